Context: an optimization exercise on an open-source flow, tuned for small area. The choices shown serve that exercise and are no tape-out recipe. At most, simulation tests tie the RTL to the original design; equivalence was not proved. Order is by start time. A run may have started before the one above it ended, and the first run may already hold edits. Some runs may be left out. An edit can pass the tests and still lose a function that they never use. For runs 5 to 9, only the layout was checked, not whether the RTL still works. The flow treats the clock pin as an ideal source, which a real chip does not have. Power and IR drop assume default switching activity.

[flow/run.sh]
#!/bin/bash
# synth_recipe.tcl (not shown) runs the flow's synth.tcl, then flattens the netlist and writes it again
# the make line also repeats each setting of config.mk as NAME=value (left out here)
make -C /OpenROAD-flow-scripts/flow DESIGN_CONFIG=/design/flow/config.mk WORK_HOME=/design/flow/orfs CLKGATE_MAP_FILE= SYNTH_SCRIPT=/design/flow/synth_recipe.tcl finish
[flow/config.mk]
export PLATFORM = sky130hd
export DESIGN_NAME = reverse
export DESIGN_NICKNAME = reverse
export VERILOG_FILES = /design/flow/design.v
export SDC_FILE = /design/flow/constraint.sdc
export NUM_CORES = 4
export LEC_CHECK = 0
export CAP_MARGIN = 20
export CORE_MARGIN = 2
export CORE_UTILIZATION = 40
export SLEW_MARGIN = 20
[flow/constraint.sdc]
create_clock -name core_clock -period 37.0 [get_ports {clk}]
set_input_delay 7.4000 -clock core_clock [delete_from_list [all_inputs] [get_ports {clk}]]
set_output_delay 7.4000 -clock core_clock [all_outputs]
set_load 0.01 [all_outputs]
[flow/design.v]
module reverse (
    input wire clk,            
    input wire rst_n,          
    input wire uart_rx,        
    output wire uart_tx        
);
    localparam CLK_FREQ = 27000000;
    localparam BAUD_RATE = 115200;
    localparam BAUD_DIV = CLK_FREQ / BAUD_RATE;   
    localparam IDLE = 0;
    localparam RECEIVING = 1;
    localparam TRANSMITTING = 2;
    reg [1:0] state;
    reg [7:0] buffer [0:31];   
    reg [4:0] rx_count;        
    reg [5:0] tx_count;        
    wire rx_ready;
    wire [7:0] rx_data;
    reg rx_clear;
    reg tx_start;
    reg [7:0] tx_data;
    wire tx_busy;
    uart_rx #(
        .CLK_FREQ(CLK_FREQ),
        .BAUD_RATE(BAUD_RATE)
    ) rx_inst (
        .clk(clk),
        .rst_n(rst_n),
        .rx(uart_rx),
        .rx_ready(rx_ready),
        .rx_data(rx_data),
        .rx_clear(rx_clear)
    );
    uart_tx #(
        .CLK_FREQ(CLK_FREQ),
        .BAUD_RATE(BAUD_RATE)
    ) tx_inst (
        .clk(clk),
        .rst_n(rst_n),
        .tx(uart_tx),
        .tx_start(tx_start),
        .tx_data(tx_data),
        .tx_busy(tx_busy)
    );
    always @(posedge clk or negedge rst_n) begin
        if (!rst_n) begin
            state <= IDLE;
            rx_count <= 0;
            tx_count <= 0;
            rx_clear <= 0;
            tx_start <= 0;
        end else begin
            rx_clear <= 0;
            tx_start <= 0;
            case (state)
                IDLE: begin
                    rx_count <= 0;
                    tx_count <= 0;
                    if (rx_ready && !rx_clear) begin
                        buffer[0] <= rx_data;
                        rx_count <= 1;
                        rx_clear <= 1;
                        state <= RECEIVING;
                    end
                end
                RECEIVING: begin
                    if (rx_ready && !rx_clear) begin
                        buffer[rx_count] <= rx_data;
                        rx_clear <= 1;
                        if (rx_count == 31) begin
                            state <= TRANSMITTING;
                            tx_count <= 0;
                        end else begin
                            rx_count <= rx_count + 1;
                        end
                    end
                end
                TRANSMITTING: begin
                    if (!tx_busy && !tx_start && tx_count < 32) begin
                        tx_data <= buffer[5'd31 - tx_count[4:0]];
                        tx_start <= 1;
                        tx_count <= tx_count + 1;
                    end else if (tx_count == 32 && !tx_busy && !tx_start) begin
                        state <= IDLE;
                    end
                end
                default: state <= IDLE;
            endcase
        end
    end
endmodule
module uart_rx #(
    parameter CLK_FREQ = 27000000,
    parameter BAUD_RATE = 115200
)(
    input wire clk,
    input wire rst_n,
    input wire rx,
    output reg rx_ready,
    output reg [7:0] rx_data,
    input wire rx_clear
);
    localparam BAUD_DIV = CLK_FREQ / BAUD_RATE;
    localparam HALF_BAUD = BAUD_DIV / 2;
    reg [1:0] rx_sync;
    reg [15:0] baud_counter;
    reg [3:0] bit_counter;
    reg [7:0] shift_reg;
    reg receiving;
    always @(posedge clk or negedge rst_n) begin
        if (!rst_n) begin
            rx_sync <= 2'b11;
            baud_counter <= 0;
            bit_counter <= 0;
            shift_reg <= 0;
            receiving <= 0;
            rx_ready <= 0;
            rx_data <= 0;
        end else begin
            rx_sync <= {rx_sync[0], rx};
            if (rx_clear) begin
                rx_ready <= 0;
            end
            if (!receiving) begin
                if (rx_sync[1] == 0) begin   
                    receiving <= 1;
                    baud_counter <= BAUD_DIV + HALF_BAUD - 1;   
                    bit_counter <= 0;
                end
            end else begin
                if (baud_counter == 0) begin
                    baud_counter <= BAUD_DIV - 1;
                    if (bit_counter < 8) begin
                        shift_reg <= {rx_sync[1], shift_reg[7:1]};
                        bit_counter <= bit_counter + 1;
                    end else begin
                        receiving <= 0;
                        rx_data <= shift_reg;
                        rx_ready <= 1;
                    end
                end else begin
                    baud_counter <= baud_counter - 1;
                end
            end
        end
    end
endmodule
module uart_tx #(
    parameter CLK_FREQ = 27000000,
    parameter BAUD_RATE = 115200
)(
    input wire clk,
    input wire rst_n,
    output reg tx,
    input wire tx_start,
    input wire [7:0] tx_data,
    output reg tx_busy
);
    localparam BAUD_DIV = CLK_FREQ / BAUD_RATE;
    reg [15:0] baud_counter;
    reg [3:0] bit_counter;
    reg [7:0] shift_reg;
    always @(posedge clk or negedge rst_n) begin
        if (!rst_n) begin
            tx <= 1;
            tx_busy <= 0;
            baud_counter <= 0;
            bit_counter <= 0;
            shift_reg <= 0;
        end else begin
            if (!tx_busy) begin
                tx <= 1;   
                if (tx_start) begin
                    shift_reg <= tx_data;
                    tx_busy <= 1;
                    baud_counter <= BAUD_DIV - 1;
                    bit_counter <= 0;
                    tx <= 0;   
                end
            end else begin
                if (baud_counter == 0) begin
                    baud_counter <= BAUD_DIV - 1;
                    if (bit_counter < 8) begin
                        tx <= shift_reg[0];
                        shift_reg <= {1'b0, shift_reg[7:1]};
                        bit_counter <= bit_counter + 1;
                    end else if (bit_counter == 8) begin
                        tx <= 1;   
                        bit_counter <= bit_counter + 1;
                    end else begin
                        tx_busy <= 0;
                    end
                end else begin
                    baud_counter <= baud_counter - 1;
                end
            end
        end
    end
endmodule
==> metrics.cfg, run 1 <==
[final_layout]
largest_register_ff_count=256
reg_top3=buffer x256, rx_inst.baud_counter x16, tx_inst.baud_counter x16
drive_above_1_share=0.112
nFillCells=3260
final_nets=1103
stdcell_count=1580
n_antenna_cell=0
area_delta_synth_final_pct=11.4
regMostFlops=buffer
regArea_um2=10100
multiInputGateArea_um2=4370
final_cell_area_um2=16400

[global_routing]
grt_pass1_wl_mm=58.5
grt_pass1_vias=9250
antenna_found_initial=0
grtUsageTotal=0.205
grt_max_degree=66
gr-total-overflow=0

[clock_network]
insertion_delay_ps=530
cts_tree=yes
cts_setup_buffers=0
clock_sinks=349
htreeDepth=2
cts_resized=0
clock_path_buffers=3
clockRootBuffer=clkbuf_16
cts_buffers=37
cts-hold-fix-buffers=0
clkSlewWorstSetupHoldPaths_ps=60

[critical_path]
end_kind=flip-flop
r2r_start=tx_count[3]
r2r_end=tx_data[7]
cpLargestDelayFamily=simple AND/OR/NAND/NOR gates
path_cells=buf_4, and3_1, and2_1, nand2_1, nor3_1
ff2ff_path_depth=6
worst_path_largest_cell_delay_ps=880
crit_start=rst_n
worstSetupPathType=input pin to flip-flop
path_buf_inv=1
path_max_fanout=24
cp.required_ps=37150
start_kind=input pin
reg2reg_slack_ps=33560
slowest_stage=nor3_1
arrival_ps=9380

[routing]
viasPerCell=5.95
wirelength_mm=38.6
drc=0
wire_per_inst_um=24.5
dr.pass1.iters=7
drt_iter0_markers=1134
vias=9400
ant_nets=0

[synth]
ys_warn_count=4
synth_fp_nets=1100
synth-edff-count=264
async_flop_share=0.244
synth_area_um2=14700
ys_types=68
ys.flop_type=edfxtp_1
ys_top_cells_by_area=edfxtp_1 (54%), dfrtp_1 (14%), mux2i_1 (3.2%)
synth_seq_area_share=0.684
synthCells=1081
syn_avg_cell_area_um2=13.6
synth_top_area_share=0.539
synth_top_area_cell=edfxtp_1
synth_seq_cells=349

[floorplan]
design.die.area_um2=38300
ios=4
fp.dieW_um=196
core_um2=36400
start_util=0.404
rows=70
die_h_um=196

[place]
placed_cell_area_um2=15200
placedCellCount=1512
place.gp.congestion=0.896
port_buffers=3
dp_hpwl_mm=24.4

[outcome]
outcome=timing/DRC/antenna clean

[sta]
fmax_ghz=0.108
slew_headroom=0.268
setup_viol=0
fin_tns_setup_ps=0
worst_slew_pin_slew_ps=1090
slew_violations=0
period_share=0.249
holdWs_ps=359
hold_violations=0
period_needed_ps=9230
rsz0062_at_grt=false
fin_worst_skew_ps=20.1

[worst_hold_path]
min_to=rx_inst.rx_sync[1]
min_from=rx_inst.rx_sync[0]
worstHoldPathCells=0
hold_path.class=flip-flop to flip-flop

[job]
drv_cap=0

final cells by class:
type	instances	area share
tap	468	0.0357
clock buffer	43	0.0579
sequential	349	0.615
timing repair buffer	17	0.00794
multi-input combinational	658	0.267
clock inverter	24	0.0123
inverter	21	0.00481
cells in the mapped netlist (all sizes together), types with 5 or more instances:
cell       n
a21boi     5
a21o       5
nor3b      7
o21ai     59
mux2      28
nor2b     11
o22ai     25
nand4     14
or3        6
o22a       6
inv       20
clkbuf    39
nor3      23
and3      13
nand3     33
a31oi     10
a22o      19
buf       14
ha        16
a22oi     25
and2      17
a2111oi    8
nor4      10
nor2      66
a21oi     32
a222oi     5
a211oi     7
nand2b     8
mux2i     47
nand2     83
xor2       5
dfrtp     82
edfxtp   264
a32o       8
how the worst max path moves through the flow:
stage	to	cells past startpoint	slack [ps]
CTS	buffer[18][0]	5	27710
detailed placement	buffer[18][2]	5	27170
global placement	buffer[18][2]	5	27270
global route	buffer[17][1]	5	27670
finish	buffer[17][4]	5	27770
floorplan	buffer[16][0]	4	28150
routing by layer:
layer,vias up,global-route usage,share of wire
li1,4191,-,-
met1,4667,0.294,0.43
met2,437,0.309,0.44
met3,105,0.0376,0.085
met4,0,0.0816,0.042
met5,-,0,0
cells in the final DEF, fill, tap and decap left out, drive strengths merged, types with 5 or more instances in the layout:
cell,netlist,routed
edfxtp,264,264
nand2,83,83
dfrtp,82,82
nor2,66,66
o21ai,59,59
mux2i,47,47
clkbuf,39,43
nand3,33,33
a21oi,32,32
mux2,28,28
a22oi,25,25
o22ai,25,25
nor3,23,23
inv,20,23
a22o,19,19
clkinv,1,18
and2,17,17
ha,16,16
buf,14,15
nand4,14,14
and3,13,13
nor2b,11,11
a31oi,10,10
nor4,10,10
nand2b,8,8
a2111oi,8,8
a32o,8,8
nor3b,7,7
a211oi,7,7
o22a,6,6
or3,6,6
a21boi,5,5
a222oi,5,5
a21o,5,5
xor2,5,5
worst reg2reg max path: stages, from the launching register on:
cell and delay [ps]:
dfrtp_2 650, buf_4 630, nor3b_1 360, and2_0 390
a22o_1 320, a311oi_1 480, nand4_1 290
kinds of logic after synthesis:
kind of cell,after synthesis,synth area share
flops,349,0.684
simple gates,314,0.108
compound gates,246,0.117
mux,75,0.0534
buf+inv,74,0.0202
fa+ha+maj,16,0.0136
xor+xnor,7,0.00417
per-stage QoR:
stage | setup slack (ps) | util
after global placement | 27270 | 0.418
after floorplan | 28150 | -
final | 27770 | 0.450
after detailed placement | 27170 | 0.418
after global routing | 27670 | 0.450
after CTS | 27710 | 0.449
Power of run 1 is not shown: the default activity estimate is doubtful for this run.
==> run 2: changes to the inputs <==
==> flow/design.v (replaced) <==
module reverse (
    input  wire clk,
    input  wire rst_n,
    input  wire uart_rx,
    output wire uart_tx
);
    localparam [7:0] BIT_LAST   = 8'd233;   
    localparam [7:0] FIRST_LAST = 8'd255;   
    localparam [1:0] S_HUNT = 2'd0;   
    localparam [1:0] S_ALN  = 2'd1;   
    localparam [1:0] S_BITS = 2'd2;   
    reg s1, s2;
    always @(posedge clk or negedge rst_n)
        if (!rst_n) begin
            s1 <= 1'b1;
            s2 <= 1'b1;
        end else begin
            s1 <= uart_rx;
            s2 <= s1;
        end
    reg [6:0] p;
    always @(posedge clk or negedge rst_n)
        if (!rst_n) p <= 7'd0;
        else        p <= p + 7'd1;
    reg [1:0] st;
    reg       m;       
    reg [4:0] j;       
    reg [3:0] n;       
    reg [7:0] c;       
    reg       tx;
    wire [4:0] idx = j ^ {5{m}};
    wire match = (p[6:4] == idx[3:1]) && (p[3] == idx[0]) && !p[2] &&
                 (p[1] == idx[0]) && (p[0] == idx[0]);
    reg [127:0] ra, rb;
    wire tick = (st == S_BITS) && (c == 8'd0);
    wire we   = tick && !m && !n[3];
    wire tap  = idx[4] ? rb[105] : ra[105];
    always @(posedge clk) begin
        ra <= {ra[126:0], (we && !idx[4]) ? s2 : ra[127]};
        rb <= {rb[126:0], (we &&  idx[4]) ? s2 : rb[127]};
    end
    always @(posedge clk) begin
        c <= c - 8'd1;
        case (st)
            S_ALN: if (match) begin
                n <= 4'd0;
                c <= m ? BIT_LAST : FIRST_LAST;
            end
            S_BITS: if (c == 8'd0) begin
                n <= n + 4'd1;
                c <= BIT_LAST;
            end
            default: ;
        endcase
    end
    always @(posedge clk or negedge rst_n) begin
        if (!rst_n) begin
            st <= S_HUNT;
            m  <= 1'b0;
            j  <= 5'd0;
            tx <= 1'b1;
        end else begin
            case (st)
                S_HUNT: if (!s2) st <= S_ALN;
                S_ALN: if (match) begin
                    st <= S_BITS;
                    if (m) tx <= 1'b0;
                end
                default: if (c == 8'd0) begin
                    if (m) begin
                        tx <= n[3] | tap;
                        if (n == 4'd9) begin
                            j <= j + 5'd1;
                            if (j == 5'd31) begin
                                m  <= 1'b0;
                                st <= S_HUNT;
                            end else
                                st <= S_ALN;
                        end
                    end else if (n == 4'd8) begin
                        j <= j + 5'd1;
                        if (j == 5'd31) begin
                            m  <= 1'b1;
                            st <= S_ALN;
                        end else
                            st <= S_HUNT;
                    end
                end
            endcase
        end
    end
    assign uart_tx = tx;
endmodule
==> run 2 against run 1 <==
Effect of this change: first-iteration DRC count shrank 89%; routed wire length decreased by 77%; synthesized cell count shrank 58%; cell count decreased by 54%; clock skew fell by 11 ps; worst hold slack worse by 41 ps; final area down 50%; sequential share of layout area rose by 10 points; worst setup slack improved by 250 ps; area after synthesis shrank 52%; core utilization up 2.3 points; critical endpoint is now uart_tx; highest routed layer unchanged.
==> metrics.cfg, run 2 <==
[outcome]
outcome=timing/DRC/antenna clean

[worst_hold_path]
worstHoldPathCells=0
hold_path.class=flip-flop to flip-flop
min_to=rb[99]
min_from=rb[98]

[final_layout]
drive_above_1_share=0.127
fin_util=0.473
final_common_cell=dfxtp_1
stdcell_count=722
final_nets=492
mostFrequentLayoutCells=dfxtp_1 (264), clkbuf_16 (28), nor2_1 (15), dfrtp_1 (15), nand2_1 (14)
final_cell_area_um2=8150
n_antenna_cell=0
nFillCells=1470
reg_top3=ra x128, rb x128, c x8
area_delta_synth_final_pct=16.3

[critical_path]
r2r_end=n[2]
reg2reg_slack_ps=34420
arrival_ps=1580
worst_path_largest_cell_delay_ps=540
worstSetupPathType=flip-flop to primary output
r2r_start=m
cp.required_ps=29600
ff2ff_path_depth=4
path_buf_inv=1
slowest_stage=dfstp_2
end_kind=primary output
path_max_fanout=3
start_kind=flip-flop
cpLargestDelayFamily=flip-flops
path_cells=clkdlybuf4s50_1
crit_start=tx

[clock_network]
clock_sinks=286
cts_tree=yes
clkSlewWorstSetupHoldPaths_ps=60
clockRootBuffer=clkbuf_16
cts_setup_buffers=0
insertion_delay_ps=520
cts_buffers=26
htreeDepth=1
cts-hold-fix-buffers=0
clock_path_buffers=3
cts_resized=0

[floorplan]
design.die.area_um2=18600
core_um2=17200
fp.dieW_um=136
die_h_um=136
rows=48
start_util=0.406
ios=4

[global_routing]
antenna_found_initial=0
grt_pass1_vias=3092
grt_pass1_wl_mm=15.0
grt_max_degree=19
gr-total-overflow=0
grtUsageTotal=0.101

[routing]
dr.pass1.iters=5
top_layer_used=met4
wl_met1_mm=4.45
drc=0
wl_met3_um=410
ant_nets=0
wire_per_inst_um=12.1
vias=3054
drt_iter0_markers=121
wirelength_mm=8.71
wl_met2_mm=3.60
viasPerCell=4.23

[sta]
rsz0062_at_grt=false
slew_headroom=0.435
fmax_ghz=0.111
fin_worst_skew_ps=9.46
period_share=0.243
setup_viol=0
period_needed_ps=8980
hold_violations=0
worst_slew_pin_slew_ps=841
fin_tns_setup_ps=0
slew_violations=0

[synth]
synth-edff-count=4
ys_types=51
ys.flop_type=dfxtp_1
synth_top_area_cell=dfxtp_1
ys_warn_count=1
synth_seq_cells=286
ys_top_cells_by_area=dfxtp_1 (75%), dfrtp_1 (5.4%), ha_1 (2.0%)
syn_avg_cell_area_um2=15.5
synth_area_um2=7010
synth_seq_area_share=0.836
synthCells=451
synth_fp_nets=465
synth_top_area_share=0.754
synthTopCellsByCount=dfxtp_1 (264), dfrtp_1 (15), nor2_1 (15), nand2_1 (14)
synth_most_common_cell=dfxtp_1
async_flop_share=0.0629

[place]
place.gp.congestion=0.735
port_buffers=3
placed_cell_area_um2=7270
dp_hpwl_mm=4.77
placedCellCount=675

[job]
drv_cap=0

run 2: cell count changes in the layout (fill, tap and decap cells not counted), moves of 19 or more:
cell,change
a22oi_1,-25
mux2_2,-23
nand2_1,-69
nor2_1,-50
dfxtp_1,+264
edfxtp_1,-260
o21ai_0,-52
a22o_1,-19
o22ai_1,-23
dfrtp_1,-59
mux2i_1,-44
nand3_1,-23
run 2: cells by family (layout without fill, tap and decap cells):
group / after synthesis / in the layout / synth area share
fa+ha+maj: 11 / 11 / 0.0196
mux: 8 / 8 / 0.0123
compound gates: 43 / 43 / 0.0436
simple gates: 67 / 67 / 0.0507
xor+xnor: 19 / 19 / 0.0238
flops: 286 / 286 / 0.836
buf+inv: 17 / 63 / 0.0136
run 2: area by class of cell:
class | count | area [um2] | share of cell area
clock buffer | 36 | 781 | 0.0958
tap | 225 | 282 | 0.0346
timing repair buffer | 3 | 30.0 | 0.00369
clock inverter | 11 | 96.3 | 0.0118
sequential | 286 | 5860 | 0.719
inverter | 13 | 48.8 | 0.00599
multi-input combinational | 148 | 1050 | 0.129
run 2: per-layer routing:
metal,global-route usage,vias to the layer above
met5,0,-
met4,0.0451,0
met3,0.0313,24
met2,0.143,52
met1,0.142,1441
li1,-,1537
run 2: worst max-delay path by stage:
| stage | slack (ps) | cells past startpoint | end |
|---|---|---|---|
| finish | 28020 | 1 | uart_tx |
| CTS | 27980 | 1 | uart_tx |
| detailed placement | 28530 | 1 | j[4] |
| floorplan | 29060 | 0 | uart_tx |
| global placement | 28550 | 1 | uart_tx |
| global route | 27960 | 1 | uart_tx |
run 2: per-stage QoR:
stage	setup WS [ps]	hold slack [ps]
after global routing	27960	325
after floorplan	29060	310
after CTS	27980	320
after detailed placement	28530	312
after global placement	28550	313
final	28020	319
Power of run 2 is not shown: the default activity estimate is doubtful for this run.
==> run 3: changes to the inputs <==
--- a/flow/config.mk
+++ b/flow/config.mk
@@ -5,7 +5,9 @@
 export SDC_FILE = /design/flow/constraint.sdc
 export NUM_CORES = 4
 export LEC_CHECK = 0
+export ABC_AREA = 1
 export CAP_MARGIN = 20
 export CORE_MARGIN = 2
-export CORE_UTILIZATION = 40
+export CORE_UTILIZATION = 60
+export CTS_BUF_LIST = sky130_fd_sc_hd__clkbuf_4
 export SLEW_MARGIN = 20
==> run 3 against run 2 <==
Effect of this change: still clean on timing, DRC and antenna; via count is 6.4% higher; cell count grew 2.8%; final area fell by 1.3%; non-clock buffer count did not move; sequential share of layout area up 0.97 points; largest cell class unchanged.
==> metrics.cfg, run 3 <==
[outcome]
outcome=timing/DRC/antenna clean

[routing]
drt_iter0_markers=116
wire_per_inst_um=11.3
vias=3248
drc=0
wirelength_mm=8.39
dr.pass1.iters=4
viasPerCell=4.38
ant_nets=0

[global_routing]
grt_use_met2=0.205
grt_pass1_wl_mm=15.3
antenna_found_initial=0
gr-total-overflow=0
grt_max_degree=19
grtUsageTotal=0.156
groute.layer.met3.usage=0.0648
grt-busiest-layer=met2
grt_pass1_vias=3469
use_met1=0.204

[floorplan]
start_util=0.614
ios=4
die_h_um=112
design.die.area_um2=12500
fp.dieW_um=112
rows=39
core_um2=11400

[place]
port_buffers=3
place.gp.congestion=0.782
dp_hpwl_mm=4.48
placed_cell_area_um2=7180
placedCellCount=627

[final_layout]
final_nets=567
fin_util=0.707
n_antenna_cell=0
area_delta_synth_final_pct=15.2
final_cell_area_um2=8040
stdcell_count=742
reg_top3=ra x128, rb x128, c x8
drive_above_1_share=0.232
mostFrequentLayoutCells=dfxtp_1 (264), clkbuf_4 (108), nand2_1 (55)
final_common_cell=dfxtp_1

[sta]
worst_slew_pin_slew_ps=783
fmax_ghz=0.110
period_share=0.245
slew_headroom=0.476
hold_violations=0
rsz0062_at_grt=false
fin_worst_skew_ps=31.8
period_needed_ps=9060
slew_violations=0
setup_viol=0
fin_tns_setup_ps=0

[critical_path]
cpLargestDelayFamily=flip-flops
worst_path_largest_cell_delay_ps=530
start_kind=flip-flop
path_cells=clkdlybuf4s50_1
path_max_fanout=2
arrival_ps=1660
slowest_stage=dfstp_2
cp.required_ps=29600
path_buf_inv=1
worstSetupPathType=flip-flop to primary output
end_kind=primary output

[clock_network]
cts_setup_buffers=0
cts-hold-fix-buffers=0
cts_resized=0
insertion_delay_ps=630
cts_tree=yes
cts_buffers=67
clock_sinks=286
clock_path_buffers=3
htreeDepth=3
clockRootBuffer=clkbuf_4
clkSlewWorstSetupHoldPaths_ps=60

[synth]
synth_fp_nets=496
muxShareOfSynthArea=0
ys_warn_count=1
synth_seq_cells=286
synthAdderAreaFrac=0.0197
synth_top_family_by_area=simple AND/OR/NAND/NOR gates
synth_top_area_share=0.757
ys_types=31
syn_avg_cell_area_um2=14.5
synth_compound_area_frac=0.0181
synth_top_area_cell=dfxtp_1
synth_most_common_cell=dfxtp_1
synth-edff-count=4
ys.flop_type=dfxtp_1
synthTopCellsByCount=dfxtp_1 (264), nand2_1 (55), inv_1 (28), nand3_1 (19), dfrtp_1 (15)
synth-simple-area-share=0.0825
synth_seq_area_share=0.840
synth_area_um2=6980
async_flop_share=0.0629
synthCells=482
ys_top_cells_by_area=dfxtp_1 (76%), dfrtp_1 (5.4%), nand2_1 (3.0%)
yosys.area_share.xor_xnor=0.0201

[worst_hold_path]
hold_path.class=flip-flop to flip-flop

[job]
drv_cap=0

-- run 3: cell types whose count changed after synthesis, sizes merged, moves of 4 or more --
cell / previous run / this run
xor2: 6 / 11
inv: 12 / 30
xnor2: 13 / 5
nor2b: 5 / 1
nor2: 15 / 19
nand3: 10 / 21
nand2: 14 / 69
mux2: 5 / 0
-- run 3: cell type report --
cell class	count	area (um2)
Clock buffer	108	811
Clock inverter	7	52.6
Fill cell	799	3330
Inverter	32	128
Multi-Input combinational cell	163	980
Sequential cell	286	5860
Tap cell	143	179
Timing Repair Buffer	3	30.0
-- run 3: final timing paths --
kind	startpoint	endpoint	slack [ps]	cells past startpoint
max in group asynchronous	rst_n	st[0]	29260	1
worst max register to register	m	n[2]	35010	7
worst min-delay path	ra[68]	ra[69]	310	0
worst min register to register	ra[68]	ra[69]	310	0
worst max-delay path	tx	uart_tx	27940	1
min in group asynchronous	rst_n	m	7230	1
-- run 3: metal layers --
| layer | vias to the layer above | share of wire | wire length (um) |
|---|---|---|---|
| met1 | 1468 | 0.50 | 4220 |
| met3 | 29 | 0.048 | 399 |
| met5 | - | 0 | 0 |
| met4 | 0 | 0.039 | 325 |
| li1 | 1691 | - | - |
| met2 | 60 | 0.41 | 3440 |
-- run 3: cell families after synthesis --
| kind of cell | Yosys count |
|---|---|
| flip-flops | 286 |
| AO/OA/AOI/OAI | 21 |
| AND/OR/NAND/NOR | 115 |
| adder cells (fa/ha/maj) | 11 |
| XOR/XNOR | 16 |
| buffers and inverters | 33 |
-- run 3: per-stage QoR --
stage | hold slack [ps] | setup slack [ps]
after floorplan | 310 | 29070
after global placement | 311 | 28540
after detailed placement | 312 | 28530
after CTS | 309 | 27870
after global routing | 320 | 27880
final | 308 | 27940
Power of run 3 is not shown: the default activity estimate is doubtful for this run.
==> run 4: changes to the inputs <==
--- a/flow/config.mk
+++ b/flow/config.mk
@@ -10,4 +10,6 @@
 export CORE_MARGIN = 2
 export CORE_UTILIZATION = 60
 export CTS_BUF_LIST = sky130_fd_sc_hd__clkbuf_4
+export CTS_CLUSTER_DIAMETER = 50
+export CTS_CLUSTER_SIZE = 12
 export SLEW_MARGIN = 20
==> run 4 against run 3 <==
Effect of this change: critical path depth unchanged; die area stayed put; register-to-register slack gained 40 ps; global-route usage is 2.0 points lower; sequential cell count unchanged; sequential share of layout area grew 6.0 points.
==> metrics.cfg, run 4 <==
[outcome]
outcome=timing/DRC/antenna clean

[floorplan]
core_um2=11400
rows=39
start_util=0.614
die_h_um=112
design.die.area_um2=12500
ios=4
fp.dieW_um=112

[routing]
vias=2970
wirelength_mm=7.79
dr.pass1.iters=4
drc=0
drt_iter0_markers=134
ant_nets=0
wire_per_inst_um=11.8
viasPerCell=4.49

[sta]
hold_violations=0
fin_worst_skew_ps=29.9
slew_violations=0
period_share=0.246
period_needed_ps=9090
fin_tns_setup_ps=0
worst_slew_pin_slew_ps=807
rsz0062_at_grt=false
slew_headroom=0.460
fmax_ghz=0.110
setup_viol=0

[worst_hold_path]
hold_path.class=flip-flop to flip-flop

[clock_network]
clockRootBuffer=clkbuf_4
cts_setup_buffers=0
clkSlewWorstSetupHoldPaths_ps=110
cts-hold-fix-buffers=0
cts_tree=yes
clock_sinks=286
insertion_delay_ps=640
htreeDepth=1
cts_resized=0
clock_path_buffers=3
cts_buffers=28

[synth]
syn_avg_cell_area_um2=14.5
ys_warn_count=1
ys.flop_type=dfxtp_1
ys_top_cells_by_area=dfxtp_1 (76%), dfrtp_1 (5.4%), nand2_1 (3.0%)
synth_top_area_cell=dfxtp_1
synth_area_um2=6980
ys_types=31
synth-edff-count=4
synth_seq_area_share=0.840
synth_top_area_share=0.757
synth_seq_cells=286
synth_fp_nets=496
async_flop_share=0.0629
synthTopCellsByCount=dfxtp_1 (264), nand2_1 (55), inv_1 (28), nand3_1 (19), dfrtp_1 (15)
synthCells=482
synth_most_common_cell=dfxtp_1

[global_routing]
grtUsageTotal=0.136
grt_max_degree=19
grt_use_met2=0.191
grt_pass1_vias=3021
gr-total-overflow=0
grt-busiest-layer=met1
grt_pass1_wl_mm=14.0
groute.layer.met3.usage=0.0327
antenna_found_initial=0
use_met1=0.202

[critical_path]
cp.required_ps=29600
arrival_ps=1690
reg2reg_slack_ps=35050
slowest_stage=dfstp_2
path_buf_inv=1
path_cells=clkdlybuf4s50_1
start_kind=flip-flop
cpLargestDelayFamily=flip-flops
worstSetupPathType=flip-flop to primary output
worst_path_largest_cell_delay_ps=550
path_max_fanout=2
end_kind=primary output

[place]
port_buffers=3
dp_hpwl_mm=4.48
place.gp.congestion=0.782

[final_layout]
n_antenna_cell=0
final_nets=528
fin_util=0.653
mostFrequentLayoutCells=dfxtp_1 (264), nand2_1 (55), clkbuf_4 (30)
reg_top3=ra x128, rb x128, c x8
drive_above_1_share=0.121
final_common_cell=dfxtp_1
area_delta_synth_final_pct=6.47

[job]
drv_cap=0

[run 4: cell count changes in the layout (fill, tap and decap cells not counted)]
cell and change:
clkinv_2 +2, clkbuf_4 -78, clkinv_4 +1, bufinv_16 -1, inv_2 -1, clkinv_1 -4
inv_4 +1
[run 4: cell type report]
type | count | area, um2
fillers | 860 | 3940
flip-flops and latches | 286 | 5860
multi-input cells | 163 | 980
repair buffers | 3 | 30.0
clock buffers | 30 | 225
well taps | 143 | 179
inverters | 32 | 128
clock inverters | 5 | 28.8
[run 4: kinds of logic after synthesis]
logic type               count (synthesis)  synth area share
AO/OA/AOI/OAI                           21            0.0181
XOR/XNOR                                16            0.0201
adder cells (fa/ha/maj)                 11            0.0197
buffers and inverters                   33            0.0199
flip-flops                             286             0.840
AND/OR/NAND/NOR                        115            0.0825
[run 4: final timing paths]
kind / start / end / depth (start not counted)
min in group asynchronous: rst_n / p[6] / 1
worst min-delay path: rb[3] / rb[4] / 0
worst max register to register: m / n[0] / 7
max in group asynchronous: rst_n / j[0] / 1
worst max-delay path: tx / uart_tx / 1
worst min register to register: rb[3] / rb[4] / 0
[run 4: layer usage]
layer	vias up	share of wire
met2	42	0.39
met3	24	0.034
met4	0	0.035
met5	-	0
li1	1562	-
met1	1342	0.54
[run 4: metrics by stage]
| step | worst slack, ps | cells | hold slack, ps | area (um2) |
|---|---|---|---|---|
| final | 27910 | 662 | 313 | 7430 |
| after floorplan | 29070 | 482 | 310 | 6980 |
| after global routing | 27830 | 662 | 317 | 7430 |
| after global placement | 28540 | 627 | 311 | 7180 |
| after CTS | 27860 | 662 | 299 | 7430 |
| after detailed placement | 28530 | 627 | 312 | 7180 |
Power of run 4 is not shown: the default activity estimate is doubtful for this run.
==> run 5: changes to the inputs <==
==> flow/design.v (replaced) <==
module reverse (
    input  wire clk,
    input  wire rst_n,
    input  wire uart_rx,
    output wire uart_tx
);
    localparam [7:0] C_END   = 8'hff;
    localparam [7:0] C_BIT   = 8'ha0;
    localparam [7:0] C_SHORT = 8'haf;
    localparam [1:0] S_HUNT = 2'd0;   
    localparam [1:0] S_ALN  = 2'd1;   
    localparam [1:0] S_BITS = 2'd2;   
    reg s1, s2;
    always @(posedge clk or negedge rst_n)
        if (!rst_n) begin
            s1 <= 1'b1;
            s2 <= 1'b1;
        end else begin
            s1 <= uart_rx;
            s2 <= s1;
        end
    reg [6:0] p;
    always @(posedge clk or negedge rst_n)
        if (!rst_n) p <= 7'd0;
        else        p <= p + 7'd1;
    reg [1:0] st;
    reg [5:0] j;       
    reg [3:0] n;       
    reg [7:0] c;       
    reg       tx;
    wire       m   = j[5];
    wire [4:0] idx = j[4:0] ^ {5{m}};
    wire match = (p[6:4] == idx[3:1]) && (p[3] == idx[0]) && !p[2] &&
                 (p[1] == idx[0]) && (p[0] == idx[0]);
    wire tick = (st == S_BITS) && (c == C_END);
    wire last = n[3] & n[0];   
    reg [127:0] ra, rb;
    wire we  = tick && !m && (n != 4'd0) && !last;
    wire tap = idx[4] ? rb[105] : ra[105];
    always @(posedge clk) begin
        ra <= {ra[126:0], (we && !idx[4]) ? s2 : ra[127]};
        rb <= {rb[126:0], (we &&  idx[4]) ? s2 : rb[127]};
    end
    always @(posedge clk) begin
        c <= {c[6:0], c[7] ^ c[5] ^ c[4] ^ c[3]};
        if (st == S_ALN && match) begin
            n <= 4'd0;
            c <= m ? C_BIT : C_SHORT;
        end else if (tick) begin
            n <= n + 4'd1;
            c <= C_BIT;
        end
    end
    always @(posedge clk or negedge rst_n) begin
        if (!rst_n) begin
            st <= S_HUNT;
            j  <= 6'd0;
            tx <= 1'b1;
        end else begin
            case (st)
                S_HUNT: if (!s2) st <= S_ALN;
                S_ALN: if (match) begin
                    st <= S_BITS;
                    if (m) tx <= 1'b0;
                end
                default: if (tick) begin
                    if (m) tx <= n[3] | tap;
                    if (last) begin
                        j  <= j + 6'd1;
                        st <= (j[4:0] == 5'd31) ^ m ? S_ALN : S_HUNT;
                    end
                end
            endcase
        end
    end
    assign uart_tx = tx;
endmodule
--- a/flow/config.mk
+++ b/flow/config.mk
@@ -10,6 +10,6 @@
 export CORE_MARGIN = 2
 export CORE_UTILIZATION = 60
 export CTS_BUF_LIST = sky130_fd_sc_hd__clkbuf_4
-export CTS_CLUSTER_DIAMETER = 50
-export CTS_CLUSTER_SIZE = 12
+export CTS_CLUSTER_DIAMETER = 40
+export CTS_CLUSTER_SIZE = 10
 export SLEW_MARGIN = 20
==> run 5 against run 4 <==
Effect of this change: area after synthesis down 4.4%; core utilization up 0.93 points; routed wire length down 2.2%; critical path depth unchanged; worst hold slack better by 1.6 ps; non-clock buffer count unchanged; die area down 4.3%; global-route usage up 0.42 points; sequential share of layout area up 2.1 points.
==> metrics.cfg, run 5 <==
[outcome]
outcome=timing/DRC/antenna clean

[synth]
synth-edff-count=0
synth_fp_nets=464
synth_top_area_share=0.805
synth_most_common_cell=dfxtp_1
ys.flop_type=dfxtp_1
async_flop_share=0.0629
synthCells=456
ys_top_cells_by_area=dfxtp_1 (80%), dfrtp_1 (5.6%), nand2_1 (3.3%)
ys_types=25
synth_seq_cells=286
synth_top_area_cell=dfxtp_1
ys_warn_count=1
synthTopCellsByCount=dfxtp_1 (268), nand2_1 (58), inv_1 (30), nand3_1 (16), dfrtp_1 (15)
synth_seq_area_share=0.873
synth_area_um2=6670
syn_avg_cell_area_um2=14.6

[place]
placed_cell_area_um2=6860
port_buffers=3
dp_hpwl_mm=4.06
place.gp.congestion=0.848
placedCellCount=598
dp_slack_ps=28550

[sta]
hold_violations=0
rsz0062_at_grt=false
slew_headroom=0.444
slew_violations=0
period_needed_ps=9040
worst_slew_pin_slew_ps=831
period_share=0.244
fin_worst_skew_ps=20.5
setup_viol=0
fmax_ghz=0.111
fin_tns_setup_ps=0
layout_setup_ws_ps=27960

[final_layout]
final_common_cell=dfxtp_1
area_delta_synth_final_pct=7.75
mostFrequentLayoutCells=dfxtp_1 (268), nand2_1 (58), clkbuf_4 (39)
final_nets=503
final_cell_area_um2=7180
stdcell_count=642
drive_above_1_share=0.108
reg_top3=ra x128, rb x128, c x8
n_antenna_cell=0

[floorplan]
design.die.area_um2=12000
core_um2=10800
die_h_um=109
fp.dieW_um=109
rows=38
ios=4
start_util=0.615

[clock_network]
cts_tree=yes
insertion_delay_ps=580
cts_buffers=35
cts-hold-fix-buffers=0
cts_resized=0
htreeDepth=2
clkSlewWorstSetupHoldPaths_ps=100
clock_sinks=286
cts_setup_buffers=0
clockRootBuffer=clkbuf_4
clock_path_buffers=3

[routing]
drt_iter0_markers=143
dr.pass1.iters=4
drc=0
viasPerCell=4.47
vias=2870
ant_nets=0
wirelength_mm=7.61
wire_per_inst_um=11.9

[critical_path]
start_kind=flip-flop
arrival_ps=1640
worstSetupPathType=flip-flop to primary output
cpLargestDelayFamily=flip-flops
end_kind=primary output
path_buf_inv=1
path_max_fanout=2
path_cells=clkdlybuf4s50_1
worst_path_largest_cell_delay_ps=550
slowest_stage=dfstp_2
cp.required_ps=29600

[global_routing]
gr-total-overflow=0
grt_max_degree=19
grt_pass1_vias=2772
grtUsageTotal=0.140
grt_pass1_wl_mm=12.9
antenna_found_initial=0

[worst_hold_path]
hold_path.class=flip-flop to flip-flop

[job]
drv_cap=0

[run 5: cell types whose count changed after synthesis, moves of 4 or more]
cell,delta
nand2_2,-10
dfxtp_1,+4
edfxtp_1,-4
o21ai_0,+8
a21oi_1,-6
ha_1,-6
[run 5: logic make-up after synthesis]
logic type,share of synthesized area
AOI/OAI and AO/OA,0.0146
xor gates and xnor gates,0.0184
adders and majority gates,0.00938
buffers and inverters,0.0203
DFF,0.873
and+or+nand+nor,0.0646
[run 5: worst paths after layout]
kind,start,to,slack (ps),cells past startpoint
worst max register to register,j[5],c[0],35140,10
worst max-delay path,tx,uart_tx,27960,1
worst min-delay path,rb[103],rb[104],310,0
worst min register to register,rb[103],rb[104],310,0
max in group asynchronous,rst_n,j[3],29190,1
min in group asynchronous,rst_n,p[5],7290,1
[run 5: final cells by class]
cell class	count	area (um2)
Multi-Input combinational cell	136	713
Inverter	33	124
Clock inverter	5	30.0
Sequential cell	286	5820
Timing Repair Buffer	3	30.0
Clock buffer	39	293
Tap cell	140	175
Fill cell	820	3660
[run 5: per-stage QoR]
step | hold WS (ps) | utilization
after floorplan | 310 | -
after global placement | 311 | 0.633
after detailed placement | 312 | 0.633
after CTS | 320 | 0.663
after global routing | 330 | 0.663
final | 315 | 0.663
[run 5: per-layer routing]
layer	global-route usage	wire length [um]	share of wire	vias to the layer above
li1	-	-	-	1487
met1	0.209	4140	0.54	1313
met2	0.181	2950	0.39	45
met3	0.0421	290	0.038	25
met4	0.0778	235	0.031	0
met5	0	0	0	-
Power of run 5 is not shown: the default activity estimate is doubtful for this run.
==> run 6: changes to the inputs <==
--- a/flow/config.mk
+++ b/flow/config.mk
@@ -9,7 +9,7 @@
 export CAP_MARGIN = 20
 export CORE_MARGIN = 2
 export CORE_UTILIZATION = 60
-export CTS_BUF_LIST = sky130_fd_sc_hd__clkbuf_4
-export CTS_CLUSTER_DIAMETER = 40
-export CTS_CLUSTER_SIZE = 10
+export CTS_BUF_LIST = sky130_fd_sc_hd__clkbuf_16
+export CTS_CLUSTER_DIAMETER = 80
+export CTS_CLUSTER_SIZE = 36
 export SLEW_MARGIN = 20
==> run 6 against run 5 <==
Effect of this change: still clean; synthesized cell count unchanged; worst setup slack better by 110 ps; maximum frequency increased by 1.2%; count of clock-buffer cells in the layout is 26 lower; via count down 4.5%; global-route usage down 0.70 points; worst hold slack got worse by 12 ps; critical path type unchanged.
==> metrics.cfg, run 6 <==
[final_layout]
multiInputGateArea_um2=713
n_antenna_cell=0
nFillCells=784
drive_above_1_share=0.0525
reg_top3=ra x128, rb x128, c x8
final_nets=480
final_common_cell=dfxtp_1
mostFrequentLayoutCells=dfxtp_1 (268), nand2_1 (58), inv_1 (33)
regArea_um2=5820
final_cell_area_um2=7240
area_delta_synth_final_pct=8.65

[sta]
fin_tns_setup_ps=0
slew_headroom=0.455
hold_violations=0
rsz0062_at_grt=false
fmax_ghz=0.112
worst_slew_pin_slew_ps=816
fin_worst_skew_ps=27.0
setup_viol=0
slew_violations=0
period_share=0.242
period_needed_ps=8940

[synth]
synthCells=456
synth_fp_nets=464
synth_seq_cells=286
synth-edff-count=0
ys_types=25
ys.flop_type=dfxtp_1
synth_most_common_cell=dfxtp_1
ys_top_cells_by_area=dfxtp_1 (80%), dfrtp_1 (5.6%), nand2_1 (3.3%)
syn_avg_cell_area_um2=14.6
synth_top_area_cell=dfxtp_1
synth_seq_area_share=0.873
synthTopCellsByCount=dfxtp_1 (268), nand2_1 (58), inv_1 (30), nand3_1 (16), dfrtp_1 (15)
synth_area_um2=6670
synth_top_area_share=0.805
ys_warn_count=1
async_flop_share=0.0629

[global_routing]
grt_pass1_wl_mm=12.5
grtUsageTotal=0.133
grt_pass1_vias=2626
antenna_found_initial=0
gr-total-overflow=0
grt_max_degree=38

[job]
drv_cap=0

[clock_network]
htreeDepth=1
cts_buffers=12
cts_setup_buffers=0
insertion_delay_ps=470
clock_sinks=286
clockRootBuffer=clkbuf_16
cts-hold-fix-buffers=0
clkSlewWorstSetupHoldPaths_ps=110
cts_tree=yes
cts_resized=0
clock_path_buffers=3

[routing]
dr.pass1.iters=5
vias=2742
drc=0
ant_nets=0
wire_per_inst_um=12.1
wirelength_mm=7.42
viasPerCell=4.45
drt_iter0_markers=113

[place]
port_buffers=3
place.gp.congestion=0.848
placed_cell_area_um2=6860
dp_hpwl_mm=4.06

[critical_path]
reg2reg_slack_ps=35140
end_kind=primary output
cp.required_ps=29600
path_max_fanout=2
slowest_stage=dfstp_2
cpLargestDelayFamily=flip-flops
worst_path_largest_cell_delay_ps=550
worstSetupPathType=flip-flop to primary output
path_buf_inv=1
arrival_ps=1540
path_cells=clkdlybuf4s50_1
start_kind=flip-flop

[worst_hold_path]
hold_path.class=flip-flop to flip-flop

[floorplan]
design.die.area_um2=12000
die_h_um=109
fp.dieW_um=109
core_um2=10800
start_util=0.615
rows=38
ios=4

[outcome]
outcome=timing/DRC/antenna clean

[run 6: cell types whose count changed in the layout (fill, tap and decap cells not counted), sizes merged]
| cell | delta |
|---|---|
| inv | +1 |
| clkbuf | -26 |
| clkinvlp | -2 |
| clkinv | +1 |
[run 6: stage by stage]
stage	setup slack [ps]	cells	utilization	hold slack [ps]
4_1_cts	28040	616	0.668	302
5_1_grt	27990	616	0.668	301
3_3_place_gp	28570	598	0.633	311
6_report	28060	616	0.668	303
3_5_place_dp	28550	598	0.633	312
2_1_floorplan	29070	456	-	310
[run 6: final timing paths]
kind,start,end,depth (start not counted)
hold / removal,ra[52],ra[53],0
min in group asynchronous,rst_n,p[0],1
setup / recovery,tx,uart_tx,1
max in group asynchronous,rst_n,st[0],1
hold reg to reg,ra[52],ra[53],0
setup reg to reg,j[5],c[0],10
[run 6: cell families (layout without fill, tap and decap cells)]
kind of cell / count (synthesis) / count (layout) / share of synthesized area
buffers and inverters: 34 / 54 / 0.0203
adder cells (fa/ha/maj): 5 / 5 / 0.00938
AO/OA/AOI/OAI: 19 / 19 / 0.0146
XOR/XNOR: 14 / 14 / 0.0184
flip-flops: 286 / 286 / 0.873
AND/OR/NAND/NOR: 98 / 98 / 0.0646
[run 6: cell type report]
cell class	count	area share
clock buffer	13	0.0449
clock inverter	5	0.00794
inverter	33	0.0171
multi-input combinational	136	0.0984
sequential	286	0.803
tap	140	0.0242
timing repair buffer	3	0.00415
[run 6: layer usage]
layer  vias up  GRT usage  wire length, um
li1       1430          -                -
met1      1269      0.204             4060
met2        29      0.190             2980
met3        14     0.0249              180
met4         0     0.0488              203
met5         -          0                0
Power of run 6 is not shown: the default activity estimate is doubtful for this run.
==> run 7: changes to the inputs <==
--- a/flow/config.mk
+++ b/flow/config.mk
@@ -8,8 +8,8 @@
 export ABC_AREA = 1
 export CAP_MARGIN = 20
 export CORE_MARGIN = 2
-export CORE_UTILIZATION = 60
-export CTS_BUF_LIST = sky130_fd_sc_hd__clkbuf_16
-export CTS_CLUSTER_DIAMETER = 80
-export CTS_CLUSTER_SIZE = 36
+export CORE_UTILIZATION = 75
+export CTS_BUF_LIST = sky130_fd_sc_hd__clkbuf_8
+export CTS_CLUSTER_DIAMETER = 50
+export CTS_CLUSTER_SIZE = 20
 export SLEW_MARGIN = 20
==> run 7 against run 6 <==
Effect of this change: global-route usage rose by 5.8 points; still clean; cell count decreased by 4.2%; critical path type unchanged; routed wire length up 17%; largest cell class unchanged.
==> metrics.cfg, run 7 <==
[sta]
fmax_ghz=0.112
fin_tns_setup_ps=0
worst_slew_pin_slew_ps=790
rsz0062_at_grt=false
layout_setup_ws_ps=28040
slew_violations=0
period_needed_ps=8960
slew_headroom=0.471
period_share=0.242
setup_viol=0
hold_violations=0
fin_worst_skew_ps=21.7

[critical_path]
path_depth=1
end_kind=primary output
path_max_fanout=2
arrival_ps=1560
slowest_stage=dfstp_2
worst_path_largest_cell_delay_ps=540
r2r_end=c[0]
cpLargestDelayFamily=flip-flops
ff2ff_path_depth=10
r2r_start=j[5]
path_cells=clkdlybuf4s50_1
start_kind=flip-flop
worstSetupPathType=flip-flop to primary output
cp.required_ps=29600
reg2reg_slack_ps=35070
path_buf_inv=1

[synth]
synthCells=456
synth-edff-count=0
synthTopCellsByCount=dfxtp_1 (268), nand2_1 (58), inv_1 (30), nand3_1 (16), dfrtp_1 (15)
synth_seq_cells=286
ys_top_cells_by_area=dfxtp_1 (80%), dfrtp_1 (5.6%), nand2_1 (3.3%)
async_flop_share=0.0629
synth_seq_area_share=0.873
synth_top_area_share=0.805
ys_warn_count=1
synth_area_um2=6670
synth_most_common_cell=dfxtp_1
synth_top_area_cell=dfxtp_1
ys_types=25
synth_fp_nets=464
syn_avg_cell_area_um2=14.6
ys.flop_type=dfxtp_1

[global_routing]
grt_pass1_vias=2975
gr-total-overflow=0
grt_max_degree=22
antenna_found_initial=0
grt_pass1_wl_mm=14.6
grtUsageTotal=0.191

[final_layout]
area_delta_synth_final_pct=6.62
nFillCells=406
reg_top3=ra x128, rb x128, c x8
n_antenna_cell=0
final_common_cell=dfxtp_1
mostFrequentLayoutCells=dfxtp_1 (268), nand2_1 (58), inv_1 (33)
fin_util=0.819
drive_above_1_share=0.0643
final_nets=486

[floorplan]
design.die.area_um2=9660
rows=34
die_h_um=98.3
fp.dieW_um=98.3
core_um2=8680
ios=4
start_util=0.768

[clock_network]
cts_setup_buffers=0
cts_tree=yes
cts_buffers=18
clockRootBuffer=clkbuf_8
htreeDepth=1
clock_sinks=286
cts_resized=0
clkSlewWorstSetupHoldPaths_ps=110
cts-hold-fix-buffers=0
clock_path_buffers=3
insertion_delay_ps=500

[place]
dp_slack_ps=28560
place.gp.congestion=0.796
dp_hpwl_mm=5.14
port_buffers=3

[routing]
viasPerCell=4.79
dr.pass1.iters=4
ant_nets=0
wire_per_inst_um=14.7
wirelength_mm=8.67
drc=0
drt_iter0_markers=81
vias=2825

[job]
drv_cap=0

[worst_hold_path]
worstHoldPathCells=0
min_to=rb[89]
min_from=rb[88]
hold_path.class=flip-flop to flip-flop

[outcome]
outcome=timing/DRC/antenna clean

==> run 7: cell counts after synthesis <==
No cell type changed its count.
==> run 7: kinds of logic after synthesis <==
family                     synth area share
xor gates and xnor gates             0.0184
and+or+nand+nor                      0.0646
adders and majority gates           0.00938
buffers and inverters                0.0203
DFF                                   0.873
AOI/OAI and AO/OA                    0.0146
==> run 7: worst max-delay path by stage <==
| stage | endpoint | from | slack (ps) |
|---|---|---|---|
| 2_1_floorplan | uart_tx | tx | 29070 |
| 3_5_place_dp | uart_tx | tx | 28560 |
| 6_report | uart_tx | tx | 28040 |
| 4_1_cts | uart_tx | tx | 28020 |
| 5_1_grt | uart_tx | tx | 28000 |
| 3_3_place_gp | uart_tx | tx | 28570 |
==> run 7: layout make-up <==
| type | count | area, um2 | area share |
|---|---|---|---|
| Clock inverter | 5 | 26.3 | 0.00370 |
| Sequential cell | 286 | 5820 | 0.819 |
| Timing Repair Buffer | 3 | 30.0 | 0.00422 |
| Clock buffer | 19 | 262 | 0.0368 |
| Multi-Input combinational cell | 136 | 713 | 0.100 |
| Tap cell | 108 | 135 | 0.0190 |
| Inverter | 33 | 124 | 0.0174 |
==> run 7: routing by layer <==
metal,global-route usage,share of wire,up-vias
met3,0.0422,0.036,20
met5,0,0,-
met2,0.297,0.46,46
li1,-,-,1447
met1,0.271,0.48,1312
met4,0.0706,0.028,0
==> run 7: through the flow <==
step / instances / area (um2) / hold slack (ps)
after floorplan: 456 / 6670 / 310
after global placement: 566 / 6820 / 311
after detailed placement: 566 / 6820 / 312
after CTS: 590 / 7110 / 330
after global routing: 590 / 7110 / 335
final: 590 / 7110 / 324
Power of run 7 is not shown: the default activity estimate is doubtful for this run.
==> run 8: changes to the inputs <==
==> flow/design.v (replaced) <==
module reverse (
    input  wire clk,
    input  wire rst_n,
    input  wire uart_rx,
    output wire uart_tx
);
    localparam [7:0] C_END   = 8'hff;
    localparam [7:0] C_BIT   = 8'ha0;
    localparam [7:0] C_SHORT = 8'haf;
    reg s1, s2;
    always @(posedge clk or negedge rst_n)
        if (!rst_n) begin
            s1 <= 1'b1;
            s2 <= 1'b1;
        end else begin
            s1 <= uart_rx;
            s2 <= s1;
        end
    reg [6:0] p;
    always @(posedge clk or negedge rst_n)
        if (!rst_n) p <= 7'd0;
        else        p <= p + 7'd1;
    reg       run;     
    reg [5:0] j;       
    reg [3:0] n;       
    reg [7:0] c;       
    reg       tx;
    wire       m   = j[5];
    wire [4:0] idx = j[4:0] ^ {5{m}};
    wire match = (p[6:4] == idx[3:1]) && (p[3] == idx[0]) && !p[2] &&
                 (p[1] == idx[0]) && (p[0] == idx[0]);
    wire go   = !run && match && (m || !s2);
    wire tick = run && (c == C_END);
    wire last = n[3] & n[0];   
    reg [127:0] ra, rb;
    wire we  = tick && !m && (n != 4'd0) && !last;
    wire tap = idx[4] ? rb[105] : ra[105];
    always @(posedge clk) begin
        ra <= {ra[126:0], (we && !idx[4]) ? s2 : ra[127]};
        rb <= {rb[126:0], (we &&  idx[4]) ? s2 : rb[127]};
    end
    always @(posedge clk) begin
        c <= {c[6:0], c[7] ^ c[5] ^ c[4] ^ c[3]};
        if (go) begin
            n <= 4'd0;
            c <= m ? C_BIT : C_SHORT;
        end else if (tick) begin
            n <= n + 4'd1;
            c <= C_BIT;
        end
    end
    always @(posedge clk or negedge rst_n) begin
        if (!rst_n) begin
            run <= 1'b0;
            j   <= 6'd0;
            tx  <= 1'b1;
        end else if (go) begin
            run <= 1'b1;
            if (m) tx <= 1'b0;
        end else if (tick) begin
            if (m) tx <= n[3] | tap;
            if (last) begin
                j   <= j + 6'd1;
                run <= 1'b0;
            end
        end
    end
    assign uart_tx = tx;
endmodule
==> flow/config.mk (replaced) <==
export PLATFORM = sky130hd
export DESIGN_NAME = reverse
export DESIGN_NICKNAME = reverse
export VERILOG_FILES = /design/flow/design.v
export SDC_FILE = /design/flow/constraint.sdc
export NUM_CORES = 4
export LEC_CHECK = 0
export ABC_AREA = 0
export CAP_MARGIN = 20
export CORE_MARGIN = 2
export CORE_UTILIZATION = 85
export CTS_BUF_LIST = sky130_fd_sc_hd__clkbuf_16
export CTS_CLUSTER_DIAMETER = 60
export CTS_CLUSTER_SIZE = 30
export SLEW_MARGIN = 20
==> run 8 against run 7 <==
Effect of this change: the flow now stops in 3_5_place_dp; area after synthesis down 3.1%; synthesized cell count is 18% lower.
==> metrics.cfg, run 8 <==
[outcome]
outcome=did not finish
failing_step=3_5_place_dp
error=Error: detail_place.tcl, 38 bad optional access

[synth]
ys_types=34
synth_seq_area_share=0.897
async_flop_share=0.0596
ys_warn_count=1
synthTopCellsByCount=dfxtp_1 (268), dfrtp_1 (14), xnor2_1 (11), inv_1 (9), xor2_1 (8)
synth_most_common_cell=dfxtp_1
synth_fp_nets=383
synth_area_um2=6460
synthCells=376
synth-edff-count=0
syn_avg_cell_area_um2=17.2
synth_seq_cells=285
synth_top_area_cell=dfxtp_1
synth_top_area_share=0.831
ys_top_cells_by_area=dfxtp_1 (83%), dfrtp_1 (5.4%), xnor2_1 (1.5%)
ys.flop_type=dfxtp_1

[place]
port_buffers=3
place.gp.congestion=0.730

[floorplan]
start_util=0.886
fp.dieW_um=91.2
die_h_um=91.2
rows=31
ios=4

==> run 8: changes by cell type after synthesis, sizes merged, moves of 3 or more <==
| cell | change |
|---|---|
| or2 | +4 |
| o21ai | -11 |
| nand3 | -10 |
| inv | -23 |
| o32ai | +3 |
| a21oi | -5 |
| nand2 | -52 |
| mux2 | +4 |
| mux2i | +3 |
| xnor2 | +7 |
| nor2 | -5 |
==> run 8: stage by stage <==
| step | cell area [um2] | instances | power (W) | setup slack [ps] |
|---|---|---|---|---|
| floorplan | 6460 | 376 | 0.000314 | 29060 |
| global placement | 6610 | 477 | 0.000315 | 28560 |
==> run 8: worst max-delay path by stage <==
stage	start	to	cells after the start
global placement	tx	uart_tx	1
floorplan	tx	uart_tx	0
==> run 8: kinds of logic after synthesis <==
logic type	after synthesis	share of synthesized area
buffers and inverters	10	0.00600
AOI/OAI and AO/OA	12	0.0161
DFF	285	0.897
and+or+nand+nor	39	0.0358
muxes	7	0.0116
xor gates and xnor gates	19	0.0258
adders and majority gates	4	0.00775
==> run 8: power by group through the flow <==
stage	registers, W	clock network (W)	logic, W
2_1_floorplan	0.000314	0	0.0000000492
3_3_place_gp	0.000314	0	0.000000587
==> run 9: changes to the inputs <==
--- a/flow/config.mk
+++ b/flow/config.mk
@@ -8,8 +8,8 @@
 export ABC_AREA = 0
 export CAP_MARGIN = 20
 export CORE_MARGIN = 2
-export CORE_UTILIZATION = 85
-export CTS_BUF_LIST = sky130_fd_sc_hd__clkbuf_16
-export CTS_CLUSTER_DIAMETER = 60
-export CTS_CLUSTER_SIZE = 30
+export CORE_UTILIZATION = 75
+export CTS_BUF_LIST = sky130_fd_sc_hd__clkbuf_8
+export CTS_CLUSTER_DIAMETER = 50
+export CTS_CLUSTER_SIZE = 20
 export SLEW_MARGIN = 20
==> run 9 against run 8 <==
Effect of this change: now clean on timing, DRC and antenna; synthesized cell count is the same; area after synthesis unchanged.
==> metrics.cfg, run 9 <==
[synth]
synthCells=376
synth_seq_cells=285
ys.flop_type=dfxtp_1
synth_area_um2=6460
synth_seq_area_share=0.897
synthTopCellsByCount=dfxtp_1 (268), dfrtp_1 (14), xnor2_1 (11), inv_1 (9), xor2_1 (8)
synth_top_area_share=0.831
ys_types=34
ys_warn_count=1
ys_top_cells_by_area=dfxtp_1 (83%), dfrtp_1 (5.4%), xnor2_1 (1.5%)
synth_most_common_cell=dfxtp_1
synth_top_area_cell=dfxtp_1
syn_avg_cell_area_um2=17.2
synth-edff-count=0
synth_fp_nets=383
async_flop_share=0.0596

[final_layout]
area_delta_synth_final_pct=7.05
drive_above_1_share=0.0948
n_antenna_cell=0
fin_util=0.833
final_nets=405
regArea_um2=5790
reg_top3=ra x128, rb x128, c x8
multiInputGateArea_um2=627
final_common_cell=dfxtp_1
mostFrequentLayoutCells=dfxtp_1 (268), clkbuf_8 (20), dfrtp_1 (14)
final_cell_area_um2=6920
nFillCells=351

[critical_path]
path_buf_inv=1
start_kind=flip-flop
cp.required_ps=29600
slowest_stage=dfstp_2
arrival_ps=1590
path_cells=clkdlybuf4s50_1
worst_path_largest_cell_delay_ps=560
end_kind=primary output
path_max_fanout=3
cpLargestDelayFamily=flip-flops
worstSetupPathType=flip-flop to primary output

[global_routing]
grt_pass1_wl_mm=14.1
grt_max_degree=22
grtUsageTotal=0.191
gr-total-overflow=0
antenna_found_initial=0
grt_pass1_vias=2713

[floorplan]
rows=33
design.die.area_um2=9370
core_um2=8300
fp.dieW_um=96.8
ios=4
die_h_um=96.8
start_util=0.778

[routing]
vias=2511
viasPerCell=4.96
wire_per_inst_um=16.6
drc=0
wirelength_mm=8.38
ant_nets=0
dr.pass1.iters=4
drt_iter0_markers=56

[place]
place.gp.congestion=0.701
dp_slack_ps=28560
placed_cell_area_um2=6620
port_buffers=3
dp_hpwl_mm=4.53

[clock_network]
insertion_delay_ps=510
clock_sinks=285
cts-hold-fix-buffers=0
clockRootBuffer=clkbuf_8
cts_setup_buffers=0
htreeDepth=1
clock_path_buffers=3
cts_tree=yes
cts_buffers=18
cts_resized=0
clkSlewWorstSetupHoldPaths_ps=120

[sta]
slew_headroom=0.369
hold_violations=0
rsz0062_at_grt=false
period_needed_ps=8990
setup_viol=0
slew_violations=0
period_share=0.243
layout_setup_ws_ps=28010
fin_worst_skew_ps=18.7
worst_slew_pin_slew_ps=940
fin_tns_setup_ps=0
fmax_ghz=0.111

[worst_hold_path]
hold_path.class=flip-flop to flip-flop

[outcome]
outcome=timing/DRC/antenna clean

[job]
drv_cap=0

run 9: cell counts after synthesis:
Identical to the previous run, type by type.
run 9: per-layer routing:
layer	vias to the layer above	share of wire	track usage
met2	43	0.46	0.302
li1	1232	-	-
met4	0	0.037	0.0878
met5	-	0	0
met1	1208	0.47	0.265
met3	28	0.030	0.0311
run 9: stage by stage:
stage | hold WS, ps | instances
floorplan | 310 | 376
global placement | 312 | 483
detailed placement | 312 | 483
CTS | 325 | 506
global route | 327 | 506
finish | 322 | 506
run 9: final cells by class:
class                      count  share of cell area
clock buffer                  20              0.0398
multi-input combinational     81              0.0906
tap                          105              0.0190
clock inverter                 3             0.00344
sequential                   285               0.838
inverter                       9             0.00489
timing repair buffer           3             0.00434
run 9: final timing paths:
path | depth (start not counted) | slack [ps] | end | start
max in group asynchronous | 1 | 29190 | p[0] | rst_n
min reg2reg | 0 | 320 | rb[22] | rb[21]
max | 1 | 28010 | uart_tx | tx
min in group asynchronous | 1 | 7320 | j[5] | rst_n
max reg2reg | 5 | 34900 | n[3] | c[5]
min | 0 | 320 | rb[22] | rb[21]
run 9: kinds of logic (layout without fill, tap and decap cells):
kind of cell,after synthesis,after routing,synth area share
and+or+nand+nor,39,39,0.0358
AOI/OAI and AO/OA,12,12,0.0161
buffers and inverters,10,35,0.00600
adders and majority gates,4,4,0.00775
xor gates and xnor gates,19,19,0.0258
muxes,7,7,0.0116
DFF,285,285,0.897
Power of run 9 is not shown: the default activity estimate is doubtful for this run.
==> run 10: changes to the inputs <==
--- a/flow/design.v
+++ b/flow/design.v
@@ -8,17 +8,13 @@
     localparam [7:0] C_BIT   = 8'ha0;
     localparam [7:0] C_SHORT = 8'haf;
     reg s1, s2;
-    always @(posedge clk or negedge rst_n)
-        if (!rst_n) begin
-            s1 <= 1'b1;
-            s2 <= 1'b1;
-        end else begin
-            s1 <= uart_rx;
-            s2 <= s1;
-        end
+    always @(posedge clk) begin
+        s1 <= uart_rx;
+        s2 <= s1;
+    end
     reg [6:0] p;
     always @(posedge clk or negedge rst_n)
-        if (!rst_n) p <= 7'd0;
+        if (!rst_n) p <= 7'd1;
         else        p <= p + 7'd1;
     reg       run;     
     reg [5:0] j;       
@@ -27,8 +23,7 @@
     reg       tx;
     wire       m   = j[5];
     wire [4:0] idx = j[4:0] ^ {5{m}};
-    wire match = (p[6:4] == idx[3:1]) && (p[3] == idx[0]) && !p[2] &&
-                 (p[1] == idx[0]) && (p[0] == idx[0]);
+    wire match = (p[6:4] == idx[3:1]) && (p[3:1] == 3'd0) && (p[0] == idx[0]);
     wire go   = !run && match && (m || !s2);
     wire tick = run && (c == C_END);
     wire last = n[3] & n[0];   
--- a/flow/config.mk
+++ b/flow/config.mk
@@ -8,8 +8,8 @@
 export ABC_AREA = 0
 export CAP_MARGIN = 20
 export CORE_MARGIN = 2
-export CORE_UTILIZATION = 75
+export CORE_UTILIZATION = 70
 export CTS_BUF_LIST = sky130_fd_sc_hd__clkbuf_8
 export CTS_CLUSTER_DIAMETER = 50
-export CTS_CLUSTER_SIZE = 20
+export CTS_CLUSTER_SIZE = 16
 export SLEW_MARGIN = 20
==> run 10 against run 9 <==
Effect of this change: still clean; core utilization decreased by 6.6 points; synthesized cell count rose by 0.27%; worst hold slack worse by 2.4 ps; die area up 7.5%; sequential cell count did not move; worst setup slack improved by 8.1 ps; area after synthesis is 0.66% higher; global-route usage is 2.2 points lower; critical path type unchanged; largest cell class unchanged.
==> metrics.cfg, run 10 <==
[outcome]
outcome=timing/DRC/antenna clean

[clock_network]
cts_setup_buffers=0
cts-hold-fix-buffers=0
clock_path_buffers=3
insertion_delay_ps=520
cts_tree=yes
clock_sinks=285
clkSlewWorstSetupHoldPaths_ps=100
cts_buffers=22
htreeDepth=1
clockRootBuffer=clkbuf_8
cts_resized=0

[routing]
wirelength_mm=7.73
viasPerCell=4.70
wire_per_inst_um=15.0
ant_nets=0
drt_iter0_markers=55
dr.pass1.iters=4
drc=0
vias=2421

[floorplan]
design.die.area_um2=10100
die_h_um=100
core_um2=9110
ios=4
start_util=0.714
rows=35
fp.dieW_um=100

[global_routing]
antenna_found_initial=0
grt_max_degree=18
grtUsageTotal=0.169
grt_pass1_vias=2644
gr-total-overflow=0
grt_pass1_wl_mm=13.2

[synth]
synth_area_um2=6500
ys_types=36
synth_seq_area_share=0.889
synth-edff-count=0
syn_avg_cell_area_um2=17.2
ys_warn_count=1
synth_fp_nets=384
synth_top_area_share=0.831
synth_top_area_cell=dfxtp_1
ys_top_cells_by_area=dfxtp_1 (83%), dfrtp_1 (5.0%), xnor2_1 (2.2%)
synthTopCellsByCount=dfxtp_1 (270), xnor2_1 (16), dfrtp_1 (13), nand2_1 (10), inv_1 (9)
synthCells=377
ys.flop_type=dfxtp_1
synth_most_common_cell=dfxtp_1
async_flop_share=0.0526
synth_seq_cells=285

[sta]
slew_violations=0
setup_viol=0
fin_tns_setup_ps=0
fin_worst_skew_ps=19.2
period_share=0.243
hold_violations=0
slew_headroom=0.546
worst_slew_pin_slew_ps=678
fmax_ghz=0.111
period_needed_ps=8980
rsz0062_at_grt=false

[final_layout]
mostFrequentLayoutCells=dfxtp_1 (270), clkbuf_8 (22), xnor2_1 (16)
multiInputGateArea_um2=666
regArea_um2=5780
area_delta_synth_final_pct=7.50
final_common_cell=dfxtp_1
n_antenna_cell=0
stdcell_count=515
reg_top3=ra x128, rb x128, c x8
final_nets=408
drive_above_1_share=0.0916
nFillCells=527

[critical_path]
worst_path_largest_cell_delay_ps=550
start_kind=flip-flop
worstSetupPathType=flip-flop to primary output
end_kind=primary output
cp.required_ps=29600
cpLargestDelayFamily=flip-flops
path_max_fanout=3
crit_start=tx
slowest_stage=dfstp_2
r2r_start=c[5]
path_cells=clkdlybuf4s50_1
path_buf_inv=1
arrival_ps=1580

[place]
dp_hpwl_mm=3.97
placedCellCount=488
place.gp.congestion=0.758
port_buffers=3

[job]
drv_cap=0

[worst_hold_path]
hold_path.class=flip-flop to flip-flop
min_from=ra[122]

run 10: per-stage QoR:
stage,util,setup slack [ps],hold slack [ps],cell area [um2]
5_1_grt,0.767,27950,336,6990
3_3_place_gp,0.730,28550,313,6650
2_1_floorplan,-,29060,310,6500
4_1_cts,0.767,27980,330,6990
6_report,0.767,28020,320,6990
3_5_place_dp,0.730,28550,312,6650
run 10: path summary, 6_finish.rpt:
check	to	slack, ps	cells past startpoint
worst max-delay path	uart_tx	28020	1
worst min register to register	ra[123]	320	0
worst max register to register	ra[0]	35120	4
worst min-delay path	ra[123]	320	0
max in group asynchronous	p[3]	29260	1
min in group asynchronous	j[5]	7280	1
run 10: area by class of cell:
| class | instances | share of cell area |
|---|---|---|
| flip-flops and latches | 285 | 0.827 |
| inverters | 9 | 0.00483 |
| multi-input cells | 80 | 0.0952 |
| clock inverters | 5 | 0.00519 |
| clock buffers | 22 | 0.0433 |
| well taps | 111 | 0.0199 |
| repair buffers | 3 | 0.00430 |
run 10: worst register-to-register path: stages, from the launching register on:
cell	delay (ps)
dfxtp_1	420
nand4_4	160
or3_1	540
nor3_1	280
mux2_1	370
run 10: kinds of logic (layout without fill, tap and decap cells):
kind of cell	after synthesis	count (layout)	share of synthesized area
mux	8	8	0.0131
compound gates	12	12	0.0206
xor+xnor	20	20	0.0269
buf+inv	12	39	0.00827
fa+ha+maj	4	4	0.00770
simple gates	36	36	0.0341
flops	285	285	0.889
run 10: layer usage:
metal	vias to the layer above	global-route usage	routed length (um)
met5	-	0	0
met4	0	0.0580	152
met3	14	0.0383	263
met2	24	0.253	3420
met1	1143	0.246	3890
li1	1240	-	-
Power of run 10 is not shown: the default activity estimate is doubtful for this run.
==> run 11: changes to the inputs <==
==> flow/flow/run.sh (new file) <==
#!/bin/bash
# Standard ORFS layout, with one change: after the standard synthesis, the
# combinational logic between the registers is re-mapped by ABC with an
# area-oriented script. Every register instance is kept as the standard
# synthesis made it (same name, same cell); only the gates between them change.
set -euo pipefail
W=$(pwd)
LIB=$FLOW_HOME/platforms/$FLOW_PLATFORM/lib/sky130_fd_sc_hd__tt_025C_1v80.lib
R=$W/orfs/results/$FLOW_PLATFORM/reverse/base

bash standard.sh synth > $W/std_synth.log 2>&1

cp $R/1_2_yosys.v $W/remap_in.v
DU=$(grep -o 'cell ("sky130_fd_sc_hd__\(lpflow\|probe\)[^"]*")' $LIB | sed 's/cell ("\(.*\)")/-dont_use \1/' | tr '\n' ' ')
sed -e "s|@LIB@|$LIB|g" -e "s|@DU@|$DU|g" -e "s|@IN@|$W/remap_in.v|g" -e "s|@OUT@|$W/remap_out.v|g" \
    flow/remap.ys > $W/remap.ys
yosys -s $W/remap.ys > $W/remap.log 2>&1

# the registers must be the same instances as before
grep -E '^\s*sky130_fd_sc_hd__(df|edf|sdf|dl)\S* ' $W/remap_in.v | sort > $W/regs_in.txt
grep -E '^\s*sky130_fd_sc_hd__(df|edf|sdf|dl)\S* ' $W/remap_out.v | sort > $W/regs_out.txt
cmp $W/regs_in.txt $W/regs_out.txt

cp $W/remap_out.v $R/1_2_yosys.v
bash standard.sh > $W/std_finish.log 2>&1
==> flow/flow/remap.ys (new file) <==
# pass 1: cell functions from the library, the registers kept as black
# boxes; flatten the gates and re-map them with ABC
read_liberty -ignore_miss_func @LIB@
blackbox sky130_fd_sc_hd__df* sky130_fd_sc_hd__edf* sky130_fd_sc_hd__sdf* sky130_fd_sc_hd__dl*
read_verilog @IN@
hierarchy -top reverse
flatten
hierarchy -top reverse
opt -purge
abc -liberty @LIB@ @DU@ -script +strash;ifraig;dc2;dch,-f;amap;topo
opt_clean -purge
write_verilog -noattr -nohex -nodec @OUT@.pass1.v
design -reset
# pass 2: the same clean-up ORFS's synthesis ends with
read_liberty -lib @LIB@
read_verilog @OUT@.pass1.v
hierarchy -check -top reverse
splitnets
opt_clean -purge
hilomap -singleton -hicell sky130_fd_sc_hd__conb_1 HI -locell sky130_fd_sc_hd__conb_1 LO
insbuf -buf sky130_fd_sc_hd__buf_4 A X
rename -hide w:*$func$*
check -assert -mapped
tee -o @OUT@.stat stat -liberty @LIB@
write_verilog -noattr -nohex -nodec @OUT@
==> flow/standard.sh (new file) <==
#!/bin/bash
# synth_recipe.tcl (not shown) runs the flow's synth.tcl, then flattens the netlist and writes it again
# the make line also repeats each setting of config.mk as NAME=value (left out here)
make -C /OpenROAD-flow-scripts/flow DESIGN_CONFIG=/design/flow/config.mk WORK_HOME=/design/flow/orfs CLKGATE_MAP_FILE= SYNTH_SCRIPT=/design/flow/synth_recipe.tcl "${@:-finish}"
removed: flow/run.sh
==> run 11 against run 10 <==
Effect of this change: critical path depth is the same; final area down 2.9%; highest routed layer unchanged; worst setup slack better by 8.7 ps; count of clock-buffer cells in the layout down 1; global-route usage fell by 0.81 points.
==> metrics.cfg, run 11 <==
[outcome]
outcome=timing/DRC/antenna clean

[clock_network]
clkSlewWorstSetupHoldPaths_ps=90
clock_path_buffers=3
cts_setup_buffers=0
clock_sinks=285
clockRootBuffer=clkbuf_8
insertion_delay_ps=500
htreeDepth=1
cts_tree=yes
cts_resized=0
cts-hold-fix-buffers=0
cts_buffers=21

[sta]
setup_viol=0
period_needed_ps=8970
rsz0062_at_grt=false
fmax_ghz=0.111
worst_slew_pin_slew_ps=738
period_share=0.243
hold_violations=0
slew_headroom=0.504
layout_setup_ws_ps=28030
slew_violations=0
fin_tns_setup_ps=0
fin_worst_skew_ps=9.75

[global_routing]
grt_pass1_vias=2562
grt_pass1_wl_mm=12.5
antenna_found_initial=0
grtUsageTotal=0.161
gr-total-overflow=0
grt_max_degree=18

[critical_path]
slowest_stage=dfstp_2
cp.required_ps=29600
r2r_end=j[5]
path_cells=clkdlybuf4s50_1
start_kind=flip-flop
path_buf_inv=1
r2r_start=run
arrival_ps=1570
worstSetupPathType=flip-flop to primary output
reg2reg_slack_ps=34680
endpoint=uart_tx
ff2ff_path_depth=11
worst_path_largest_cell_delay_ps=550
crit_start=tx
end_kind=primary output
path_max_fanout=3
path_depth=1
cpLargestDelayFamily=flip-flops

[routing]
wire_per_inst_um=13.7
drt_iter0_markers=56
wirelength_mm=7.19
vias=2475
ant_nets=0
dr.pass1.iters=4
drc=0
viasPerCell=4.71

[final_layout]
mostFrequentLayoutCells=dfxtp_1 (270), clkbuf_8 (21), clkinv_1 (18), nor2_1 (18), nand2_1 (16)
drive_above_1_share=0.0600
final_nets=418
area_delta_synth_final_pct=7.51
n_antenna_cell=0
reg_top3=ra x128, rb x128, c x8
final_common_cell=dfxtp_1

[synth]
syn_avg_cell_area_um2=16.2
synthCells=389
ys_warn_count=1
synth_fp_nets=392
synth_area_um2=6310

[floorplan]
design.die.area_um2=9800
start_util=0.724
die_h_um=99.0
ios=4
core_um2=8720
rows=34
fp.dieW_um=99.0

[worst_hold_path]
hold_path.class=flip-flop to flip-flop
worstHoldPathCells=0

[job]
drv_cap=0

[place]
dp_hpwl_mm=4.03
dp_slack_ps=28550
place.gp.congestion=0.760
port_buffers=3

run 11: cell types whose count changed in the layout (fill, tap and decap cells not counted), sizes merged, moves of 4 or more:
cell,before,now
a21oi,2,7
clkinv,1,19
ha,4,0
inv,13,2
mux2,4,0
mux2i,4,0
nand2,10,16
nor2,2,18
o21ai,2,8
xnor2,16,1
xor2,4,0
run 11: through the flow:
step                 util  area [um2]  hold WS (ps)  instances
global placement    0.743        6480           312        500
floorplan               -        6310           310        389
global route        0.778        6790           328        525
detailed placement  0.743        6480           312        500
finish              0.778        6790           327        525
CTS                 0.778        6790           323        525
run 11: routing by layer:
layer | up-vias | share of wire | GRT usage
met1 | 1148 | 0.53 | 0.240
li1 | 1286 | - | -
met5 | - | 0 | 0
met3 | 16 | 0.027 | 0.0340
met2 | 25 | 0.43 | 0.235
met4 | 0 | 0.022 | 0.0611
run 11: how the worst min path moves through the flow:
stage,from,endpoint,slack [ps]
global route,ra[123],ra[124],330
floorplan,ra[99],ra[100],310
finish,ra[123],ra[124],330
global placement,rb[37],rb[38],310
detailed placement,ra[100],ra[101],310
CTS,ra[123],ra[124],320
run 11: layout make-up:
type / count / area [um2]
tap: 108 / 135
fill: 512 / 1930
sequential: 285 / 5780
multi-input combinational: 86 / 464
inverter: 18 / 67.6
clock inverter: 4 / 20.0
timing repair buffer: 3 / 30.0
clock buffer: 21 / 289
Power of run 11 is not shown: the default activity estimate is doubtful for this run.
==> run 12: changes to the inputs <==
--- a/flow/flow/run.sh
+++ b/flow/flow/run.sh
@@ -4,6 +4,9 @@
 # area-oriented script. Every register instance is kept as the standard
 # synthesis made it (same name, same cell); only the gates between them change.
 set -euo pipefail
+
+# clock tree: clusters of flip-flops, each driven by one buffer
+STD_ARGS=("CTS_ARGS=-sink_clustering_enable -repair_clock_nets -sink_clustering_size 20 -sink_clustering_max_diameter 50 -buf_list {sky130_fd_sc_hd__clkbuf_4 sky130_fd_sc_hd__clkbuf_8} -dont_use_dummy_load")
 W=$(pwd)
 LIB=$FLOW_HOME/platforms/$FLOW_PLATFORM/lib/sky130_fd_sc_hd__tt_025C_1v80.lib
 R=$W/orfs/results/$FLOW_PLATFORM/reverse/base
@@ -22,4 +25,4 @@
 cmp $W/regs_in.txt $W/regs_out.txt
 
 cp $W/remap_out.v $R/1_2_yosys.v
-bash standard.sh > $W/std_finish.log 2>&1
+bash standard.sh "${STD_ARGS[@]}" finish > $W/std_finish.log 2>&1
==> run 12 against run 11 <==
Effect of this change: worst setup slack gained 52 ps; sequential cell count is the same; via count shrank 0.97%; routed wire length shrank 3.6%; register-to-register slack is essentially flat; area after synthesis is the same; maximum frequency grew 0.58%; synthesized cell count is the same; critical path depth is the same; die area is the same; cell count shrank 1.3%; critical endpoint unchanged.
==> metrics.cfg, run 12 <==
[outcome]
outcome=timing/DRC/antenna clean

[sta]
rsz0062_at_grt=false
slew_violations=0
period_share=0.241
layout_setup_ws_ps=28080
period_needed_ps=8920
hold_violations=0
setup_viol=0
slew_headroom=0.484
fin_tns_setup_ps=0
fin_worst_skew_ps=49.1
worst_slew_pin_slew_ps=767
fmax_ghz=0.112

[final_layout]
regArea_um2=5780
multiInputGateArea_um2=464
final_nets=415
drive_above_1_share=0.0488
final_common_cell=dfxtp_1
n_antenna_cell=0
nFillCells=517
area_delta_synth_final_pct=6.54
mostFrequentLayoutCells=dfxtp_1 (270), clkinv_1 (18), nor2_1 (18), clkbuf_8 (18), nand2_1 (16)
reg_top3=ra x128, rb x128, c x8
stdcell_count=518
fin_util=0.771

[critical_path]
path_cells=clkdlybuf4s50_1
end_kind=primary output
slowest_stage=dfstp_2
reg2reg_slack_ps=34690
start_kind=flip-flop
cpLargestDelayFamily=flip-flops
path_buf_inv=1
r2r_start=run
endpoint=uart_tx
path_max_fanout=3
worstSetupPathType=flip-flop to primary output
crit_start=tx
path_depth=1
arrival_ps=1520
ff2ff_path_depth=11
r2r_end=j[5]
worst_path_largest_cell_delay_ps=540
cp.required_ps=29600

[floorplan]
die_h_um=99.0
core_um2=8720
rows=34
start_util=0.724
ios=4
design.die.area_um2=9800
fp.dieW_um=99.0

[global_routing]
grtUsageTotal=0.154
grt_pass1_vias=2494
antenna_found_initial=0
grt_pass1_wl_mm=11.9
grt_max_degree=21
gr-total-overflow=0

[clock_network]
cts_resized=0
insertion_delay_ps=490
clockRootBuffer=clkbuf_8
clock_sinks=285
cts_setup_buffers=0
htreeDepth=1
cts-hold-fix-buffers=0
clock_path_buffers=3
clkSlewWorstSetupHoldPaths_ps=100
cts_tree=yes
cts_buffers=18

[synth]
synthCells=389
synth_fp_nets=392
syn_avg_cell_area_um2=16.2
synth_area_um2=6310
ys_warn_count=1

[routing]
wl_met1_mm=3.76
dr.pass1.iters=4
ant_nets=0
wl_met3_um=238
viasPerCell=4.73
wirelength_mm=6.93
drc=0
wl_met2_mm=2.80
drt_iter0_markers=45
top_layer_used=met4
vias=2451
wire_per_inst_um=13.4

[worst_hold_path]
hold_path.class=flip-flop to flip-flop

[job]
drv_cap=0

[place]
place.gp.congestion=0.760
dp_hpwl_mm=4.03
dp_slack_ps=28550
port_buffers=3
placedCellCount=500

==> run 12: per-layer routing <==
layer  track usage  vias to the layer above
met5             0                        -
met4        0.0537                        0
met3        0.0411                       15
met2         0.216                       29
met1         0.236                     1127
li1              -                     1280
==> run 12: worst min path at each step <==
stage	start	endpoint	slack, ps	depth (start not counted)
floorplan	ra[99]	ra[100]	310	0
global placement	rb[37]	rb[38]	310	0
detailed placement	ra[100]	ra[101]	310	0
CTS	ra[103]	ra[104]	280	0
global route	ra[111]	ra[112]	280	0
finish	ra[103]	ra[104]	280	0
==> run 12: cell type report <==
| class | count | area share |
|---|---|---|
| Clock buffer | 18 | 0.0368 |
| Inverter | 18 | 0.0100 |
| Timing Repair Buffer | 3 | 0.00446 |
| Tap cell | 108 | 0.0201 |
| Sequential cell | 285 | 0.860 |
| Multi-Input combinational cell | 86 | 0.0690 |
==> run 12: stage by stage <==
| step | hold slack [ps] | instance area (um2) |
|---|---|---|
| final | 277 | 6730 |
| after global routing | 282 | 6730 |
| after CTS | 279 | 6730 |
| after detailed placement | 312 | 6480 |
| after global placement | 312 | 6480 |
| after floorplan | 310 | 6310 |
==> run 12: worst register-to-register path: stages, from the launching register on <==
cell and delay [ps]:
dfrtp_1 420, nand4_1 160, nor3_1 270, clkinv_1 250, nor2_1 250, nand2_1 130, nor2_1 190, nand2_1 120
nor2_1 170, nand2_1 100, clkinv_1 60, o22ai_1 70
Power of run 12 is not shown: the default activity estimate is doubtful for this run.
==> run 13: changes to the inputs <==
--- a/flow/flow/run.sh
+++ b/flow/flow/run.sh
@@ -6,7 +6,7 @@
 set -euo pipefail
 
 # clock tree: clusters of flip-flops, each driven by one buffer
-STD_ARGS=("CTS_ARGS=-sink_clustering_enable -repair_clock_nets -sink_clustering_size 20 -sink_clustering_max_diameter 50 -buf_list {sky130_fd_sc_hd__clkbuf_4 sky130_fd_sc_hd__clkbuf_8} -dont_use_dummy_load")
+STD_ARGS=("CTS_ARGS=-sink_clustering_enable -repair_clock_nets -sink_clustering_size 10 -sink_clustering_max_diameter 40 -buf_list sky130_fd_sc_hd__clkbuf_4 -root_buf sky130_fd_sc_hd__clkbuf_8 -dont_use_dummy_load")
 W=$(pwd)
 LIB=$FLOW_HOME/platforms/$FLOW_PLATFORM/lib/sky130_fd_sc_hd__tt_025C_1v80.lib
 R=$W/orfs/results/$FLOW_PLATFORM/reverse/base
==> run 13 against run 12 <==
Effect of this change: global-route usage up 0.69 points; worst setup slack worse by 26 ps; core utilization up 0.44 points; worst hold slack better by 33 ps; clock skew down 16 ps; routed wire length up 3.0%; synthesized cell count unchanged; register-to-register slack about the same; sequential cell count unchanged.
==> metrics.cfg, run 13 <==
[synth]
synth_area_um2=6310
synthCells=389
syn_avg_cell_area_um2=16.2
ys_warn_count=1
synth_fp_nets=392

[global_routing]
antenna_found_initial=0
gr-total-overflow=0
grt_pass1_vias=2640
grt_pass1_wl_mm=12.1
grt_max_degree=16
grtUsageTotal=0.161

[clock_network]
htreeDepth=2
clock_path_buffers=3
cts-hold-fix-buffers=0
cts_resized=0
clkSlewWorstSetupHoldPaths_ps=100
insertion_delay_ps=470
clock_sinks=285
cts_setup_buffers=0
cts_buffers=34
cts_tree=yes
clockRootBuffer=clkbuf_8

[worst_hold_path]
hold_path.class=flip-flop to flip-flop

[final_layout]
final_nets=431
mostFrequentLayoutCells=dfxtp_1 (270), clkbuf_4 (29), clkinv_1 (18), nor2_1 (18), nand2_1 (16)
reg_top3=ra x128, rb x128, c x8
n_antenna_cell=0
area_delta_synth_final_pct=7.15
drive_above_1_share=0.0845
final_common_cell=dfxtp_1
fin_util=0.776
stdcell_count=534

[critical_path]
path_buf_inv=1
worstSetupPathType=flip-flop to primary output
slowest_stage=dfstp_2
cpLargestDelayFamily=flip-flops
path_cells=clkdlybuf4s50_1
cp.required_ps=29600
start_kind=flip-flop
arrival_ps=1550
path_max_fanout=3
worst_path_largest_cell_delay_ps=550
end_kind=primary output

[sta]
period_share=0.242
slew_violations=0
fin_tns_setup_ps=0
worst_slew_pin_slew_ps=741
setup_viol=0
holdWs_ps=310
slew_headroom=0.501
fmax_ghz=0.112
period_needed_ps=8950
rsz0062_at_grt=false
fin_worst_skew_ps=33.4
hold_violations=0

[job]
drv_cap=0

[floorplan]
design.die.area_um2=9800
start_util=0.724
die_h_um=99.0
ios=4
rows=34
fp.dieW_um=99.0
core_um2=8720

[routing]
wire_per_inst_um=13.4
vias=2527
wirelength_mm=7.14
dr.pass1.iters=4
drt_iter0_markers=68
ant_nets=0
drc=0
viasPerCell=4.73

[place]
port_buffers=3
placedCellCount=500
place.gp.congestion=0.760
dp_hpwl_mm=4.03

[outcome]
outcome=timing/DRC/antenna clean

==> run 13: area by class of cell <==
cell class | count | area, um2
inverters | 18 | 67.6
fillers | 537 | 1950
well taps | 108 | 135
repair buffers | 3 | 30.0
clock buffers | 34 | 287
multi-input cells | 86 | 464
flip-flops and latches | 285 | 5780
==> run 13: final timing paths <==
| path | slack [ps] | start | to | cells past startpoint |
|---|---|---|---|---|
| min in group asynchronous | 7330 | rst_n | run | 1 |
| worst min-delay path | 310 | ra[92] | ra[93] | 0 |
| max in group asynchronous | 29200 | rst_n | p[3] | 1 |
| worst max-delay path | 28050 | tx | uart_tx | 1 |
| worst min register to register | 310 | ra[92] | ra[93] | 0 |
| worst max register to register | 34690 | run | j[5] | 11 |
==> run 13: per-layer routing <==
metal,vias up,track usage,share of wire
met4,0,0.0854,0.018
met3,11,0.0539,0.043
met5,-,0,0
met2,43,0.224,0.42
li1,1325,-,-
met1,1148,0.227,0.52
==> run 13: through the flow <==
step / setup slack (ps) / instance area (um2)
final: 28050 / 6770
after detailed placement: 28550 / 6480
after floorplan: 29060 / 6310
after global routing: 28010 / 6770
after CTS: 28030 / 6770
after global placement: 28550 / 6480
Power of run 13 is not shown: the default activity estimate is doubtful for this run.
==> run 14: changes to the inputs <==
--- a/flow/design.v
+++ b/flow/design.v
@@ -6,7 +6,7 @@
 );
     localparam [7:0] C_END   = 8'hff;
     localparam [7:0] C_BIT   = 8'ha0;
-    localparam [7:0] C_SHORT = 8'haf;
+    localparam [7:0] C_SHORT = 8'ha8;
     reg s1, s2;
     always @(posedge clk) begin
         s1 <= uart_rx;
@@ -29,7 +29,7 @@
     wire last = n[3] & n[0];   
     reg [127:0] ra, rb;
     wire we  = tick && !m && (n != 4'd0) && !last;
-    wire tap = idx[4] ? rb[105] : ra[105];
+    wire tap = idx[4] ? rb[84] : ra[84];
     always @(posedge clk) begin
         ra <= {ra[126:0], (we && !idx[4]) ? s2 : ra[127]};
         rb <= {rb[126:0], (we &&  idx[4]) ? s2 : rb[127]};
--- a/flow/flow/run.sh
+++ b/flow/flow/run.sh
@@ -1,15 +1,20 @@
 #!/bin/bash
-# Standard ORFS layout, with one change: after the standard synthesis, the
-# combinational logic between the registers is re-mapped by ABC with an
-# area-oriented script. Every register instance is kept as the standard
-# synthesis made it (same name, same cell); only the gates between them change.
+# Standard ORFS layout (standard.sh), with these changes:
+# - after the standard synthesis, the combinational logic between the
+#   registers is re-mapped by ABC with an area-oriented script (remap.ys);
+#   every register instance is kept as the standard synthesis made it (same
+#   name, same cell), only the gates between them change;
+# - clock tree: flip-flops clustered 20 to a clkbuf_8, no dummy loads;
+# - the port buffers are buf_1 cells.
+# Each tool's output goes to a log file of its own in this folder.
 set -euo pipefail
-
-# clock tree: clusters of flip-flops, each driven by one buffer
-STD_ARGS=("CTS_ARGS=-sink_clustering_enable -repair_clock_nets -sink_clustering_size 10 -sink_clustering_max_diameter 40 -buf_list sky130_fd_sc_hd__clkbuf_4 -root_buf sky130_fd_sc_hd__clkbuf_8 -dont_use_dummy_load")
 W=$(pwd)
 LIB=$FLOW_HOME/platforms/$FLOW_PLATFORM/lib/sky130_fd_sc_hd__tt_025C_1v80.lib
 R=$W/orfs/results/$FLOW_PLATFORM/reverse/base
+STD_ARGS=(
+  "CTS_ARGS=-sink_clustering_enable -repair_clock_nets -sink_clustering_size 20 -sink_clustering_max_diameter 50 -buf_list {sky130_fd_sc_hd__clkbuf_4 sky130_fd_sc_hd__clkbuf_8} -dont_use_dummy_load"
+  "BUFFER_PORTS_ARGS=-buffer_cell sky130_fd_sc_hd__buf_1"
+)
 
 bash standard.sh synth > $W/std_synth.log 2>&1
 
==> run 14 against run 13 <==
Effect of this change: highest routed layer unchanged; still clean on timing, DRC and antenna; sequential share of layout area grew 0.99 points; critical endpoint unchanged; worst hold slack lost 9.0 ps; non-clock buffer count is the same; cell count shrank 2.8%; register-to-register slack lost 110 ps; global-route usage shrank 0.90 points.
==> metrics.cfg, run 14 <==
[sta]
slew_headroom=0.469
rsz0062_at_grt=false
fin_worst_skew_ps=73.9
slew_violations=0
holdWs_ps=301
worst_slew_pin_slew_ps=796
fmax_ghz=0.118
setup_viol=0
period_needed_ps=8490
fin_tns_setup_ps=0
hold_violations=0
period_share=0.230

[critical_path]
r2r_end=n[0]
r2r_start=j[5]
reg2reg_slack_ps=34580
worstSetupPathType=flip-flop to primary output
path_max_fanout=2
crit_start=tx
path_depth=1
start_kind=flip-flop
path_buf_inv=1
end_kind=primary output
worst_path_largest_cell_delay_ps=530
ff2ff_path_depth=10
endpoint=uart_tx
cp.required_ps=29600
path_cells=buf_1
slowest_stage=dfstp_2
arrival_ps=1090
cpLargestDelayFamily=flip-flops

[clock_network]
clock_path_buffers=3
cts_tree=yes
cts-hold-fix-buffers=0
clockRootBuffer=clkbuf_8
insertion_delay_ps=500
clkSlewWorstSetupHoldPaths_ps=110
htreeDepth=1
cts_setup_buffers=0
cts_buffers=18
cts_resized=0
clock_sinks=285

[final_layout]
drive_above_1_share=0.0487
final_common_cell=dfxtp_1
n_antenna_cell=0
fin_util=0.767
final_nets=416
regArea_um2=5780
mostFrequentLayoutCells=dfxtp_1 (270), clkinv_1 (26), nor2_1 (20)
area_delta_synth_final_pct=6.26
multiInputGateArea_um2=414
reg_top3=ra x128, rb x128, c x8
nFillCells=506

[synth]
synth_area_um2=6290
synth_fp_nets=393
synthCells=390
syn_avg_cell_area_um2=16.1
ys_warn_count=1

[outcome]
outcome=timing/DRC/antenna clean

[global_routing]
grt_pass1_wl_mm=11.8
grtUsageTotal=0.152
gr-total-overflow=0
grt_pass1_vias=2405
antenna_found_initial=0
grt_max_degree=21

[routing]
viasPerCell=4.70
wire_per_inst_um=13.6
ant_nets=0
drt_iter0_markers=42
wirelength_mm=7.04
vias=2439
dr.pass1.iters=4
drc=0

[job]
drv_cap=0

[floorplan]
fp.dieW_um=98.8
ios=4
core_um2=8720
rows=34
start_util=0.722
die_h_um=98.8
design.die.area_um2=9770

[place]
port_buffers=3
place.gp.congestion=0.735
dp_hpwl_mm=3.71

[worst_hold_path]
hold_path.class=flip-flop to flip-flop
worstHoldPathCells=0

## run 14: how the worst min path moves through the flow
stage / from / end / slack, ps
floorplan: ra[99] / ra[100] / 310
global placement: ra[62] / ra[63] / 310
detailed placement: ra[35] / ra[36] / 310
CTS: ra[112] / ra[113] / 290
global route: ra[112] / ra[113] / 300
finish: ra[112] / ra[113] / 300
## run 14: metal layers
layer / up-vias / wire (um) / GRT usage
li1: 1265 / - / -
met1: 1135 / 3730 / 0.233
met2: 21 / 2910 / 0.219
met3: 18 / 179 / 0.0319
met4: 0 / 221 / 0.0537
met5: - / 0 / 0
## run 14: layout make-up
cell class | instances | area share
clock buffer | 18 | 0.0370
inverter | 26 | 0.0146
multi-input combinational | 79 | 0.0619
sequential | 285 | 0.865
tap | 108 | 0.0202
timing repair buffer | 3 | 0.00168
## run 14: per-stage QoR
stage / cell area [um2] / worst slack, ps / instances
2_1_floorplan: 6290 / 29070 / 390
3_3_place_gp: 6440 / 28950 / 501
3_5_place_dp: 6440 / 28950 / 501
4_1_cts: 6690 / 28490 / 519
5_1_grt: 6690 / 28460 / 519
6_report: 6690 / 28510 / 519
Power of run 14 is not shown: the default activity estimate is doubtful for this run.
==> run 15: changes to the inputs <==
--- a/flow/flow/run.sh
+++ b/flow/flow/run.sh
@@ -12,7 +12,7 @@
 LIB=$FLOW_HOME/platforms/$FLOW_PLATFORM/lib/sky130_fd_sc_hd__tt_025C_1v80.lib
 R=$W/orfs/results/$FLOW_PLATFORM/reverse/base
 STD_ARGS=(
-  "CTS_ARGS=-sink_clustering_enable -repair_clock_nets -sink_clustering_size 20 -sink_clustering_max_diameter 50 -buf_list {sky130_fd_sc_hd__clkbuf_4 sky130_fd_sc_hd__clkbuf_8} -dont_use_dummy_load"
+  "CTS_ARGS=-sink_clustering_enable -repair_clock_nets -sink_clustering_size 24 -sink_clustering_max_diameter 60 -buf_list {sky130_fd_sc_hd__clkbuf_8 sky130_fd_sc_hd__clkbuf_16} -dont_use_dummy_load"
   "BUFFER_PORTS_ARGS=-buffer_cell sky130_fd_sc_hd__buf_1"
 )
 
==> run 15 against run 14 <==
Effect of this change: still clean on timing, DRC and antenna; first-iteration DRC count increased by 29%; worst hold slack improved by 12 ps; routed wire length increased by 16%.
==> metrics.cfg, run 15 <==
[sta]
fin_worst_skew_ps=19.4
worst_slew_pin_slew_ps=782
period_needed_ps=8570
rsz0062_at_grt=false
slew_headroom=0.479
slew_violations=0
fin_tns_setup_ps=0
setup_viol=0
period_share=0.232
fmax_ghz=0.117
hold_violations=0

[worst_hold_path]
min_from=ra[52]
worstHoldPathCells=0
hold_path.class=flip-flop to flip-flop
min_to=ra[53]

[critical_path]
slowest_stage=dfstp_2
path_cells=buf_1
start_kind=flip-flop
crit_start=tx
end_kind=primary output
ff2ff_path_depth=10
cp.required_ps=29600
worst_path_largest_cell_delay_ps=540
path_max_fanout=2
arrival_ps=1170
reg2reg_slack_ps=34550
path_buf_inv=1
worstSetupPathType=flip-flop to primary output
r2r_start=j[5]
cpLargestDelayFamily=flip-flops
r2r_end=n[0]

[final_layout]
regArea_um2=5780
area_delta_synth_final_pct=7.75
mostFrequentLayoutCells=dfxtp_1 (270), clkinv_1 (26), nor2_1 (20)
final_common_cell=dfxtp_1
drive_above_1_share=0.0417
multiInputGateArea_um2=414
reg_top3=ra x128, rb x128, c x8
nFillCells=456
final_nets=413
n_antenna_cell=0

[global_routing]
gr-total-overflow=0
grt_pass1_wl_mm=13.3
grt_max_degree=25
antenna_found_initial=0
grtUsageTotal=0.176
grt_pass1_vias=2535

[floorplan]
design.die.area_um2=9770
die_h_um=98.8
start_util=0.722
ios=4
fp.dieW_um=98.8
core_um2=8720
rows=34

[routing]
drc=0
dr.pass1.iters=5
drt_iter0_markers=54
viasPerCell=4.77
vias=2462
ant_nets=0
wire_per_inst_um=15.8
wirelength_mm=8.14

[place]
dp_hpwl_mm=3.71
place.gp.congestion=0.735
port_buffers=3

[synth]
synth_area_um2=6290
ys_warn_count=1
synthCells=390
syn_avg_cell_area_um2=16.1
synth_fp_nets=393

[clock_network]
clock_path_buffers=3
cts_tree=yes
cts-hold-fix-buffers=0
htreeDepth=1
cts_resized=0
clockRootBuffer=clkbuf_8
cts_buffers=15
clock_sinks=285
cts_setup_buffers=0
clkSlewWorstSetupHoldPaths_ps=90
insertion_delay_ps=500

[outcome]
outcome=timing/DRC/antenna clean

[job]
drv_cap=0

-- run 15: changes by cell type in the layout (fill, tap and decap cells not counted) --
cell / delta
clkbuf_16: +12
clkbuf_8: -15
-- run 15: worst register-to-register path, delay by kind of cell (launching register included) --
| family | cells | cell delay [ps] |
|---|---|---|
| DFF | 1 | 440 |
| AOI/OAI and AO/OA | 4 | 830 |
| buffers and inverters | 3 | 630 |
| and+or+nand+nor | 3 | 470 |
-- run 15: cell type report --
cell class | instances | share of cell area
inverter | 26 | 0.0144
tap | 108 | 0.0199
multi-input combinational | 79 | 0.0611
timing repair buffer | 3 | 0.00166
sequential | 285 | 0.853
clock buffer | 15 | 0.0504
-- run 15: worst max-delay path by stage --
stage	to	slack, ps	cells past startpoint
finish	uart_tx	28430	1
global route	uart_tx	28380	1
CTS	uart_tx	28410	1
detailed placement	uart_tx	28950	1
global placement	uart_tx	28950	1
floorplan	uart_tx	29070	0
-- run 15: per-layer routing --
layer  routed length (um)  global-route usage
met5                    0                   0
met2                 3810               0.282
met1                 3930               0.257
met3                  280              0.0312
met4                  128              0.0411
-- run 15: stage by stage --
stage | cells | hold slack, ps | worst slack (ps) | instance area, um2 | utilization
floorplan | 390 | 310 | 29070 | 6290 | -
detailed placement | 501 | 312 | 28950 | 6440 | 0.739
global route | 516 | 317 | 28380 | 6780 | 0.778
CTS | 516 | 303 | 28410 | 6780 | 0.778
finish | 516 | 313 | 28430 | 6780 | 0.778
global placement | 501 | 310 | 28950 | 6440 | 0.739
Power of run 15 is not shown: the default activity estimate is doubtful for this run.
==> run 16: changes to the inputs <==
--- a/flow/flow/run.sh
+++ b/flow/flow/run.sh
@@ -12,7 +12,7 @@
 LIB=$FLOW_HOME/platforms/$FLOW_PLATFORM/lib/sky130_fd_sc_hd__tt_025C_1v80.lib
 R=$W/orfs/results/$FLOW_PLATFORM/reverse/base
 STD_ARGS=(
-  "CTS_ARGS=-sink_clustering_enable -repair_clock_nets -sink_clustering_size 24 -sink_clustering_max_diameter 60 -buf_list {sky130_fd_sc_hd__clkbuf_8 sky130_fd_sc_hd__clkbuf_16} -dont_use_dummy_load"
+  "CTS_ARGS=-sink_clustering_enable -repair_clock_nets -sink_clustering_size 12 -sink_clustering_max_diameter 45 -buf_list {sky130_fd_sc_hd__clkbuf_4} -dont_use_dummy_load"
   "BUFFER_PORTS_ARGS=-buffer_cell sky130_fd_sc_hd__buf_1"
 )
 
==> run 16 against run 15 <==
Effect of this change: sequential cell count unchanged; count of clock-buffer cells in the layout increased by 12; first-iteration DRC count is 46% lower; die area is the same; maximum frequency decreased by 0.89%; via count up 0.20%; area after synthesis unchanged; critical path type unchanged.
==> metrics.cfg, run 16 <==
[outcome]
outcome=timing/DRC/antenna clean

[place]
dp_slack_ps=28950
placed_cell_area_um2=6440
port_buffers=3
place.gp.congestion=0.735
dp_hpwl_mm=3.71

[final_layout]
multiInputGateArea_um2=414
nFillCells=531
final_common_cell=dfxtp_1
regArea_um2=5780
area_delta_synth_final_pct=5.55
final_nets=425
mostFrequentLayoutCells=dfxtp_1 (270), clkbuf_4 (27), clkinv_1 (26)
reg_top3=ra x128, rb x128, c x8
n_antenna_cell=0
fin_util=0.762
final_cell_area_um2=6640
drive_above_1_share=0.0690

[synth]
syn_avg_cell_area_um2=16.1
synth_area_um2=6290
synth_fp_nets=393
synthCells=390
ys_warn_count=1

[global_routing]
groute.layer.met3.usage=0.0340
grt_pass1_vias=2420
grt_max_degree=16
grtUsageTotal=0.143
grt-busiest-layer=met1
use_met1=0.224
grt_use_met2=0.194
antenna_found_initial=0
gr-total-overflow=0
grt_pass1_wl_mm=11.2

[routing]
wire_per_inst_um=12.5
wirelength_mm=6.62
viasPerCell=4.67
drt_iter0_markers=29
drc=0
vias=2467
dr.pass1.iters=4
ant_nets=0

[sta]
worst_slew_pin_slew_ps=804
setup_viol=0
slew_violations=0
hold_violations=0
slew_headroom=0.464
layout_setup_ws_ps=28350
rsz0062_at_grt=false
fin_tns_setup_ps=0
fin_worst_skew_ps=28.9
fmax_ghz=0.116
period_share=0.234
period_needed_ps=8650

[clock_network]
cts_resized=0
cts_buffers=27
cts-hold-fix-buffers=0
clock_sinks=285
clkSlewWorstSetupHoldPaths_ps=110
htreeDepth=1
insertion_delay_ps=580
clockRootBuffer=clkbuf_4
clock_path_buffers=3
cts_tree=yes
cts_setup_buffers=0

[critical_path]
path_buf_inv=1
slowest_stage=dfstp_2
cpLargestDelayFamily=flip-flops
arrival_ps=1250
cp.required_ps=29600
worst_path_largest_cell_delay_ps=540
start_kind=flip-flop
path_max_fanout=2
worstSetupPathType=flip-flop to primary output
path_cells=buf_1
end_kind=primary output

[floorplan]
start_util=0.722
fp.dieW_um=98.8
ios=4
design.die.area_um2=9770
rows=34
core_um2=8720
die_h_um=98.8

[job]
drv_cap=0

[worst_hold_path]
hold_path.class=flip-flop to flip-flop

[run 16: per-stage QoR]
| step | instances | hold WS, ps |
|---|---|---|
| final | 528 | 313 |
| after global routing | 528 | 303 |
| after CTS | 528 | 298 |
| after detailed placement | 501 | 312 |
| after global placement | 501 | 310 |
| after floorplan | 390 | 310 |
[run 16: final timing paths]
check	slack (ps)	endpoint	depth (start not counted)	start
max	28350	uart_tx	1	tx
min	310	ra[53]	0	ra[52]
max reg2reg	34580	c[0]	10	j[5]
min reg2reg	310	ra[53]	0	ra[52]
max in group asynchronous	29610	run	1	rst_n
min in group asynchronous	6890	p[3]	1	rst_n
[run 16: area by class of cell]
cell class / instances / area share
inverters: 26 / 0.0147
clock buffers: 27 / 0.0305
well taps: 108 / 0.0203
flip-flops and latches: 285 / 0.870
repair buffers: 3 / 0.00169
multi-input cells: 79 / 0.0623
[run 16: per-layer routing]
metal,vias up,wire length [um],share of wire
li1,1284,-,-
met1,1149,3610,0.55
met2,26,2680,0.40
met3,8,221,0.033
met4,0,108,0.016
met5,-,0,0
Power of run 16 is not shown: the default activity estimate is doubtful for this run.
==> run 17: changes to the inputs <==
--- a/flow/design.v
+++ b/flow/design.v
@@ -18,17 +18,20 @@
         else        p <= p + 7'd1;
     reg       run;     
     reg [5:0] j;       
-    reg [3:0] n;       
     reg [7:0] c;       
     reg       tx;
     wire       m   = j[5];
     wire [4:0] idx = j[4:0] ^ {5{m}};
-    wire match = (p[6:4] == idx[3:1]) && (p[3:1] == 3'd0) && (p[0] == idx[0]);
+    wire [6:0] t0  = {idx[3:1], 3'b000, idx[0]};
+    wire match = (p == t0);
     wire go   = !run && match && (m || !s2);
     wire tick = run && (c == C_END);
-    wire last = n[3] & n[0];   
+    wire [4:0] u    = p[4:0] - t0[4:0];
+    wire       last = (u[4:1] == 4'd2);               
+    wire       high = (u == 5'd26) || (u == 5'd4);    
+    wire       skip = (u == 5'd11) || (u == 5'd5);    
     reg [127:0] ra, rb;
-    wire we  = tick && !m && (n != 4'd0) && !last;
+    wire we  = tick && !m && !skip;
     wire tap = idx[4] ? rb[84] : ra[84];
     always @(posedge clk) begin
         ra <= {ra[126:0], (we && !idx[4]) ? s2 : ra[127]};
@@ -36,13 +39,10 @@
     end
     always @(posedge clk) begin
         c <= {c[6:0], c[7] ^ c[5] ^ c[4] ^ c[3]};
-        if (go) begin
-            n <= 4'd0;
+        if (go)
             c <= m ? C_BIT : C_SHORT;
-        end else if (tick) begin
-            n <= n + 4'd1;
+        else if (tick)
             c <= C_BIT;
-        end
     end
     always @(posedge clk or negedge rst_n) begin
         if (!rst_n) begin
@@ -53,7 +53,7 @@
             run <= 1'b1;
             if (m) tx <= 1'b0;
         end else if (tick) begin
-            if (m) tx <= n[3] | tap;
+            if (m) tx <= high | tap;
             if (last) begin
                 j   <= j + 6'd1;
                 run <= 1'b0;
--- a/flow/flow/run.sh
+++ b/flow/flow/run.sh
@@ -12,7 +12,7 @@
 LIB=$FLOW_HOME/platforms/$FLOW_PLATFORM/lib/sky130_fd_sc_hd__tt_025C_1v80.lib
 R=$W/orfs/results/$FLOW_PLATFORM/reverse/base
 STD_ARGS=(
-  "CTS_ARGS=-sink_clustering_enable -repair_clock_nets -sink_clustering_size 12 -sink_clustering_max_diameter 45 -buf_list {sky130_fd_sc_hd__clkbuf_4} -dont_use_dummy_load"
+  "CTS_ARGS=-sink_clustering_enable -repair_clock_nets -sink_clustering_size 20 -sink_clustering_max_diameter 50 -buf_list {sky130_fd_sc_hd__clkbuf_4 sky130_fd_sc_hd__clkbuf_8} -dont_use_dummy_load"
   "BUFFER_PORTS_ARGS=-buffer_cell sky130_fd_sc_hd__buf_1"
 )
 
==> run 17 against run 16 <==
Effect of this change: highest routed layer unchanged; sequential share of layout area down 0.41 points; still clean on timing, DRC and antenna; core utilization barely moved; routed wire length is 3.3% lower; count of clock-buffer cells in the layout shrank 9; critical path type unchanged; register-to-register slack got worse by 270 ps; die area down 1.6%; clock skew rose by 7.5 ps; critical endpoint unchanged; global-route usage rose by 0.23 points; worst hold slack got worse by 3.1 ps; synthesized cell count fell by 1.3%; maximum frequency grew 1.1%; first-iteration DRC count increased to 2.6 times the previous value.
==> metrics.cfg, run 17 <==
[job]
drv_cap=0

[critical_path]
path_cells=buf_1
path_max_fanout=2
slowest_stage=dfstp_2
cpLargestDelayFamily=flip-flops
path_depth=1
ff2ff_path_depth=12
end_kind=primary output
arrival_ps=1150
worst_path_largest_cell_delay_ps=540
cp.required_ps=29600
worstSetupPathType=flip-flop to primary output
path_buf_inv=1
start_kind=flip-flop

[clock_network]
cts-hold-fix-buffers=0
clockRootBuffer=clkbuf_8
insertion_delay_ps=480
cts_resized=0
clock_sinks=281
cts_buffers=18
cts_tree=yes
htreeDepth=1
clock_path_buffers=3
clkSlewWorstSetupHoldPaths_ps=100
cts_setup_buffers=0

[floorplan]
die_h_um=98.0
start_util=0.717
design.die.area_um2=9610
ios=4
fp.dieW_um=98.0
rows=34
core_um2=8640

[sta]
fin_tns_setup_ps=0
hold_violations=0
setup_viol=0
holdWs_ps=310
fin_worst_skew_ps=36.4
period_needed_ps=8550
rsz0062_at_grt=false
period_share=0.231
slew_headroom=0.469
worst_slew_pin_slew_ps=797
slew_violations=0
fmax_ghz=0.117

[routing]
wl_met1_mm=3.52
dr.pass1.iters=4
wl_met3_um=229
viasPerCell=4.55
wire_per_inst_um=12.4
wirelength_mm=6.40
drc=0
wl_met2_mm=2.48
top_layer_used=met4
ant_nets=0
drt_iter0_markers=76
vias=2340

[final_layout]
final_common_cell=dfxtp_1
reg_top3=ra x128, rb x128, c x8
drive_above_1_share=0.0493
mostFrequentLayoutCells=dfxtp_1 (266), nor2_1 (28), clkinv_1 (19)
nFillCells=532
area_delta_synth_final_pct=6.37
final_nets=411
n_antenna_cell=0

[global_routing]
grt_max_degree=21
grt_pass1_vias=2387
antenna_found_initial=0
grt_pass1_wl_mm=11.3
grtUsageTotal=0.145
gr-total-overflow=0

[worst_hold_path]
worstHoldPathCells=0
hold_path.class=flip-flop to flip-flop

[place]
dp_hpwl_mm=3.61
port_buffers=3
place.gp.congestion=0.832

[outcome]
outcome=timing/DRC/antenna clean

[synth]
syn_avg_cell_area_um2=16.1
synth_area_um2=6190
ys_warn_count=1
synthCells=385
synth_fp_nets=388

-- run 17: area by class of cell --
| class | count | area (um2) | share of cell area |
|---|---|---|---|
| inverter | 19 | 71.3 | 0.0108 |
| clock buffer | 18 | 248 | 0.0376 |
| multi-input combinational | 85 | 414 | 0.0629 |
| sequential | 281 | 5700 | 0.866 |
| timing repair buffer | 3 | 11.3 | 0.00171 |
| tap | 108 | 135 | 0.0205 |
-- run 17: path summary, 6_finish.rpt --
| check | startpoint | slack [ps] | end |
|---|---|---|---|
| hold / removal | s1 | 310 | s2 |
| hold reg to reg | s1 | 310 | s2 |
| max in group asynchronous | rst_n | 29490 | j[4] |
| setup reg to reg | j[5] | 34310 | j[5] |
| min in group asynchronous | rst_n | 6980 | j[1] |
| setup / recovery | tx | 28450 | uart_tx |
-- run 17: layer usage --
layer,up-vias,GRT usage
li1,1256,-
met1,1040,0.232
met2,29,0.194
met3,15,0.0336
met4,0,0.0566
met5,-,0
-- run 17: stage by stage --
step                utilization  cells  worst slack (ps)  cell area (um2)
finish                    0.762    514             28450             6580
global route              0.762    514             28390             6580
CTS                       0.762    514             28420             6580
detailed placement        0.734    496             28940             6330
global placement          0.734    496             28950             6330
floorplan                     -    385             29070             6190
Power of run 17 is not shown: the default activity estimate is doubtful for this run.
==> run 18: changes to the inputs <==
--- a/flow/flow/run.sh
+++ b/flow/flow/run.sh
@@ -12,7 +12,7 @@
 LIB=$FLOW_HOME/platforms/$FLOW_PLATFORM/lib/sky130_fd_sc_hd__tt_025C_1v80.lib
 R=$W/orfs/results/$FLOW_PLATFORM/reverse/base
 STD_ARGS=(
-  "CTS_ARGS=-sink_clustering_enable -repair_clock_nets -sink_clustering_size 20 -sink_clustering_max_diameter 50 -buf_list {sky130_fd_sc_hd__clkbuf_4 sky130_fd_sc_hd__clkbuf_8} -dont_use_dummy_load"
+  "CTS_ARGS=-sink_clustering_enable -repair_clock_nets -sink_clustering_size 22 -sink_clustering_max_diameter 45 -buf_list {sky130_fd_sc_hd__clkbuf_4 sky130_fd_sc_hd__clkbuf_8} -dont_use_dummy_load"
   "BUFFER_PORTS_ARGS=-buffer_cell sky130_fd_sc_hd__buf_1"
 )
 
==> run 18 against run 17 <==
Effect of this change: clock skew grew 3.3 ps; first-iteration DRC count shrank 32%; via count is essentially flat; worst setup slack gained 30 ps; critical path depth is the same; core utilization shrank 0.16 points; highest routed layer unchanged.
==> metrics.cfg, run 18 <==
[critical_path]
path_max_fanout=2
end_kind=primary output
slowest_stage=dfstp_2
cp.required_ps=29600
cpLargestDelayFamily=flip-flops
worst_path_largest_cell_delay_ps=530
start_kind=flip-flop
worstSetupPathType=flip-flop to primary output
path_buf_inv=1
path_cells=buf_1
arrival_ps=1120

[place]
port_buffers=3
dp_hpwl_mm=3.61
place.gp.congestion=0.832

[final_layout]
n_antenna_cell=0
area_delta_synth_final_pct=6.15
reg_top3=ra x128, rb x128, c x8
drive_above_1_share=0.0469
final_common_cell=dfxtp_1
final_nets=410
mostFrequentLayoutCells=dfxtp_1 (266), nor2_1 (28), clkinv_1 (19)

[routing]
vias=2341
ant_nets=0
wirelength_mm=6.35
wire_per_inst_um=12.4
drc=0
dr.pass1.iters=4
viasPerCell=4.56
drt_iter0_markers=52

[worst_hold_path]
hold_path.class=flip-flop to flip-flop

[clock_network]
cts_tree=yes
clkSlewWorstSetupHoldPaths_ps=110
cts-hold-fix-buffers=0
htreeDepth=1
cts_resized=0
clock_sinks=281
cts_setup_buffers=0
clock_path_buffers=3
cts_buffers=17
clockRootBuffer=clkbuf_8
insertion_delay_ps=480

[floorplan]
rows=34
ios=4
die_h_um=98.0
fp.dieW_um=98.0
design.die.area_um2=9610
start_util=0.717
core_um2=8640

[synth]
ys_warn_count=1
syn_avg_cell_area_um2=16.1
synthCells=385
synth_area_um2=6190
synth_fp_nets=388

[global_routing]
grt_pass1_wl_mm=11.1
grtUsageTotal=0.142
gr-total-overflow=0
grt_max_degree=23
grt_pass1_vias=2359
antenna_found_initial=0

[sta]
fmax_ghz=0.117
slew_headroom=0.473
fin_worst_skew_ps=39.7
setup_viol=0
rsz0062_at_grt=false
fin_tns_setup_ps=0
slew_violations=0
period_share=0.230
holdWs_ps=311
worst_slew_pin_slew_ps=791
period_needed_ps=8520
hold_violations=0

[outcome]
outcome=timing/DRC/antenna clean

[job]
drv_cap=0

[run 18: layer usage]
metal / vias to the layer above / global-route usage / share of wire
met1: 1047 / 0.229 / 0.55
met4: 0 / 0.0534 / 0.025
li1: 1248 / - / -
met5: - / 0 / 0
met3: 14 / 0.0308 / 0.037
met2: 32 / 0.191 / 0.39
[run 18: final timing paths]
kind	startpoint	endpoint	slack, ps	cells past startpoint
min reg2reg	rb[5]	rb[6]	310	0
min in group asynchronous	rst_n	run	6970	1
max reg2reg	j[5]	j[5]	34290	12
max in group asynchronous	rst_n	j[4]	29500	1
max	tx	uart_tx	28480	1
min	rb[5]	rb[6]	310	0
[run 18: worst register-to-register path: cells and delay by family, from the launching register on]
family	cells	cell delay (ps)
compound gates	3	680
simple gates	8	1350
flops	1	390
buf+inv	1	200
[run 18: per-stage QoR]
stage                     worst slack (ps)  utilization  instance area [um2]  instances
after floorplan                      29070            -                 6190        385
after global placement               28950        0.734                 6330        496
after detailed placement             28940        0.734                 6330        496
after CTS                            28450        0.761                 6570        513
after global routing                 28430        0.761                 6570        513
final                                28480        0.761                 6570        513
[run 18: cell type report]
class / count / area [um2]
clock buffers: 17 / 234
multi-input cells: 85 / 414
fillers: 540 / 2070
well taps: 108 / 135
flip-flops and latches: 281 / 5700
repair buffers: 3 / 11.3
inverters: 19 / 71.3
Power of run 18 is not shown: the default activity estimate is doubtful for this run.
==> run 19: changes to the inputs <==
--- a/flow/flow/run.sh
+++ b/flow/flow/run.sh
@@ -12,7 +12,7 @@
 LIB=$FLOW_HOME/platforms/$FLOW_PLATFORM/lib/sky130_fd_sc_hd__tt_025C_1v80.lib
 R=$W/orfs/results/$FLOW_PLATFORM/reverse/base
 STD_ARGS=(
-  "CTS_ARGS=-sink_clustering_enable -repair_clock_nets -sink_clustering_size 22 -sink_clustering_max_diameter 45 -buf_list {sky130_fd_sc_hd__clkbuf_4 sky130_fd_sc_hd__clkbuf_8} -dont_use_dummy_load"
+  "CTS_ARGS=-sink_clustering_enable -repair_clock_nets -sink_clustering_size 16 -sink_clustering_max_diameter 40 -buf_list {sky130_fd_sc_hd__clkbuf_4 sky130_fd_sc_hd__clkbuf_8} -sink_clustering_buffer sky130_fd_sc_hd__clkbuf_8 -root_buf sky130_fd_sc_hd__clkbuf_8 -dont_use_dummy_load"
   "BUFFER_PORTS_ARGS=-buffer_cell sky130_fd_sc_hd__buf_1"
 )
 
==> run 19 against run 18 <==
Effect of this change: still clean; core utilization grew 0.80 points; critical path depth is the same; sequential cell count is the same; worst hold slack lost 16 ps; area after synthesis is the same; critical path type unchanged.
==> metrics.cfg, run 19 <==
[routing]
dr.pass1.iters=4
vias=2379
drc=0
viasPerCell=4.59
drt_iter0_markers=34
wire_per_inst_um=12.5
wirelength_mm=6.46
ant_nets=0

[critical_path]
worstSetupPathType=flip-flop to primary output
end_kind=primary output
slowest_stage=dfstp_2
path_buf_inv=1
path_max_fanout=2
cpLargestDelayFamily=flip-flops
path_cells=buf_1
cp.required_ps=29600
worst_path_largest_cell_delay_ps=530
arrival_ps=1130
start_kind=flip-flop

[floorplan]
design.die.area_um2=9610
rows=34
fp.dieW_um=98.0
ios=4
start_util=0.717
core_um2=8640
die_h_um=98.0

[clock_network]
cts-hold-fix-buffers=0
cts_resized=0
cts_buffers=22
clock_sinks=281
clkSlewWorstSetupHoldPaths_ps=90
clockRootBuffer=clkbuf_8
cts_tree=yes
cts_setup_buffers=0
htreeDepth=1
insertion_delay_ps=490
clock_path_buffers=3

[place]
port_buffers=3
place.gp.congestion=0.832
dp_hpwl_mm=3.61

[synth]
synth_area_um2=6190
synth_fp_nets=388
synthCells=385
syn_avg_cell_area_um2=16.1
ys_warn_count=1

[sta]
fmax_ghz=0.117
period_share=0.231
worst_slew_pin_slew_ps=788
rsz0062_at_grt=false
fin_worst_skew_ps=34.4
slew_headroom=0.474
setup_viol=0
period_needed_ps=8530
fin_tns_setup_ps=0
slew_violations=0
hold_violations=0

[final_layout]
final_common_cell=dfxtp_1
mostFrequentLayoutCells=dfxtp_1 (266), nor2_1 (28), clkbuf_8 (22)
n_antenna_cell=0
drive_above_1_share=0.0585
final_nets=415
reg_top3=ra x128, rb x128, c x8
area_delta_synth_final_pct=7.26

[outcome]
outcome=timing/DRC/antenna clean

[global_routing]
gr-total-overflow=0
grt_pass1_wl_mm=11.3
grt_max_degree=17
grt_pass1_vias=2455
grtUsageTotal=0.146
antenna_found_initial=0

[job]
drv_cap=0

[worst_hold_path]
hold_path.class=flip-flop to flip-flop

==> run 19: changes by cell type in the layout (fill, tap and decap cells not counted) <==
| cell | previous run | this run |
|---|---|---|
| clkbuf_8 | 17 | 22 |
==> run 19: final cells by class <==
cell class / count / area, um2
inverters: 19 / 71.3
repair buffers: 3 / 11.3
multi-input cells: 85 / 414
fillers: 527 / 2000
flip-flops and latches: 281 / 5700
clock buffers: 22 / 303
well taps: 108 / 135
==> run 19: worst paths after layout <==
kind / startpoint / end / slack (ps) / cells past startpoint
worst max-delay path: tx / uart_tx / 28470 / 1
worst min-delay path: ra[85] / ra[86] / 290 / 0
worst max register to register: j[5] / j[5] / 34300 / 12
worst min register to register: ra[85] / ra[86] / 290 / 0
max in group asynchronous: rst_n / p[1] / 29510 / 1
min in group asynchronous: rst_n / j[2] / 6990 / 1
==> run 19: stage by stage <==
stage	area, um2	setup WS (ps)	cells	hold slack (ps)	util
3_5_place_dp	6330	28940	496	312	0.734
2_1_floorplan	6190	29070	385	310	-
5_1_grt	6640	28410	518	294	0.769
3_3_place_gp	6330	28950	496	313	0.734
4_1_cts	6640	28440	518	287	0.769
6_report	6640	28470	518	295	0.769
==> run 19: per-layer routing <==
metal,global-route usage,up-vias,share of wire
met5,0,-,0
met4,0.0566,0,0.013
met3,0.0365,6,0.038
met2,0.200,30,0.41
met1,0.226,1088,0.54
li1,-,1255,-
Power of run 19 is not shown: the default activity estimate is doubtful for this run.
==> run 20: changes to the inputs <==
--- a/flow/flow/run.sh
+++ b/flow/flow/run.sh
@@ -4,17 +4,21 @@
 #   registers is re-mapped by ABC with an area-oriented script (remap.ys);
 #   every register instance is kept as the standard synthesis made it (same
 #   name, same cell), only the gates between them change;
-# - clock tree: flip-flops clustered 20 to a clkbuf_8, no dummy loads;
+# - clock tree: flip-flops clustered 12 to a clkbuf_4, no dummy loads; after
+#   routing, the slew at the flip-flop clock pins is measured (clkslew.tcl)
+#   and any leaf buffer whose pins see more than 116 ps is upsized in the
+#   clock tree (upsize.tcl), then the layout is routed again from there;
+#   if that does not settle, the clock tree is rebuilt with clkbuf_8 leaves;
 # - the port buffers are buf_1 cells.
 # Each tool's output goes to a log file of its own in this folder.
 set -euo pipefail
 W=$(pwd)
 LIB=$FLOW_HOME/platforms/$FLOW_PLATFORM/lib/sky130_fd_sc_hd__tt_025C_1v80.lib
 R=$W/orfs/results/$FLOW_PLATFORM/reverse/base
-STD_ARGS=(
-  "CTS_ARGS=-sink_clustering_enable -repair_clock_nets -sink_clustering_size 16 -sink_clustering_max_diameter 40 -buf_list {sky130_fd_sc_hd__clkbuf_4 sky130_fd_sc_hd__clkbuf_8} -sink_clustering_buffer sky130_fd_sc_hd__clkbuf_8 -root_buf sky130_fd_sc_hd__clkbuf_8 -dont_use_dummy_load"
-  "BUFFER_PORTS_ARGS=-buffer_cell sky130_fd_sc_hd__buf_1"
-)
+LIMIT_PS=116
+CTS_MAIN="CTS_ARGS=-sink_clustering_enable -repair_clock_nets -sink_clustering_size 12 -sink_clustering_max_diameter 45 -buf_list {sky130_fd_sc_hd__clkbuf_4} -dont_use_dummy_load"
+CTS_SAFE="CTS_ARGS=-sink_clustering_enable -repair_clock_nets -sink_clustering_size 20 -sink_clustering_max_diameter 50 -buf_list {sky130_fd_sc_hd__clkbuf_4 sky130_fd_sc_hd__clkbuf_8} -dont_use_dummy_load"
+PORTS="BUFFER_PORTS_ARGS=-buffer_cell sky130_fd_sc_hd__buf_1"
 
 bash standard.sh synth > $W/std_synth.log 2>&1
 
@@ -30,4 +34,26 @@
 cmp $W/regs_in.txt $W/regs_out.txt
 
 cp $W/remap_out.v $R/1_2_yosys.v
-bash standard.sh "${STD_ARGS[@]}" finish > $W/std_finish.log 2>&1
+bash standard.sh "$CTS_MAIN" "$PORTS" finish > $W/std_finish_0.log 2>&1
+
+# leaf buffers whose flip-flop clock pins see too much slew
+slow() {
+  ODB=$R/6_final.odb LIB=$LIB SDC=$R/6_final.sdc SPEF=$R/6_final.spef OUT=$W/clkslew_$1.txt \
+    openroad -no_init -exit flow/clkslew.tcl > $W/clkslew_$1.log 2>&1 || exit 1
+  [[ -s $W/clkslew_$1.txt ]] || exit 1
+  awk -v l=$LIMIT_PS '$2 > l {print $1}' $W/clkslew_$1.txt > $W/slow_$1.txt
+  [[ -s $W/slow_$1.txt ]]
+}
+
+i=0
+while slow $i; do
+  i=$((i + 1))
+  if [[ $i -gt 3 ]]; then
+    bash standard.sh "$CTS_SAFE" "$PORTS" clean_cts > $W/std_clean_cts.log 2>&1
+    bash standard.sh "$CTS_SAFE" "$PORTS" finish > $W/std_finish_safe.log 2>&1
+    break
+  fi
+  ODB=$R/4_1_cts.odb LIB=$LIB LIST=$W/slow_$((i - 1)).txt \
+    openroad -no_init -exit flow/upsize.tcl > $W/upsize_$i.log 2>&1
+  bash standard.sh "$CTS_MAIN" "$PORTS" finish > $W/std_finish_$i.log 2>&1
+done
==> flow/flow/clkslew.tcl (new file) <==
# per clock-tree leaf driver: the worst slew at the flip-flop clock pins it drives (ps)
read_db $::env(ODB)
read_liberty $::env(LIB)
read_sdc $::env(SDC)
read_spef $::env(SPEF)
set out [open $::env(OUT) w]
set worst [dict create]
foreach pin [get_pins -hierarchical */CLK] {
  set inst [get_property $pin full_name]
  set s 0.0
  foreach a {max min} {
    foreach e {rise fall} {
      set v [get_property $pin slew_${a}_$e]
      if {[string is double -strict $v]} { set s [expr {max($s, [sta::time_ui_sta $v] * 1e12)}] }
    }
  }
  set net [get_nets -of_objects $pin]
  set drv ""
  foreach p [get_pins -of_objects $net -filter "direction==output"] { set drv [get_full_name [get_cells -of_objects $p]] }
  if {![dict exists $worst $drv] || [dict get $worst $drv] < $s} { dict set worst $drv $s }
}
dict for {k v} $worst { puts $out "$k [format %.2f $v]" }
close $out
==> flow/flow/upsize.tcl (new file) <==
# upsize the named clock-tree buffers in the CTS result and legalize
read_liberty $::env(LIB)
read_db $::env(ODB)
set f [open $::env(LIST)]
foreach name [split [string trim [read $f]] "\n"] {
  if {$name eq ""} { continue }
  set inst [[ord::get_db_block] findInst $name]
  set m [[$inst getMaster] getName]
  set to [dict get {sky130_fd_sc_hd__clkbuf_4 sky130_fd_sc_hd__clkbuf_8 sky130_fd_sc_hd__clkbuf_8 sky130_fd_sc_hd__clkbuf_16} $m]
  puts "upsize $name $m -> $to"
  replace_cell $name $to
}
close $f
detailed_placement
check_placement -verbose
write_db $::env(ODB)
--- a/flow/config.mk
+++ b/flow/config.mk
@@ -9,7 +9,4 @@
 export CAP_MARGIN = 20
 export CORE_MARGIN = 2
 export CORE_UTILIZATION = 70
-export CTS_BUF_LIST = sky130_fd_sc_hd__clkbuf_8
-export CTS_CLUSTER_DIAMETER = 50
-export CTS_CLUSTER_SIZE = 16
 export SLEW_MARGIN = 20
==> run 20 against run 19 <==
Effect of this change: first-iteration DRC count rose by 35%; non-clock buffer count did not move; core utilization fell by 1.0 points; cell count rose by 0.97%; global-route usage rose by 0.19 points; synthesized cell count did not move; sequential cell count did not move; routed wire length barely moved; worst setup slack got worse by 92 ps; critical path depth did not move; final area fell by 1.3%.
==> metrics.cfg, run 20 <==
[sta]
hold_violations=0
period_share=0.233
fin_worst_skew_ps=47.6
rsz0062_at_grt=false
holdWs_ps=287
slew_violations=0
fin_tns_setup_ps=0
worst_slew_pin_slew_ps=790
setup_viol=0
slew_headroom=0.473
fmax_ghz=0.116
period_needed_ps=8630

[routing]
drc=0
vias=2394
drt_iter0_markers=46
wire_per_inst_um=12.4
ant_nets=0
dr.pass1.iters=4
wirelength_mm=6.46
viasPerCell=4.58

[clock_network]
cts_resized=0
clockRootBuffer=clkbuf_4
clock_path_buffers=3
insertion_delay_ps=580
htreeDepth=1
clkSlewWorstSetupHoldPaths_ps=110
cts_tree=yes
clock_sinks=281
cts_setup_buffers=0
cts_buffers=27
cts-hold-fix-buffers=0

[final_layout]
regArea_um2=5700
nFillCells=539
final_cell_area_um2=6550
area_delta_synth_final_pct=5.84
final_common_cell=dfxtp_1
final_nets=420
n_antenna_cell=0
mostFrequentLayoutCells=dfxtp_1 (266), nor2_1 (28), clkbuf_4 (25)
drive_above_1_share=0.0699
reg_top3=ra x128, rb x128, c x8
fin_util=0.758
multiInputGateArea_um2=414

[place]
dp_hpwl_mm=3.61
place.gp.congestion=0.832
placed_cell_area_um2=6330
port_buffers=3

[worst_hold_path]
hold_path.class=flip-flop to flip-flop

[global_routing]
grt_pass1_wl_mm=11.5
antenna_found_initial=0
gr-total-overflow=0
grt_max_degree=16
grt_pass1_vias=2502
grtUsageTotal=0.148

[synth]
synthCells=385
synth_fp_nets=388
synth_area_um2=6190
ys_warn_count=1
syn_avg_cell_area_um2=16.1

[outcome]
outcome=timing/DRC/antenna clean

[job]
drv_cap=0

[floorplan]
design.die.area_um2=9610
rows=34
start_util=0.717
core_um2=8640
die_h_um=98.0
ios=4
fp.dieW_um=98.0

[critical_path]
path_cells=buf_1
worst_path_largest_cell_delay_ps=530
slowest_stage=dfstp_2
start_kind=flip-flop
cpLargestDelayFamily=flip-flops
arrival_ps=1230
path_max_fanout=2
end_kind=primary output
path_buf_inv=1
cp.required_ps=29600
worstSetupPathType=flip-flop to primary output

run 20: layout make-up:
| cell class | instances | area share |
|---|---|---|
| repair buffers | 3 | 0.00172 |
| clock buffers | 27 | 0.0329 |
| multi-input cells | 85 | 0.0632 |
| flip-flops and latches | 281 | 0.871 |
| well taps | 108 | 0.0206 |
| inverters | 19 | 0.0109 |
run 20: final timing paths:
check,startpoint,endpoint,slack [ps],cells after the start
max reg2reg,j[5],j[5],34290,12
min reg2reg,rb[11],rb[12],290,0
max,tx,uart_tx,28370,1
min,rb[11],rb[12],290,0
max in group asynchronous,rst_n,p[5],29590,1
min in group asynchronous,rst_n,j[1],6870,1
run 20: layer usage:
layer	part of all wire	routed length (um)	track usage	vias up
met2	0.40	2590	0.200	38
met3	0.043	277	0.0408	11
met1	0.54	3480	0.227	1071
met5	0	0	0	-
met4	0.018	119	0.0630	0
li1	-	-	-	1274
run 20: per-stage QoR:
stage          setup slack [ps]  std cells
4_1_cts                   28270        523
2_1_floorplan             29070        385
3_5_place_dp              28940        496
5_1_grt                   28300        523
6_report                  28370        523
3_3_place_gp              28950        496
Power of run 20 is not shown: the default activity estimate is doubtful for this run.
==> run 21: changes to the inputs <==
--- a/flow/flow/run.sh
+++ b/flow/flow/run.sh
@@ -6,7 +6,7 @@
 #   name, same cell), only the gates between them change;
 # - clock tree: flip-flops clustered 12 to a clkbuf_4, no dummy loads; after
 #   routing, the slew at the flip-flop clock pins is measured (clkslew.tcl)
-#   and any leaf buffer whose pins see more than 116 ps is upsized in the
+#   and any leaf buffer whose pins see more than 110 ps is upsized in the
 #   clock tree (upsize.tcl), then the layout is routed again from there;
 #   if that does not settle, the clock tree is rebuilt with clkbuf_8 leaves;
 # - the port buffers are buf_1 cells.
@@ -15,7 +15,7 @@
 W=$(pwd)
 LIB=$FLOW_HOME/platforms/$FLOW_PLATFORM/lib/sky130_fd_sc_hd__tt_025C_1v80.lib
 R=$W/orfs/results/$FLOW_PLATFORM/reverse/base
-LIMIT_PS=116
+LIMIT_PS=110
 CTS_MAIN="CTS_ARGS=-sink_clustering_enable -repair_clock_nets -sink_clustering_size 12 -sink_clustering_max_diameter 45 -buf_list {sky130_fd_sc_hd__clkbuf_4} -dont_use_dummy_load"
 CTS_SAFE="CTS_ARGS=-sink_clustering_enable -repair_clock_nets -sink_clustering_size 20 -sink_clustering_max_diameter 50 -buf_list {sky130_fd_sc_hd__clkbuf_4 sky130_fd_sc_hd__clkbuf_8} -dont_use_dummy_load"
 PORTS="BUFFER_PORTS_ARGS=-buffer_cell sky130_fd_sc_hd__buf_1"
==> run 21 against run 20 <==
Effect of this change: global-route usage unchanged; via count is essentially flat; sequential cell count unchanged; cell count did not move; critical endpoint unchanged; routed wire length rose by 0.23%; non-clock buffer count stayed put; die area did not move; maximum frequency is essentially flat; count of clock-buffer cells in the layout unchanged; final area grew 0.29%; area after synthesis did not move; register-to-register slack hardly changed.
==> metrics.cfg, run 21 <==
[sta]
hold_violations=0
period_needed_ps=8630
fin_tns_setup_ps=0
fin_worst_skew_ps=55.8
setup_viol=0
rsz0062_at_grt=false
slew_violations=0
worst_slew_pin_slew_ps=790
fmax_ghz=0.116
period_share=0.233
slew_headroom=0.473

[clock_network]
cts-hold-fix-buffers=0
clockRootBuffer=clkbuf_4
insertion_delay_ps=590
clkSlewWorstSetupHoldPaths_ps=110
htreeDepth=1
cts_resized=0
cts_setup_buffers=0
cts_tree=yes
clock_sinks=281
cts_buffers=27
clock_path_buffers=3

[final_layout]
final_common_cell=dfxtp_1
reg_top3=ra x128, rb x128, c x8
drive_above_1_share=0.0699
area_delta_synth_final_pct=6.15
final_nets=420
n_antenna_cell=0
mostFrequentLayoutCells=dfxtp_1 (266), nor2_1 (28), clkbuf_4 (22)

[routing]
drt_iter0_markers=50
wirelength_mm=6.48
drc=0
ant_nets=0
viasPerCell=4.57
wire_per_inst_um=12.4
dr.pass1.iters=4
vias=2392

[job]
drv_cap=0

[global_routing]
grtUsageTotal=0.148
grt_pass1_vias=2500
grt_pass1_wl_mm=11.5
antenna_found_initial=0
grt_max_degree=16
gr-total-overflow=0

[critical_path]
slowest_stage=dfstp_2
start_kind=flip-flop
arrival_ps=1230
path_max_fanout=2
cpLargestDelayFamily=flip-flops
path_depth=1
ff2ff_path_depth=12
cp.required_ps=29600
worst_path_largest_cell_delay_ps=530
end_kind=primary output
path_cells=buf_1
path_buf_inv=1
reg2reg_slack_ps=34290
worstSetupPathType=flip-flop to primary output

[floorplan]
start_util=0.717
ios=4
rows=34
design.die.area_um2=9610
core_um2=8640
fp.dieW_um=98.0
die_h_um=98.0

[place]
port_buffers=3
place.gp.congestion=0.832
dp_hpwl_mm=3.61

[synth]
synthCells=385
ys_warn_count=1
synth_area_um2=6190
synth_fp_nets=388
syn_avg_cell_area_um2=16.1

[worst_hold_path]
worstHoldPathCells=0
hold_path.class=flip-flop to flip-flop

[outcome]
outcome=timing/DRC/antenna clean

## run 21: path summary, 6_finish.rpt
check                      startpoint  endpoint
min                            rb[11]    rb[12]
max reg2reg                      j[5]      j[5]
min in group asynchronous       rst_n      j[1]
min reg2reg                    rb[11]    rb[12]
max in group asynchronous       rst_n      p[5]
max                                tx   uart_tx
## run 21: area by class of cell
type                       count  area, um2
clock buffer                  27        234
timing repair buffer           3       11.3
multi-input combinational     85        414
fill                         535       2070
sequential                   281       5700
tap                          108        135
inverter                      19       71.3
## run 21: per-stage QoR
step,util,instances,hold slack (ps),area [um2],setup WS [ps]
floorplan,-,385,310,6190,29070
global placement,0.734,496,313,6330,28950
detailed placement,0.734,496,312,6330,28940
CTS,0.757,523,286,6540,28270
global route,0.761,523,283,6570,28290
finish,0.761,523,287,6570,28370
## run 21: layer usage
layer,global-route usage,part of all wire,vias up
met5,0,0,-
met4,0.0630,0.018,0
met3,0.0408,0.044,11
met2,0.200,0.40,38
met1,0.227,0.54,1070
li1,-,-,1273
Power of run 21 is not shown: the default activity estimate is doubtful for this run.

## what the ideal ports hide
Ports are ideal in the flow. The routed layouts listed here were re-timed in OpenROAD. Step 1 sets driving cells, clkbuf_16 on the clock port and buf_2 on the other inputs (assumed; they add their load-dependent delay and slew). Step 2 also shifts input and output timing later by t, the mid clock arrival at the registers, as if the neighbouring blocks saw the same clock. a / b / c = no drivers / after step 1 / after step 2; a / b = the first two.
run | t, ns | slack for setup (ns) | hold WS [ns] | worst slew at a driven data input, ns
run 1 | 0.578 | 27.770 / 27.800 / 27.222 | 0.359 / 0.359 / 0.359 | 0.03
run 2 | 0.551 | 28.017 / 27.979 / 28.530 | 0.319 / 0.319 / 0.319 | 0.03
run 3 | 0.639 | 27.940 / 27.910 / 28.549 | 0.308 / 0.308 / 0.308 | 0.03
run 4 | 0.650 | 27.913 / 27.882 / 28.532 | 0.313 / 0.313 / 0.313 | 0.03
run 5 | 0.598 | 27.955 / 27.926 / 28.524 | 0.315 / 0.315 / 0.315 | 0.03
run 6 | 0.492 | 28.061 / 28.025 / 28.518 | 0.303 / 0.303 / 0.303 | 0.03
run 7 | 0.519 | 28.040 / 28.008 / 28.527 | 0.324 / 0.324 / 0.324 | 0.05
run 9 | 0.528 | 28.011 / 27.981 / 28.509 | 0.322 / 0.322 / 0.322 | 0.05
run 10 | 0.540 | 28.019 / 27.985 / 28.525 | 0.320 / 0.320 / 0.320 | 0.03
run 11 | 0.522 | 28.027 / 27.995 / 28.517 | 0.327 / 0.327 / 0.327 | 0.03
run 12 | 0.504 | 28.079 / 28.046 / 28.549 | 0.277 / 0.277 / 0.277 | 0.03
run 13 | 0.494 | 28.054 / 28.017 / 28.511 | 0.310 / 0.310 / 0.310 | 0.03
run 14 | 0.494 | 28.506 / 28.474 / 28.967 | 0.301 / 0.301 / 0.301 | 0.03
run 15 | 0.518 | 28.430 / 28.399 / 28.917 | 0.313 / 0.313 / 0.313 | 0.03
run 16 | 0.595 | 28.353 / 28.323 / 28.918 | 0.313 / 0.313 / 0.313 | 0.03
run 17 | 0.491 | 28.449 / 28.418 / 28.909 | 0.310 / 0.310 / 0.310 | 0.03
run 18 | 0.497 | 28.480 / 28.448 / 28.946 | 0.311 / 0.311 / 0.311 | 0.03
run 19 | 0.504 | 28.465 / 28.433 / 28.937 | 0.295 / 0.295 / 0.295 | 0.03
run 20 | 0.586 | 28.373 / 28.344 / 28.929 | 0.287 / 0.287 / 0.287 | 0.03
run 21 | 0.595 | 28.367 / 28.338 / 28.933 | 0.287 / 0.287 / 0.287 | 0.03
After both steps every run listed still meets setup and hold. The setup slack of run 1, which loses most, moves by +0.030 ns with the drivers and by -0.548 ns with both steps.
